Context: an optimization exercise on an open-source flow, tuned for a short achievable clock period and few clock cycles. The choices shown serve that exercise and are no tape-out recipe. Function was checked by simulation only, so behaviour that the tests miss may differ from the original. The runs stand in the order in which they began. Some may have run side by side, so a run need not build on the results above it, and the first need not be the original design. Some runs may be left out. An edit can pass the tests and still lose a function that they never use. Power and IR drop assume default switching activity.

<file path="flow/design.v">
  module enhanced (
	input clock,reset,Aeq0,Apos,enter,
	input [2:0] ir,
	output reg IRload,JMPmux,PCload,Meminst,MemWr,
	output reg [1:0] Asel,
	output reg Aload,Sub,Halt,
	output [3:0] showstate
  );
  reg [3:0] state, next_state;
  parameter s0=4'b0000,s1=4'b0001,s2=4'b0010,s3=4'b1000,s4=4'b1001,s5=4'b1010,s6=4'b1011,s7=4'b1100,s8=4'b1101,s9=4'b1110,s10=4'b1111;
  always @(posedge clock or negedge reset)
  begin
  if (reset == 0)
	state<=s0;
  else
	state<=next_state;
   end
   always @ (*)
   begin
   case (state)
	s0: begin
		{IRload,JMPmux,PCload,Meminst,MemWr,Asel[1:0],Aload,Sub,Halt}=10'b0000000000;
		next_state = s1;
	   end
	s1: begin
		{IRload,JMPmux,PCload,Meminst,MemWr,Asel[1:0],Aload,Sub,Halt}=10'b1010000000;
		next_state = s2;
		end
	s2: begin
		{IRload,JMPmux,PCload,Meminst,MemWr,Asel[1:0],Aload,Sub,Halt}=10'b0001000000;
		case(ir)
		3'b000 : next_state = s3;
		3'b001 : next_state = s4;
		3'b010 : next_state = s5;
		3'b011 : next_state = s6;
		3'b100 : next_state = s7;
		3'b101 : next_state = s8;
		3'b110 : next_state = s9;
		3'b111 : next_state = s10;
		endcase
		end
	s3: begin
		{IRload,JMPmux,PCload,Meminst,MemWr,Asel[1:0],Aload,Sub,Halt}=10'b0000010100;
		next_state = s0;
		end
	s4: begin
		{IRload,JMPmux,PCload,Meminst,MemWr,Asel[1:0],Aload,Sub,Halt}=10'b0001100000;
		next_state = s0;
		end
	s5: begin
		{IRload,JMPmux,PCload,Meminst,MemWr,Asel[1:0],Aload,Sub,Halt}=10'b0000000100;
		next_state = s0;
		end
	s6: begin
		{IRload,JMPmux,PCload,Meminst,MemWr,Asel[1:0],Aload,Sub,Halt}=10'b0000000110;
		next_state = s0;
		end
	s7: begin
		{IRload,JMPmux,PCload,Meminst,MemWr,Asel[1:0],Aload,Sub,Halt}=10'b0000001100;
		if(enter == 1)
		next_state = s0;
		else
		next_state = s7;
		end
	s8: begin
		if(Aeq0 == 1)
		{IRload,JMPmux,PCload,Meminst,MemWr,Asel[1:0],Aload,Sub,Halt}=10'b0110000000;
		else
		{IRload,JMPmux,PCload,Meminst,MemWr,Asel[1:0],Aload,Sub,Halt}=10'b0100000000;
		next_state = s0;
		end
	s9: begin
		if(Apos == 1)
		{IRload,JMPmux,PCload,Meminst,MemWr,Asel[1:0],Aload,Sub,Halt}=10'b0110000000;
		else
		{IRload,JMPmux,PCload,Meminst,MemWr,Asel[1:0],Aload,Sub,Halt}=10'b0100000000;
		next_state = s0;
		end
	s10: begin
		{IRload,JMPmux,PCload,Meminst,MemWr,Asel[1:0],Aload,Sub,Halt}=10'b0000000001;
		next_state = s10;
		end
	default : begin
		{IRload,JMPmux,PCload,Meminst,MemWr,Asel[1:0],Aload,Sub,Halt}=10'b0000000000;
		next_state = s0;
		end
	endcase
	end
	assign showstate = state;
	endmodule
module enhanced_dp(
	input clock,reset,
	input IRload,JMPmux,PCload,Meminst,MemWr,Aload,sub,
	input [1:0] Asel,
	input [7:0] input1,
	input prog_we,
	input [4:0] prog_addr,
	input [7:0] prog_data,
	input [4:0] dbg_addr,
	output [7:0] dbg_data,
	output Aeq0,Apos,
	output [2:0] ir,
	output [7:0] out1
);
reg [7:0] inData;
reg [7:0] ir_reg;
reg [4:0] pc;
reg [7:0] avalue;
reg [7:0] ram [31:0];
always @ (posedge clock , negedge reset) begin
if (reset == 0)
begin
	ir_reg <= 0;
end
else
	if(IRload == 0)
	begin
	ir_reg <= ir_reg;
	end
	else
	begin
	ir_reg[7:5] <= inData[7:5];
	ir_reg[4:0] <= inData[4:0];
	end
end
always @ (posedge clock , negedge reset)begin
if (reset ==0)
	pc <= 0;
else
	begin
	if (PCload == 0)
	pc <= pc;
	else
	begin
	if (JMPmux == 1)
	pc <= ir_reg[4:0];
	else
	pc <= pc +1;
	end
	end
end
always @ (posedge clock)begin
if (MemWr == 0)
	begin
	if(Meminst == 1) begin
	inData <= ram[ir_reg[4:0]];
	end
	else
	inData<=ram[pc];
	end
end
always @ (posedge clock)begin
if (prog_we == 1)
	ram[prog_addr] <= prog_data;
else if (MemWr == 1)
	begin
	if(Meminst ==1)
	ram[ir_reg[4:0]] <=  avalue;
	else
	ram[pc] <= avalue;
	end
end
always @ (posedge clock , negedge reset) begin
if (reset ==0)
	avalue <= 0;
else
	if(Aload == 0)
	avalue <= avalue;
	else
	begin
	case (Asel)
	2'b00 : begin
			if(sub == 1)
			avalue <= avalue - inData;
			else
			avalue <= avalue + inData;
			end
	2'b01 : avalue <= input1;
	2'b10 : avalue <= inData;
	default : avalue <= avalue;
	endcase
	end
end
assign Aeq0= ~(|avalue);
assign Apos= ~(avalue>>7);
assign out1= avalue;
assign ir = ir_reg[7:5];
assign dbg_data = ram[dbg_addr];
endmodule
module integrate(
input clock,reset,enter,
input [7:0] in1,
input prog_we,
input [4:0] prog_addr,
input [7:0] prog_data,
input [4:0] dbg_addr,
output [7:0] dbg_data,
output halt,
output in_req,
output [7:0] out1
);
wire IRload,JMPmux,PCload,Meminst,MemWr,Aload,Sub,Aeq0,Apos;
wire [1:0] Asel;
wire [2:0] irReg;
wire [3:0] statechg;
enhanced e1(clock,reset,Aeq0,Apos,enter,irReg[2:0],IRload,JMPmux,PCload,Meminst,MemWr,Asel[1:0],Aload,Sub,halt,statechg[3:0]);
enhanced_dp e2(clock,reset,IRload,JMPmux,PCload,Meminst,MemWr,Aload,Sub,Asel[1:0],in1[7:0],prog_we,prog_addr[4:0],prog_data[7:0],dbg_addr[4:0],dbg_data[7:0],Aeq0,Apos,irReg[2:0],out1[7:0]);
assign in_req = (statechg == 4'b1100);
endmodule
</file>
<file path="flow/run.sh">
#!/bin/bash
# synth_recipe.tcl (not shown) runs the flow's synth.tcl, then flattens the netlist and writes it again
# the make line also repeats each setting of config.mk as NAME=value (left out here)
make -C /OpenROAD-flow-scripts/flow DESIGN_CONFIG=/design/flow/config.mk WORK_HOME=/design/flow/orfs CLKGATE_MAP_FILE= SYNTH_SCRIPT=/design/flow/synth_recipe.tcl finish
</file>
<file path="flow/config.mk">
export PLATFORM = sky130hd
export DESIGN_NAME = integrate
export DESIGN_NICKNAME = integrate
export VERILOG_FILES = /design/flow/design.v
export SDC_FILE = /design/flow/constraint.sdc
export NUM_CORES = 4
export LEC_CHECK = 0
export CAP_MARGIN = 20
export CORE_MARGIN = 2
export CORE_UTILIZATION = 40
export PLACE_DENSITY = 0.6
export SLEW_MARGIN = 20
</file>
<file path="flow/constraint.sdc">
create_clock -name core_clock -period 6.5 [get_ports {clock}]
set_input_delay 1.3000 -clock core_clock [delete_from_list [all_inputs] [get_ports {clock}]]
set_output_delay 1.3000 -clock core_clock [all_outputs]
set_load 0.01 [all_outputs]
</file>
==> run notes, run 1 <==
STA:
- Based on the critical path, the design can be clocked at up to ~190 MHz.
- The final max-slew violation count is 0.
- The final setup skew is between 30 and 40 ps.
- Setup repair after global routing left no endpoint under its margin.
- In this run the tightest slew margin relative to its limit is 0.2184.
- The total of endpoints with negative setup slack in the final report is 0.
- Subtracting the final worst setup slack from the clock period gives 5368 ps.
- The least setup slack across all paths after layout is 1132 ps.
- The fraction of the cycle the final worst path needs is 0.8258.
- The number of hold-slack violations in the final timing report is 0.
- Adding up every negative setup slack in the final design gives 0 ps.
- The transition time at the pin with the least slew margin is 1168 ps.

Setup path:
- The kind of critical path is in2out.
- The critical path goes through buf_4 > buf_12 > mux4_2 > mux4_2 > mux2_2 > clkdlybuf4s50_1.
- The startpoint kind of the worst setup timing path is an input port.
- For the worst setup path, the data required time is between 5000 and 6000 ps.
- For this design, the slowest cell found on the critical path is sky130_fd_sc_hd__mux4_2.
- The cell that appears most often on the critical path is sky130_fd_sc_hd__mux4_2.
- Among cell families on the critical path, the largest total delay comes from multiplexers.
- The worst setup path is captured at an output port.
- In this run the worst path has a maximum fanout of 43.
- The largest incremental delay on the critical path is 580 ps.
- The critical path contains buffers and inverters numbering 3 combined.
- Data arrives at the worst endpoint at roughly 4100 ps.

CTS:
- The TritonCTS clock tree is built.
- The count of instances resized after the clock tree is built is 0.
- The level count of the clock H-tree is 2.
- The clock slew seen by the registers of the worst setup and hold paths is 60 ps.
- The clock tree root buffer cell is sky130_fd_sc_hd__clkbuf_16.
- The number of clock sinks is 289.
- The cts-stage hold buffer count is 0.
- Buffers added to address setup during post-CTS repair amount to 0.
- The clock insertion delay at the later pin of the skew report is approximately 570 ps.
- The maximum buffer depth of the clock tree is 3.
- The number of buffers inserted during clock tree synthesis is 34.

Pwr:
- The total power draw is ~0.0075 W.
- The analysis attributes to cell leakage a power of approximately 5.8 nW.
- The worst ir drop on vdd is 0.2042 mV.
- Power spread over the standard cell area amounts to slightly above 400 nW/um^2.

Final layout:
- e2.ram holds more flip-flops than any other register.
- The library cell used most frequently in the layout, excluding fill and tap cells, is sky130_fd_sc_hd__edfxtp_1.
- Measured on the finished design, the core utilization comes to 0.4567.
- Summing all multi-input logic gate instances after layout gives 7216 sq um.
- The number of flip-flops under the largest register name is 256.
- The total inserted antenna cells is 0.
- Of the cells placed in the final design, the portion with a size suffix greater than 1 is 0.3134.
- The growth of design area from synthesis to finish is 12.33%.
- The net total in the final layout is 1036.
- The library cells used most frequently in the layout, excluding fill and tap cells, are sky130_fd_sc_hd__edfxtp_1, sky130_fd_sc_hd__mux4_2, sky130_fd_sc_hd__nor2_1.
- After filler insertion, the fill cell instance count of the layout stands at between 3k and 4k.
- The sequential cells in the finished layout cover a total of 8569 sq um.

Yosys:
- Of the post-synthesis cell area, the dominant cell type holds 0.4896.
- The mean post-synth cell area is 16.64 sq um.
- By area the synthesized netlist is led by sky130_fd_sc_hd__edfxtp_1, sky130_fd_sc_hd__mux4_2, sky130_fd_sc_hd__dfrtp_1, sky130_fd_sc_hd__mux2_2, sky130_fd_sc_hd__mux2i_1.
- Counting flops with a built-in enable in the synthesized netlist gives 264.
- Counting every instance in the synthesized netlist gives 973.
- The compound-cell area share of the yosys netlist came to 0.06321.
- The number of warnings printed during yosys synthesis is 2.
- After synthesis the cells add up to around 16000 sq um.
- Summed over all instances, the cell type with the most area after synthesis is sky130_fd_sc_hd__edfxtp_1.
- The total nets after synthesis is 1016.
- Among all flip-flop cells after synthesis, the most frequent one is sky130_fd_sc_hd__edfxtp_1.
- The number of distinct standard cells referenced by the synthesized netlist is 58.
- The register bit count reported by yosys is between 200 and 300.
- The sequential cell area fraction in the yosys report is 0.5283.
- In the synthesized netlist the async set-or-reset flop fraction comes to 0.08651.
- The post-synthesis share of cell area spent on xor and xnor gates is 0.007032.
- Of the total synthesized cell area, the portion taken by full adders, half adders and majority gates is 0.01051.
- The portion of synthesized area spent on multiplexers is 0.3154.
- Of the total synthesized cell area, the portion taken by AND, OR, NAND and NOR gates is 0.04807.
- The main combinational cell family by area after synthesis is multiplexers.

Die:
- The initial standard-cell utilization of the core is 0.4066.
- In this run the standard cell core region covers 39820 sq um.
- The count of boundary I/O pins is 48.
- The horizontal extent of the die is approximately 200 um.
- After floorplanning, the core was divided into 73 placement rows.
- The die is 205.2 um tall.
- The floorplan step defined a die boundary enclosing 42100 sq um.

GRT:
- The total routing resource utilization after global routing is 0.2337.
- Entering global routing, the biggest net connects 55 pins.
- The number of antenna violations at the first check in global routing is 2.
- The via count of the first global-routing pass is 9838.
- The remaining global-route overflow is 0.
- The first-pass GRT wire length is about 70 mm.

Placement:
- Input and output buffers added on the ports amount to 47.
- The routability congestion estimate is 0.9380.
- The HPWL after detailed placement is 32.02 mm.
- The worst slack at placement is 1106 ps.

Detailed routing:
- Once detail routing completed, the nets flagged for antenna violations numbered 0.
- The first-iteration detailed-routing DRC count is 1463.
- The count of unresolved DRC violations after routing is 0.
- The final routed wirelength across all metal layers is 48.14 mm.
- The final route contains 10.29k vias.
- The via-per-instance ratio is 6.671.
- The number of iterations in the first detailed-routing pass is 5.
- Dividing the detail-routed wire length by the instance count gives 31.20 um.

Worst hold path:
- The tightest min-delay check is of the reg2reg type.

Status:
- The run finished with no timing, DRC or antenna violations.

Flow run:
- The max-capacitance violation count is 0.
[per-stage QoR]
stage	hold slack [ps]	cell area (sq um)	std cells
3_5_place_dp	487.6	17120	1482
6_report	500.3	18190	1543
5_1_grt	519.2	18190	1543
4_1_cts	500.2	18170	1543
2_1_floorplan	471.6	16190	973
3_3_place_gp	488.3	17110	1482
[layer usage]
| metal | GRT usage | vias up | wire length, um |
|---|---|---|---|
| li1 | - | 4157 | - |
| met1 | 0.3447 | 5285 | 19760 |
| met2 | 0.3261 | 753 | 20320 |
| met3 | 0.08188 | 94 | 6544 |
| met4 | 0.06835 | 4 | 1492 |
| met5 | 0 | - | 27 |
[area by class of cell]
type / count / share of cell area
Multi-Input combinational cell: 586 / 0.3967
Tap cell: 525 / 0.03612
Timing Repair Buffer: 66 / 0.03467
Sequential cell: 289 / 0.4712
Clock inverter: 15 / 0.008187
Inverter: 16 / 0.003302
Clock buffer: 46 / 0.04981
[path summary, 6_finish.rpt]
| path | from | to | slack [ps] | cells after the start |
|---|---|---|---|---|
| worst max-delay path | dbg_addr[0] | dbg_data[0] | 1130 | 6 |
| worst min-delay path | e2.ir_reg[5] | e2.ir_reg[5] | 500 | 1 |
| worst max register to register | e1.state[3] | e2.ram[5][5] | 2520 | 6 |
| worst min register to register | e2.ir_reg[5] | e2.ir_reg[5] | 500 | 1 |
| max in group asynchronous | reset | e2.ir_reg[0] | 5070 | 2 |
| min in group asynchronous | reset | e1.state[0] | 1130 | 2 |
[Yosys cell counts, types with 6 or more instances]
cell type / n
sky130_fd_sc_hd__buf_2: 20
sky130_fd_sc_hd__a21o_1: 7
sky130_fd_sc_hd__o211ai_1: 8
sky130_fd_sc_hd__edfxtp_1: 264
sky130_fd_sc_hd__o221ai_1: 6
sky130_fd_sc_hd__buf_1: 7
sky130_fd_sc_hd__nor2b_1: 12
sky130_fd_sc_hd__a22oi_1: 15
sky130_fd_sc_hd__a221oi_1: 19
sky130_fd_sc_hd__o22ai_1: 9
sky130_fd_sc_hd__buf_4: 12
sky130_fd_sc_hd__mux4_2: 197
sky130_fd_sc_hd__nor2_1: 57
sky130_fd_sc_hd__a21oi_1: 17
sky130_fd_sc_hd__dfrtp_1: 25
sky130_fd_sc_hd__o21ai_0: 12
sky130_fd_sc_hd__nand2b_1: 10
sky130_fd_sc_hd__mux2_2: 31
sky130_fd_sc_hd__mux2i_1: 32
sky130_fd_sc_hd__a22o_1: 14
sky130_fd_sc_hd__clkbuf_1: 42
sky130_fd_sc_hd__nand2_1: 35
sky130_fd_sc_hd__xnor2_1: 12
sky130_fd_sc_hd__nor3_1: 14
sky130_fd_sc_hd__ha_1: 12
sky130_fd_sc_hd__a31oi_1: 6
sky130_fd_sc_hd__inv_1: 16
[report_power, final]
part / switching [W] / total [W] / leakage (nW) / internal, W
logic: 0.00164 / 0.00309 / 2.63 / 0.00145
registers: 0.000375 / 0.00260 / 2.69 / 0.00223
clock network: 0.000797 / 0.00183 / 0.506 / 0.00104
total: 0.00281 / 0.00752 / 5.83 / 0.00472
[logic make-up after synthesis]
logic type / count (synthesis)
buffers and inverters: 98
AOI/OAI and AO/OA: 139
adders and majority gates: 13
muxes: 260
and+or+nand+nor: 161
DFF: 289
xor gates and xnor gates: 13
Testbench counts, summed over its fixed seeds: cycles 68,356.
==> inputs of run 2 (changes only) <==
==> flow/design.v (replaced) <==
module integrate(
input clock,reset,enter,
input [7:0] in1,
input prog_we,
input [4:0] prog_addr,
input [7:0] prog_data,
input [4:0] dbg_addr,
output [7:0] dbg_data,
output halt,
output in_req,
output [7:0] out1
);
reg [7:0] ram [31:0];
reg [4:0] pc;
reg [7:0] avalue;
reg halted;
wire [7:0] ins = ram[pc];
wire [2:0] op = ins[7:5];
wire [4:0] addr = ins[4:0];
wire [7:0] opd = ram[addr];
wire run = reset & ~halted;
wire [4:0] pc1 = pc + 5'd1;
always @(posedge clock or negedge reset) begin
  if (reset == 0) begin
    pc <= 0;
    avalue <= 0;
    halted <= 0;
  end else if (!halted) begin
    case (op)
      3'b000: begin avalue <= opd; pc <= pc1; end
      3'b001: pc <= pc1;
      3'b010: begin avalue <= avalue + opd; pc <= pc1; end
      3'b011: begin avalue <= avalue - opd; pc <= pc1; end
      3'b100: if (enter) begin avalue <= in1; pc <= pc1; end
      3'b101: pc <= (avalue == 8'd0) ? addr : pc1;
      3'b110: pc <= (avalue[7] == 1'b0) ? addr : pc1;
      3'b111: halted <= 1'b1;
    endcase
  end
end
always @(posedge clock) begin
  if (prog_we)
    ram[prog_addr] <= prog_data;
  else if (run && op == 3'b001)
    ram[addr] <= avalue;
end
assign halt = reset & (halted | op == 3'b111);
assign in_req = run & (op == 3'b100);
assign out1 = avalue;
assign dbg_data = ram[dbg_addr];
endmodule
==> run notes, run 2 <==
Status:
- The run finished with no timing, DRC or antenna violations.

Setup path:
- The slowest stage of the critical path belongs to the cell sky130_fd_sc_hd__or4_4.
- The number of buffers and inverters on the critical path is 3.
- The number of cells on the worst reg-to-reg path is 26.
- The largest incremental delay on the critical path is 620 ps.
- Counting buffers and inverters, the worst setup path is 26 cells deep.
- The worst path arrival time is 6660 ps.
- The most numerous cell type found on the critical path is sky130_fd_sc_hd__buf_4.
- STA classifies the critical path endpoint as a flop.
- The worst setup path is launched from a flop.
- At the worst endpoint, the required time is 6960 ps.
- In this run the worst path has a maximum fanout of 7.
- The kind of cell adding the most delay to the critical path is compound AO/OA/AOI/OAI gates.
- The kind of critical path is reg2reg.

GRT:
- The number of antenna violations at the first check in global routing came to 0.
- The global routing stage identified its most utilized layer as met2.
- For met2 alone, demand over resource in global routing was 0.4128.
- The first global-routing pass estimated 83.90 mm of wire.
- The pin count of the biggest net entering global routing is 65.
- In the global route stage, met1 resource usage came out at 0.3865.
- For met3 alone, demand over resource in global routing was 0.06531.
- Global routing finished with a remaining overflow of 0.
- For this run, the total global-route usage over all layers was measured as 0.2752.
- The via count of the first global-routing pass is 12.27k.

STA:
- The number of hold-slack violations in the final timing report was 0.
- Static timing analysis puts the maximum clock frequency at roughly 160 MHz.
- Setup violations remaining at the end of the flow were counted as 0.
- Across the routed clock network, the largest skew measured is roughly 21 ps.
- Summed over all failing endpoints, the final setup total negative slack is 0 ps.
- Headroom to the max-slew limit came out at 0.3365.
- At the pin with the least slew margin, the transition time is 982.8 ps.
- The fraction of the cycle the final worst path needs is 0.9536.
- Setup repair after global routing left no endpoint under its margin.
- The final max-slew violation count is 0.
- The time the final worst path needs with I/O delays and setup is 6199 ps.

Final layout:
- Relative to the synthesized area, the layout overhead comes to 16.77%.
- Leaving out fill and tap cells, the most frequent cells in the layout are sky130_fd_sc_hd__edfxtp_1, sky130_fd_sc_hd__nand2_1, sky130_fd_sc_hd__mux4_2.
- Leaving out fill and tap cells, the most frequent cell in the layout is sky130_fd_sc_hd__edfxtp_1.
- After the last flow step, the layout net total stands at approximately 1.4k.
- After filler insertion, the fill cell instance count of the layout stands at 3582.
- In the final layout, the registers with the most flip-flops are ram x256, avalue x8, pc x5.
- The layout cell share with drive strength beyond 1 is 0.2719.
- The register with the most flip-flops in the final layout is ram.
- The number of flip-flops under the largest register name is 256.

Die:
- The die is slightly above 200 um wide.
- The total area inside the core boundary comes to 40650 sq um.
- The die is 206.6 um tall.
- 48 I/O pins were placed.
- The cell row count is 74.
- The floorplan step defined a die boundary enclosing 42670 sq um.
- The initial standard-cell utilization of the core is 0.4038.

Detailed routing:
- The number of nets with antenna violations after detailed routing is 0.
- For this run, design rule violations remaining after detail routing come to 0.
- The number of vias in the routed layout is 12.70k.
- After detailed routing, the number of vias per cell comes to 6.589.
- The first routing iteration left approximately 1.8k violations.
- For this block, the routed nets add up to 58.66 mm of wire.
- The number of iterations in the first detailed-routing pass is 8.
- After detailed routing, the average wire length per cell comes to just over 30 um.

Yosys:
- The fraction of registers with async set/reset is 0.05185.
- Sorting the synthesized cells by area gives the leading types as sky130_fd_sc_hd__edfxtp_1, sky130_fd_sc_hd__mux4_2, sky130_fd_sc_hd__mux2i_1, sky130_fd_sc_hd__nand2_1, sky130_fd_sc_hd__mux2_2.
- The register bit count reported by yosys is between 200 and 300.
- The top cell type by total area after synthesis is sky130_fd_sc_hd__edfxtp_1.
- The cell area after technology mapping is 16410 sq um.
- By count the netlist is led by sky130_fd_sc_hd__edfxtp_1, sky130_fd_sc_hd__nand2_1, sky130_fd_sc_hd__mux4_2.
- Each instance of the synthesized netlist takes up on average between 10 and 15 sq um.
- For this run, the register share of the synthesized area comes to 0.4897.
- Counting flops with a built-in enable in the synthesized netlist gives between 200 and 300.
- The cell count after synthesis came out at roughly 1.3k.
- The number of warnings printed during yosys synthesis is 1.
- Of the post-synthesis cell area, the dominant cell type holds 0.4684.
- The number of distinct standard cells referenced by the synthesized netlist is 84.
- Yosys instantiated no cell more often than sky130_fd_sc_hd__edfxtp_1.
- When the netlist entered floorplanning its net count stood at 1296.
- The main flop type after synthesis is sky130_fd_sc_hd__edfxtp_1.

Worst hold path:
- The worst min-delay path class is reg2reg.
- The cell depth of the worst hold path is 2.

CTS:
- In this run, CTS created clock tree buffers numbering 30.
- The clock insertion delay at the later pin of the skew report is 590 ps.
- The number of clock sinks is 270.
- The root buffer cell chosen for the clock tree is sky130_fd_sc_hd__clkbuf_16.
- In this run the number of H-tree levels came out at 1.
- The cts-stage hold buffer count is 0.
- The longest clock path from root to sink contains 3 buffers.
- The clock slew seen by the registers of the worst setup and hold paths is around 60 ps.
- TritonCTS built the clock tree.

Flow run:
- The max-capacitance violation count is 0.

Placement:
- The routability congestion estimate is 0.9667.
- Buffers placed on the I/O ports in this run total 47.
- The HPWL after detailed placement is 40.52 mm.
run 2: changes by cell type in the layout (fill, tap and decap cells not counted), sizes merged, moves of 16 or more:
| cell | previous run | this run |
|---|---|---|
| nor2 | 58 | 77 |
| mux2i | 32 | 110 |
| o21ai | 13 | 40 |
| mux4 | 197 | 122 |
| buf | 21 | 130 |
| a21oi | 17 | 38 |
| nand2 | 35 | 124 |
| and3 | 3 | 19 |
| nand3 | 5 | 70 |
run 2: worst paths after layout:
kind                         from         to  slack (ps)
max                         pc[0]  avalue[7]         300
min                        halted     halted         530
max reg2reg                 pc[0]  avalue[7]         300
min reg2reg                halted     halted         530
max in group asynchronous   reset      pc[0]        5190
min in group asynchronous   reset  avalue[3]        1070
run 2: layout make-up:
cell class	count	area (sq um)	share of cell area
Sequential cell	270	8044	0.4197
Multi-Input combinational cell	879	7921	0.4133
Clock inverter	17	121.4	0.006333
Clock buffer	35	769.5	0.04015
Inverter	16	60.06	0.003134
Timing Repair Buffer	177	1578	0.08233
Antenna cell	2	5.005	0.0002611
Tap cell	532	665.6	0.03473
run 2: cells by family (layout without fill, tap and decap cells):
| kind of cell | Yosys count | in the layout | share of synthesized area |
|---|---|---|---|
| flip-flops | 270 | 270 | 0.4897 |
| buffers and inverters | 107 | 245 | 0.03164 |
| XOR/XNOR | 9 | 9 | 0.004803 |
| other | 0 | 2 | 0 |
| AND/OR/NAND/NOR | 363 | 363 | 0.1056 |
| AO/OA/AOI/OAI | 231 | 231 | 0.1023 |
| multiplexers | 266 | 266 | 0.2578 |
| adder cells (fa/ha/maj) | 10 | 10 | 0.008081 |
run 2: repair_timing:
item,4_1_cts,5_1_grt
setup buffers,0,10
gates resized for setup,0,12
setup endpoints to repair,0,1
run 2: metrics by stage:
| step | util | hold WS (ps) | cells | area [sq um] | setup slack [ps] |
|---|---|---|---|---|---|
| 3_5_place_dp | 0.4453 | 519.9 | 1863 | 18100 | 302.9 |
| 3_3_place_gp | 0.4452 | 499.8 | 1863 | 18090 | 376.8 |
| 4_1_cts | 0.4672 | 534.1 | 1915 | 18990 | 273.5 |
| 5_1_grt | 0.4714 | 560.7 | 1926 | 19160 | 0.2256 |
| 2_1_floorplan | - | 468.4 | 1256 | 16410 | 936.0 |
| 6_report | 0.4715 | 525.3 | 1928 | 19160 | 301.4 |
run 2: metal layers:
metal	vias up	wire length, um
met3	154	6118
met1	6397	24050
met4	0	2712
met5	-	0
met2	831	25780
li1	5322	-
run 2: worst register-to-register path: cells and delay by family (launching register included):
family | cells | cell delay [ps]
adders and majority gates | 1 | 300
muxes | 3 | 650
DFF | 1 | 550
and+or+nand+nor | 8 | 1760
xor gates and xnor gates | 2 | 340
AOI/OAI and AO/OA | 9 | 1890
buffers and inverters | 3 | 580
Testbench counts for the RTL of run 2, summed over its fixed seeds: cycles 16,705.
Power of run 2 is not shown: the default activity estimate is doubtful for this run.
==> inputs of run 3 (changes only) <==
==> flow/design.v (replaced) <==
module integrate(
input clock,reset,enter,
input [7:0] in1,
input prog_we,
input [4:0] prog_addr,
input [7:0] prog_data,
input [4:0] dbg_addr,
output [7:0] dbg_data,
output halt,
output in_req,
output [7:0] out1
);
localparam W = 3;
localparam NS = 2 * W - 1;    
reg [255:0] ram;
reg [5*(NS+1)-1:0] pcs;       
reg [8*W-1:0] ir;
reg [7:0] avalue;
function [7:0] rd;
  input [255:0] m;
  input [4:0] a;
  rd = m[a*8 +: 8];
endfunction
function [7:0] padd;
  input [7:0] x, y;
  input cin;
  reg [7:0] g, p, g1, p1, g2, p2, g3;
  begin
    g = x & y;
    p = x ^ y;
    g[0] = g[0] | (p[0] & cin);
    g1 = g | ({p[7:1], 1'b0} & {g[6:0], 1'b0});
    p1 = p & {p[6:0], 1'b1};
    g2 = g1 | ({p1[7:2], 2'b0} & {g1[5:0], 2'b0});
    p2 = p1 & {p1[5:0], 2'b11};
    g3 = g2 | ({p2[7:4], 4'b0} & {g2[3:0], 4'b0});
    padd = p ^ {g3[6:0], cin};
  end
endfunction
function [7:0] add3;
  input [7:0] x, y, z;
  input c0, c1;
  reg [7:0] s, c;
  begin
    s = x ^ y ^ z;
    c = {(x[6:0] & y[6:0]) | (x[6:0] & z[6:0]) | (y[6:0] & z[6:0]), c0};
    add3 = padd(s, c, c1);
  end
endfunction
wire [2:0] op [0:W-1];
wire [4:0] ad [0:W-1];
wire [7:0] val [0:W-1];
genvar gj;
generate for (gj = 0; gj < W; gj = gj + 1) begin : slot
  assign op[gj] = ir[8*gj+5 +: 3];
  assign ad[gj] = ir[8*gj +: 5];
  assign val[gj] = (op[gj] == 3'b100) ? in1 : rd(ram, ad[gj]);
end endgenerate
wire az = (avalue == 8'd0);
wire ap = ~avalue[7];
reg [W-1:0] reach, exec, tk, isalu, isldin, isaddsub, isst, isj;
reg [W:0] len;                
reg ireq, alu_seen, in_seen, hit, tgt_found, tgt_hit;
reg [4:0] tgt;
reg [7:0] anew, base, tx, ty;
reg [7:0] rl [1:W];
reg [8*NS-1:0] sq;            
reg [8*W-1:0] tw;             
reg [8*W-1:0] irn;
reg [4:0] q, xa;
reg [7:0] w8;
reg ldin_seen;
integer j, k, i;
always @(*) begin
  for (j = 0; j < W; j = j + 1) begin
    isalu[j] = op[j] == 3'b000 || op[j] == 3'b010 || op[j] == 3'b011 || op[j] == 3'b100;
    isldin[j] = op[j] == 3'b000 || op[j] == 3'b100;
    isaddsub[j] = op[j] == 3'b010 || op[j] == 3'b011;
    isst[j] = op[j] == 3'b001;
    isj[j] = op[j] == 3'b101 || op[j] == 3'b110;
    tk[j] = (op[j] == 3'b101 && az) || (op[j] == 3'b110 && ap);
  end
  alu_seen = 1'b0;
  in_seen = 1'b0;
  ireq = 1'b0;
  for (j = 0; j < W; j = j + 1) begin
    hit = 1'b0;
    for (k = 0; k < j; k = k + 1)
      if (isst[k] && (ad[k] == pcs[5*j +: 5] ||
          ((op[j] == 3'b000 || isaddsub[j]) && ad[k] == ad[j])))
        hit = 1'b1;
    if (j == 0)
      reach[j] = op[j] != 3'b111;
    else
      reach[j] = exec[j-1] && !tk[j-1] && op[j] != 3'b111 && !hit &&
                 !(alu_seen && (isst[j] || isj[j])) &&
                 !(in_seen && op[j] == 3'b100) &&
                 !(j >= 2 && isaddsub[j] && isalu[j-1] && isalu[j-2] && !isldin[j-1]);
    exec[j] = reach[j] && (op[j] != 3'b100 || enter);
    if (reach[j] && op[j] == 3'b100) ireq = 1'b1;
    if (isalu[j]) alu_seen = 1'b1;
    if (op[j] == 3'b100) in_seen = 1'b1;
  end
  len = 0;
  len[0] = !exec[0];
  for (j = 1; j < W; j = j + 1)
    len[j] = exec[j-1] && !exec[j];
  len[W] = exec[W-1];
  ldin_seen = 1'b0;
  for (j = 1; j <= W; j = j + 1) begin
    if (isldin[j-1]) ldin_seen = 1'b1;
    base = ldin_seen ? 8'd0 : avalue;
    ty = isalu[j-1] ? (val[j-1] ^ {8{op[j-1] == 3'b011}}) : 8'd0;
    if (j >= 2) begin
      tx = (isalu[j-2] && !isldin[j-1]) ? (val[j-2] ^ {8{op[j-2] == 3'b011}}) : 8'd0;
      rl[j] = add3(base, tx, ty, isalu[j-2] && !isldin[j-1] && op[j-2] == 3'b011,
                   isalu[j-1] && op[j-1] == 3'b011);
    end else
      rl[j] = padd(base, ty, isalu[j-1] && op[j-1] == 3'b011);
  end
  anew = avalue;
  for (j = 1; j <= W; j = j + 1)
    if (len[j]) anew = rl[j];
  tgt_found = 1'b0;
  tgt = 5'd0;
  tgt_hit = 1'b0;
  for (j = W - 1; j >= 0; j = j - 1)
    if (tk[j]) begin
      tgt = ad[j];
    end
  for (j = 0; j < W; j = j + 1)
    if (exec[j] && tk[j]) tgt_hit = 1'b1;
  for (i = 0; i < NS; i = i + 1) begin
    xa = pcs[5*(i+1) +: 5];
    w8 = rd(ram, xa);
    for (k = 0; k < W; k = k + 1)
      if (exec[k] && isst[k] && ad[k] == xa) w8 = avalue;
    sq[8*i +: 8] = w8;
  end
  for (i = 0; i < W; i = i + 1) begin
    xa = tgt + i[4:0];
    w8 = rd(ram, xa);
    for (k = 0; k < W; k = k + 1)
      if (exec[k] && isst[k] && ad[k] == xa) w8 = avalue;
    tw[8*i +: 8] = w8;
  end
  irn = ir;
  q = pcs[4:0];
  for (j = 1; j <= W; j = j + 1)
    if (len[j]) begin
      irn = sq[8*(j-1) +: 8*W];
      q = pcs[5*j +: 5];
    end
  if (tgt_hit) begin
    irn = tw;
    q = tgt;
  end
end
always @(posedge clock) begin
  for (i = 0; i < 32; i = i + 1) begin
    if (prog_we && prog_addr == i)
      ram[8*i +: 8] <= prog_data;
    else if (reset)
      for (k = 0; k < W; k = k + 1)
        if (exec[k] && isst[k] && ad[k] == i) ram[8*i +: 8] <= avalue;
  end
end
always @(posedge clock) begin
  for (i = 0; i < W; i = i + 1) begin
    if (!reset)
      ir[8*i +: 8] <= (prog_we && prog_addr == i) ? prog_data : ram[8*i +: 8];
    else
      ir[8*i +: 8] <= irn[8*i +: 8];
  end
end
always @(posedge clock or negedge reset) begin
  if (reset == 0) begin
    for (k = 0; k <= NS; k = k + 1) pcs[5*k +: 5] <= k;
    avalue <= 0;
  end else begin
    for (k = 0; k <= NS; k = k + 1) pcs[5*k +: 5] <= q + k;
    avalue <= anew;
  end
end
assign halt = reset & (op[0] == 3'b111);
assign in_req = reset & ireq;
assign out1 = avalue;
assign dbg_data = rd(ram, dbg_addr);
endmodule
--- a/flow/config.mk
+++ b/flow/config.mk
@@ -5,8 +5,11 @@
 export SDC_FILE = /design/flow/constraint.sdc
 export NUM_CORES = 4
 export LEC_CHECK = 0
+export ABC_CLOCK_PERIOD_IN_PS = 2500
 export CAP_MARGIN = 20
 export CORE_MARGIN = 2
 export CORE_UTILIZATION = 40
 export PLACE_DENSITY = 0.6
+export SETUP_SLACK_MARGIN = 3.0
 export SLEW_MARGIN = 20
+export TNS_END_PERCENT = 100
==> run notes, run 3 <==
Status:
- The run finished with no timing, DRC or antenna violations.

STA:
- The worst path in the final design needs a cycle of 4934 ps, including I/O delays and setup.
- For the final database, setup skew stands at 60.13 ps.
- At the pin with the least slew margin, the transition time is around 1200 ps.
- Setup repair after global routing could not meet its margin everywhere.
- The number of hold-slack violations in the final timing report is 0.
- Setup total negative slack on the finished layout was measured at 0 ps.
- The maximum frequency from static timing analysis is 202.7 MHz.
- Hold is met by 510.1 ps.
- In the finished design, the share of the clock period the worst path needs comes to 0.7590.
- The final max-slew violation count is 0.
- The relative max-transition margin is 0.2174.
- The total of endpoints with negative setup slack in the final report is 0.

Final layout:
- The net total in the final layout is 3971.
- Relative to the synthesized area, the layout overhead comes to 25.62%.
- The largest registers in the layout are ram x256, ir x24, pcs x24.
- The register with the highest flop count is ram.
- Of the cells placed in the final design, the portion with a size suffix greater than 1 is 0.4975.
- The library cell used most frequently in the layout, excluding fill and tap cells, is sky130_fd_sc_hd__mux4_2.
- The finished layout holds 5329 standard cells, fillers aside.
- In the layout the commonest cells are sky130_fd_sc_hd__mux4_2, sky130_fd_sc_hd__nand2_1, sky130_fd_sc_hd__buf_4.
- The register with the most flip-flops in the layout has 256 of them.
- After filler insertion, the fill cell instance count of the layout stands at 8847.

Setup path:
- STA classifies the critical path startpoint as a flop.
- For the worst setup path, the data required time is ~7000 ps.
- The setup check on the worst reg-to-reg path leaves a slack of 1570 ps.
- The origin of the worst setup path is ram[16].
- The destination of the worst register-to-register timing path is avalue[7].
- The worst path arrival time is 5460 ps.
- The nature of the critical path endpoint is a flop.
- The startpoint identified for the worst register-to-register timing path is ram[16].
- The number of cells on the worst reg-to-reg path is 22.
- The kind of critical path is reg2reg.
- The biggest fanout along the worst timing path is 10.

Detailed routing:
- The first detailed-routing pass ran for 12 iterations.
- Summing over every cut layer, the via total after detailed routing is 41.58k.
- The first-iteration detailed-routing DRC count is 7811.
- The final routed wirelength across all metal layers is ~220 mm.
- After detailed routing, the number of vias per cell comes to just under 8.
- After detailed routing, the number of remaining DRC violations is 0.
- The number of nets with antenna violations after detailed routing is 0.
- The average wire per standard cell is 41.25 um.

Yosys:
- The number of warnings printed during yosys synthesis is 3.
- The top cell type by total area after synthesis is sky130_fd_sc_hd__mux4_2.
- The number of nets handed over by synthesis was between 3k and 4k.
- The register bit count reported by yosys is ~310.
- After technology mapping, the gate count stands at between 3k and 4k.
- By count the netlist is led by sky130_fd_sc_hd__mux4_2, sky130_fd_sc_hd__nand2_1, sky130_fd_sc_hd__clkbuf_1.
- The mean post-synth cell area is 11.44 sq um.
- Of the post-synthesis cell area, the dominant cell type holds 0.3625.
- The cell with the most instances after synthesis is sky130_fd_sc_hd__mux4_2.
- The number of flops mapped to enable cells by yosys is 280.
- Yosys attributes the largest share of cell area to sky130_fd_sc_hd__mux4_2, sky130_fd_sc_hd__edfxtp_1, sky130_fd_sc_hd__mux2_2, sky130_fd_sc_hd__mux2i_1, sky130_fd_sc_hd__nand2_1.
- The fraction of registers with async set/reset is 0.1026.
- The number of distinct standard cells referenced by the synthesized netlist is 100.
- The sequential cell area fraction in the yosys report is 0.2172.
- The main flop type after synthesis is sky130_fd_sc_hd__edfxtp_1.
- After synthesis the cells add up to 42430 sq um.

GRT:
- The first-pass GRT wire length is roughly 300 mm.
- The number of antenna violations at the first check in global routing was 6.
- The via count of the first global-routing pass is 39.58k.
- After global routing the overflow that remains totals 0.
- The total routing resource utilization after global routing is 0.3949.
- The pin count of the biggest net entering global routing is 74.

CTS:
- The clock tree root buffer cell is sky130_fd_sc_hd__clkbuf_16.
- TritonCTS built the clock tree.
- TritonCTS created 41 clock buffers.
- The number of clock sinks is 312.
- The clock insertion delay at the later pin of the skew report is 620 ps.
- The clock passes through at most 3 buffers.
- The level count of the clock H-tree is 2.
- The clock slew seen by the registers of the worst setup and hold paths is approximately 70 ps.

Die:
- The cell row count is around 120.
- The overall die area is 108700 sq um.
- The horizontal extent of the die is 329.7 um.
- In this run the vertical extent of the chip is between 300 and 400 um.
- The core footprint is 105300 sq um.
- The initial standard-cell utilization of the core is 0.4031.
- The count of boundary I/O pins is 48.

Placement:
- The routability congestion estimate is 1.074.
- The number of port buffers is 47.
- The placed cell count is 4879.
- Detailed placement ended at an HPWL of 143.3 mm.

Worst hold path:
- The worst min-delay path class is in2async.

Flow run:
- The max-capacitance violation count is 0.
-- run 3: cell type report --
| type | count | area [sq um] | area share |
|---|---|---|---|
| Clock inverter | 17 | 200.2 | 0.003756 |
| Timing Repair Buffer | 597 | 7144 | 0.1340 |
| Multi-Input combinational cell | 2902 | 33580 | 0.6299 |
| Clock buffer | 56 | 1155 | 0.02167 |
| Antenna cell | 10 | 25.02 | 0.0004695 |
| Inverter | 41 | 188.9 | 0.003545 |
| Timing Repair inverter | 3 | 26.28 | 0.0004929 |
| Tap cell | 1391 | 1740 | 0.03265 |
| Sequential cell | 312 | 9245 | 0.1734 |
-- run 3: critical path, cell delays in order, from the launching register on --
cell and delay (ps):
sky130_fd_sc_hd__edfxtp_1 700, sky130_fd_sc_hd__mux4_2 580, sky130_fd_sc_hd__mux4_2 500, sky130_fd_sc_hd__mux2i_4 180, sky130_fd_sc_hd__buf_12 140, sky130_fd_sc_hd__nand3_1 60
sky130_fd_sc_hd__o21ai_1 80, sky130_fd_sc_hd__inv_1 60, sky130_fd_sc_hd__o21ai_2 170, sky130_fd_sc_hd__nor2b_4 170, sky130_fd_sc_hd__fa_1 400, sky130_fd_sc_hd__inv_2 80
sky130_fd_sc_hd__fa_2 190, sky130_fd_sc_hd__inv_2 50, sky130_fd_sc_hd__a21o_1 170, sky130_fd_sc_hd__a21o_1 170, sky130_fd_sc_hd__a21o_1 180, sky130_fd_sc_hd__a21oi_2 200
sky130_fd_sc_hd__o21ai_1 100, sky130_fd_sc_hd__xor2_1 180, sky130_fd_sc_hd__xnor2_1 160, sky130_fd_sc_hd__o221ai_1 140, sky130_fd_sc_hd__o21ai_1 160
-- run 3: metrics by stage --
stage | worst slack (ps) | utilization | instance area [sq um]
final | 1566 | 0.5064 | 53300
after global placement | 730.9 | 0.4247 | 44710
after CTS | 1652 | 0.4926 | 51860
after global routing | 1389 | 0.5061 | 53280
after detailed placement | 986.5 | 0.4250 | 44740
after floorplan | 1738 | - | 43330
-- run 3: cell families after synthesis --
kind of cell,share of synthesized area
simple gates,0.08979
fa+ha+maj,0.01622
flops,0.2172
xor+xnor,0.02722
buf+inv,0.04892
mux,0.4977
compound gates,0.1029
-- run 3: how the worst max path moves through the flow --
stage,to,slack [ps],cells after the start
finish,avalue[7],1570,22
global route,avalue[6],1390,22
CTS,avalue[7],1650,22
detailed placement,avalue[7],990,18
global placement,avalue[7],730,20
floorplan,avalue[6],1740,24
-- run 3: metal layers --
layer  up-vias  GRT usage  routed length [um]
met1     20338     0.4684               69120
met3      1245     0.1904               38740
met5         -   0.005217                 287
li1      15408          -                   -
met2      4582     0.5558               89480
met4        10     0.2870               22190
-- run 3: repair_timing --
item	4_1_cts	5_1_grt
hold endpoints to repair	0	0
setup endpoints to repair	371	386
pin swaps	129	100
gates resized for setup	564	162
hold buffers	0	0
gates cloned	37	5
setup buffers	272	53
Testbench counts for the RTL of run 3, summed over its fixed seeds: cycles 8,680.
Power of run 3 is not shown: the default activity estimate is doubtful for this run.
==> inputs of run 4 (changes only) <==
==> flow/design.v (replaced) <==
module integrate(
input clock,reset,enter,
input [7:0] in1,
input prog_we,
input [4:0] prog_addr,
input [7:0] prog_data,
input [4:0] dbg_addr,
output [7:0] dbg_data,
output halt,
output in_req,
output [7:0] out1
);
localparam W = 4;
localparam JAL = 1;           
localparam NS = 2 * W - 1;    
reg [255:0] ram;
reg [5*(NS+1)-1:0] pcs;       
reg [31:0] poh;               
reg [8*W-1:0] ir;
reg [32*W-1:0] oh;            
reg [7:0] avalue;
function [31:0] dec;
  input [4:0] a;
  begin
    dec = 32'd0;
    dec[a] = 1'b1;
  end
endfunction
function [31:0] rot;
  input [31:0] x;
  input integer n;
  rot = (x << n) | (x >> (32 - n));
endfunction
function [7:0] rdoh;
  input [255:0] m;
  input [31:0] s;
  integer b;
  begin
    rdoh = 8'd0;
    for (b = 0; b < 32; b = b + 1)
      rdoh = rdoh | (m[8*b +: 8] & {8{s[b]}});
  end
endfunction
function [7:0] padd;
  input [7:0] x, y;
  input cin;
  reg [7:0] g, p, g1, p1, g2, p2, g3;
  begin
    g = x & y;
    p = x ^ y;
    g[0] = g[0] | (p[0] & cin);
    g1 = g | ({p[7:1], 1'b0} & {g[6:0], 1'b0});
    p1 = p & {p[6:0], 1'b1};
    g2 = g1 | ({p1[7:2], 2'b0} & {g1[5:0], 2'b0});
    p2 = p1 & {p1[5:0], 2'b11};
    g3 = g2 | ({p2[7:4], 4'b0} & {g2[3:0], 4'b0});
    padd = p ^ {g3[6:0], cin};
  end
endfunction
function [7:0] add3;
  input [7:0] x, y, z;
  input c0, c1;
  reg [7:0] s, c;
  begin
    s = x ^ y ^ z;
    c = {(x[6:0] & y[6:0]) | (x[6:0] & z[6:0]) | (y[6:0] & z[6:0]), c0};
    add3 = padd(s, c, c1);
  end
endfunction
wire [2:0] op [0:W-1];
wire [4:0] ad [0:W-1];
wire [7:0] mv [0:W-1];
wire [7:0] val [0:W-1];
genvar gj;
generate for (gj = 0; gj < W; gj = gj + 1) begin : slot
  assign op[gj] = ir[8*gj+5 +: 3];
  assign ad[gj] = ir[8*gj +: 5];
  assign mv[gj] = rdoh(ram, oh[32*gj +: 32]);
  assign val[gj] = (op[gj] == 3'b100) ? in1 : mv[gj];
end endgenerate
wire az = (avalue == 8'd0);
wire ap = ~avalue[7];
wire [31:0] aoh = dec(avalue[4:0]);
reg [W-1:0] reach, exec, tk, isalu, isldin, isaddsub, isst, isj, jal, aluseen, tsel, tsel2;
reg [W:0] len, rsel;
reg ireq, alu_seen, in_seen, hit, fw, tbase;
reg [7:0] anew, base, tx, ty, w8;
reg [7:0] rl [1:W];
reg [8*NS-1:0] sq;            
reg [32*NS-1:0] sqoh;
reg [8*W*W-1:0] tw;           
reg [32*W*W-1:0] twoh;
reg [8*W-1:0] irb, irn;
reg [32*W-1:0] ohb, ohn;
reg [4:0] qb, q;
reg [31:0] pohb, pohn, s32;
reg [4:0] xa;
reg ldin_seen;
integer j, k, i;
integer ii, kk, i2, k3;
always @(*) begin
  for (j = 0; j < W; j = j + 1) begin
    isalu[j] = op[j] == 3'b000 || op[j] == 3'b010 || op[j] == 3'b011 || op[j] == 3'b100;
    isldin[j] = op[j] == 3'b000 || op[j] == 3'b100;
    isaddsub[j] = op[j] == 3'b010 || op[j] == 3'b011;
    isst[j] = op[j] == 3'b001;
    isj[j] = op[j] == 3'b101 || op[j] == 3'b110;
    tk[j] = (op[j] == 3'b101 && az) || (op[j] == 3'b110 && ap);
  end
  alu_seen = 1'b0;
  in_seen = 1'b0;
  ireq = 1'b0;
  for (j = 0; j < W; j = j + 1) begin
    aluseen[j] = alu_seen;
    jal[j] = alu_seen && isj[j];
    hit = 1'b0;
    for (k = 0; k < j; k = k + 1)
      if (isst[k] && (ad[k] == pcs[5*j +: 5] ||
          ((op[j] == 3'b000 || isaddsub[j]) && ad[k] == ad[j])))
        hit = 1'b1;
    if (j == 0)
      reach[j] = op[j] != 3'b111;
    else
      reach[j] = exec[j-1] && !(tk[j-1] && !aluseen[j-1]) && !jal[j-1] &&
                 op[j] != 3'b111 && !hit &&
                 !(alu_seen && isst[j]) &&
                 !(JAL == 0 && alu_seen && isj[j]) &&
                 !(in_seen && op[j] == 3'b100) &&
                 !(j >= 2 && isaddsub[j] && isalu[j-1] && isalu[j-2] && !isldin[j-1]);
    exec[j] = reach[j] && (op[j] != 3'b100 || enter);
    if (reach[j] && op[j] == 3'b100) ireq = 1'b1;
    if (isalu[j]) alu_seen = 1'b1;
    if (op[j] == 3'b100) in_seen = 1'b1;
  end
  len = 0;
  len[0] = !exec[0];
  for (j = 1; j < W; j = j + 1)
    len[j] = exec[j-1] && !exec[j];
  len[W] = exec[W-1];
  rsel = 0;
  for (j = 1; j <= W; j = j + 1)
    if (len[j]) begin
      if (jal[j-1]) rsel[j-1] = 1'b1;
      else rsel[j] = 1'b1;
    end
  ldin_seen = 1'b0;
  for (j = 1; j <= W; j = j + 1) begin
    if (isldin[j-1]) ldin_seen = 1'b1;
    base = ldin_seen ? 8'd0 : avalue;
    ty = isalu[j-1] ? (val[j-1] ^ {8{op[j-1] == 3'b011}}) : 8'd0;
    if (j >= 2) begin
      tx = (isalu[j-2] && !isldin[j-1]) ? (val[j-2] ^ {8{op[j-2] == 3'b011}}) : 8'd0;
      rl[j] = add3(base, tx, ty, isalu[j-2] && !isldin[j-1] && op[j-2] == 3'b011,
                   isalu[j-1] && op[j-1] == 3'b011);
    end else
      rl[j] = padd(base, ty, isalu[j-1] && op[j-1] == 3'b011);
  end
  anew = avalue;
  for (j = 1; j <= W; j = j + 1)
    if (rsel[j]) anew = rl[j];
  for (j = 0; j < W; j = j + 1) begin
    tsel[j] = exec[j] && tk[j] && !aluseen[j];
    tsel2[j] = 1'b0;
    if (j >= 1 && exec[j] && jal[j])
      tsel2[j] = (op[j] == 3'b101) ? (rl[j] == 8'd0) : !rl[j][7];
  end
  for (i = 0; i < NS; i = i + 1) begin
    xa = pcs[5*(i+1) +: 5];
    w8 = rdoh(ram, rot(poh, i + 1));
    fw = 1'b0;
    for (k = 0; k < W; k = k + 1)
      if (exec[k] && isst[k] && ad[k] == xa) fw = 1'b1;
    sq[8*i +: 8] = fw ? avalue : w8;
    sqoh[32*i +: 32] = fw ? aoh : dec(w8[4:0]);
  end
  for (j = 0; j < W; j = j + 1)
    for (i = 0; i < W; i = i + 1) begin
      xa = ad[j] + i;
      w8 = (i == 0) ? mv[j] : rdoh(ram, rot(oh[32*j +: 32], i));
      fw = 1'b0;
      for (k = 0; k < W; k = k + 1)
        if (exec[k] && isst[k] && ad[k] == xa) fw = 1'b1;
      tw[8*(W*j+i) +: 8] = fw ? avalue : w8;
      twoh[32*(W*j+i) +: 32] = fw ? aoh : dec(w8[4:0]);
    end
  irb = ir;
  ohb = oh;
  qb = pcs[4:0];
  pohb = poh;
  for (j = 1; j <= W; j = j + 1)
    if (len[j]) begin
      irb = sq[8*(j-1) +: 8*W];
      ohb = sqoh[32*(j-1) +: 32*W];
      qb = pcs[5*j +: 5];
      pohb = rot(poh, j);
    end
  for (j = 0; j < W; j = j + 1)
    if (tsel[j]) begin
      irb = tw[8*W*j +: 8*W];
      ohb = twoh[32*W*j +: 32*W];
      qb = ad[j];
      pohb = oh[32*j +: 32];
    end
  irn = irb;
  ohn = ohb;
  q = qb;
  pohn = pohb;
  for (j = 1; j < W; j = j + 1)
    if (tsel2[j]) begin
      irn = tw[8*W*j +: 8*W];
      ohn = twoh[32*W*j +: 32*W];
      q = ad[j];
      pohn = oh[32*j +: 32];
    end
end
always @(posedge clock) begin
  for (ii = 0; ii < 32; ii = ii + 1) begin
    if (prog_we && prog_addr == ii)
      ram[8*ii +: 8] <= prog_data;
    else if (reset)
      for (kk = 0; kk < W; kk = kk + 1)
        if (exec[kk] && isst[kk] && oh[32*kk + ii]) ram[8*ii +: 8] <= avalue;
  end
end
always @(posedge clock) begin
  for (i2 = 0; i2 < W; i2 = i2 + 1) begin
    if (!reset) begin
      ir[8*i2 +: 8] <= (prog_we && prog_addr == i2) ? prog_data : ram[8*i2 +: 8];
      oh[32*i2 +: 32] <= dec((prog_we && prog_addr == i2) ? prog_data[4:0] : ram[8*i2 +: 5]);
    end else begin
      ir[8*i2 +: 8] <= irn[8*i2 +: 8];
      oh[32*i2 +: 32] <= ohn[32*i2 +: 32];
    end
  end
end
always @(posedge clock or negedge reset) begin
  if (reset == 0) begin
    for (k3 = 0; k3 <= NS; k3 = k3 + 1) pcs[5*k3 +: 5] <= k3;
    poh <= 32'd1;
    avalue <= 0;
  end else begin
    for (k3 = 0; k3 <= NS; k3 = k3 + 1) pcs[5*k3 +: 5] <= q + k3;
    poh <= pohn;
    avalue <= anew;
  end
end
assign halt = reset & (op[0] == 3'b111);
assign in_req = reset & ireq;
assign out1 = avalue;
assign dbg_data = rdoh(ram, dec(dbg_addr));
endmodule
==> run notes, run 4 <==
Status:
- The flow did not finish.
- The flow halted during 5_1_grt.
- The first error in the log reads "[ERROR GRT-0116] Global routing finished with congestion. Check the congestion regions in the DRC Viewer".

Yosys:
- Counting flops with a built-in enable in the synthesized netlist gives 416.
- The top cell type by total area after synthesis is sky130_fd_sc_hd__a22oi_1.
- Counting flops with an async set or reset pin after synthesis yields a share of 0.1440.
- The gate count after technology mapping is 13.67k.
- The number of distinct standard cells referenced by the synthesized netlist is 141.
- The register bit count reported by yosys is 486.
- The total nets after synthesis is 13.86k.
- The sequential cell area fraction in the yosys report is 0.1487.
- During synthesis, Yosys emitted a total of 3 warnings.
- The share of synthesized area in the top cell type comes to 0.2061.
- In the synthesized netlist the dominant register cell turns out to be sky130_fd_sc_hd__edfxtp_1.
- By area the synthesized netlist is led by sky130_fd_sc_hd__a22oi_1, sky130_fd_sc_hd__edfxtp_1, sky130_fd_sc_hd__clkbuf_1, sky130_fd_sc_hd__nand4_1, sky130_fd_sc_hd__a221oi_1.
- The cell area that synthesis handed to floorplanning was approximately 96000 sq um.
- In this run the mean area of a mapped cell was 7.013 sq um.
- The cell with the most instances after synthesis is sky130_fd_sc_hd__a22oi_1.
- Ranked by instance count, the synthesized netlist is headed by sky130_fd_sc_hd__a22oi_1, sky130_fd_sc_hd__clkbuf_1, sky130_fd_sc_hd__nand2_1.

GRT:
- Entering global routing, the biggest net connects around 130 pins.
- The via count of the first global-routing pass is ~170k.
- In the global route stage, overall resource usage came out at 0.8910.
- The remaining global-route overflow is 1657.
- The first-pass GRT wire length is approximately 1600 mm.

CTS:
- The clock tree root buffer cell is sky130_fd_sc_hd__clkbuf_16.
- The number of clock sinks is just under 500.
- After clock tree synthesis, the flow added hold-fix buffers numbering 0.
- The clock tree synthesis step divided the H-tree into 3 levels.
- The number of buffers inserted during clock tree synthesis is 69.
- In this run the deepest clock path goes through 3 buffers.

Die:
- From left edge to right edge, the die measures 493.5 um.
- The count of boundary I/O pins is 48.
- The floorplan has 179 rows.
- The initial standard-cell utilization of the core is 0.4025.
- The die is between 400 and 500 um tall.

Placement:
- At the end of routability-driven placement, the weighted congestion stood at 1.303.
- Port buffering added 47 buffers.
- The worst slack at placement is -821.7 ps.
- After detailed placement, the design holds a cell count of between 15k and 20k.
- Once detailed placement completed, the half-perimeter wirelength came to around 750 mm.
[run 4: changes by cell type after synthesis, sizes merged, moves of 194 or more]
cell    change
a22o      +331
nand3     +294
a31oi     +194
a21oi     +550
a221oi    +399
nand4     +698
o21ai     +558
mux4      -684
a22oi    +2605
clkbuf   +1181
nor3      +194
nor2      +733
nand2     +546
buf       +471
[run 4: kinds of logic after synthesis]
| group | count (synthesis) | share of synthesized area |
|---|---|---|
| flip-flops | 486 | 0.1487 |
| AND/OR/NAND/NOR | 3865 | 0.2032 |
| adder cells (fa/ha/maj) | 162 | 0.02342 |
| AO/OA/AOI/OAI | 6239 | 0.4652 |
| multiplexers | 272 | 0.03080 |
| buffers and inverters | 2281 | 0.09527 |
| XOR/XNOR | 360 | 0.03335 |
[run 4: timing repair]
| item | CTS |
|---|---|
| gates cloned | 4 |
| pin swaps | 70 |
| buffers inserted | 81 |
| gates resized for setup | 188 |
| endpoints found under the setup margin | 597 |
[run 4: per-stage QoR]
step,cell area [sq um],hold slack [ps]
3_5_place_dp,113700,635.3
4_1_cts,117600,653.3
3_3_place_gp,113600,623.2
2_1_floorplan,96840,964.4
[run 4: worst max-delay path by stage]
stage                      start  endpoint  slack [ps]  cells past startpoint
after detailed placement  in1[0]     ir[4]        -820                     21
after CTS                 oh[82]    oh[72]         310                     26
after global placement    in1[0]     ir[4]        -700                     21
after floorplan           ram[0]   pcs[34]         730                     28
[run 4: metal layers]
metal	global-route usage	GRT overflow
met2	0.9682	754
met3	0.8272	153
met1	0.8994	113
met4	0.8665	612
met5	0.6166	25
Testbench counts for the RTL of run 4, summed over its fixed seeds: cycles 6,803.
==> inputs of run 5 (changes only) <==
==> flow/design.v (replaced) <==
module integrate(
input clock,reset,enter,
input [7:0] in1,
input prog_we,
input [4:0] prog_addr,
input [7:0] prog_data,
input [4:0] dbg_addr,
output [7:0] dbg_data,
output halt,
output in_req,
output [7:0] out1
);
localparam W = 4;
localparam NS = 2 * W - 1;    
reg [255:0] ram;
reg [5*(NS+1)-1:0] pcs;       
reg [8*W-1:0] ir;
reg [7:0] avalue;
function [7:0] rd;
  input [255:0] m;
  input [4:0] a;
  rd = m[a*8 +: 8];
endfunction
function [7:0] padd;
  input [7:0] x, y;
  input cin;
  reg [7:0] g, p, g1, p1, g2, p2, g3;
  begin
    g = x & y;
    p = x ^ y;
    g[0] = g[0] | (p[0] & cin);
    g1 = g | ({p[7:1], 1'b0} & {g[6:0], 1'b0});
    p1 = p & {p[6:0], 1'b1};
    g2 = g1 | ({p1[7:2], 2'b0} & {g1[5:0], 2'b0});
    p2 = p1 & {p1[5:0], 2'b11};
    g3 = g2 | ({p2[7:4], 4'b0} & {g2[3:0], 4'b0});
    padd = p ^ {g3[6:0], cin};
  end
endfunction
function [7:0] add3;
  input [7:0] x, y, z;
  input c0, c1;
  reg [7:0] s, c;
  begin
    s = x ^ y ^ z;
    c = {(x[6:0] & y[6:0]) | (x[6:0] & z[6:0]) | (y[6:0] & z[6:0]), c0};
    add3 = padd(s, c, c1);
  end
endfunction
wire [2:0] op [0:W-1];
wire [4:0] ad [0:W-1];
wire [7:0] mv [0:W-1];
genvar gj;
generate for (gj = 0; gj < W; gj = gj + 1) begin : slot
  assign op[gj] = ir[8*gj+5 +: 3];
  assign ad[gj] = ir[8*gj +: 5];
  assign mv[gj] = rd(ram, ad[gj]);
end endgenerate
wire az = (avalue == 8'd0);
wire ap = ~avalue[7];
reg [W-1:0] reach, exec, tk, isalu, isldin, isaddsub, isst, isj;
reg [W:0] len;                
reg ireq, alu_seen, in_seen, hit, tgt_found, tgt_hit;
reg [4:0] tgt;
reg [7:0] anew, base, tx, ty;
reg [7:0] bsel, tsx, tsy;
reg cx, cy;
reg [8*NS-1:0] sq;            
reg [8*W-1:0] tw;             
reg [8*W-1:0] irn;
reg [4:0] q, xa;
reg [7:0] w8;
reg ldin_seen, in_last;
integer j, k, i;
always @(*) begin
  for (j = 0; j < W; j = j + 1) begin
    isalu[j] = op[j] == 3'b000 || op[j] == 3'b010 || op[j] == 3'b011 || op[j] == 3'b100;
    isldin[j] = op[j] == 3'b000 || op[j] == 3'b100;
    isaddsub[j] = op[j] == 3'b010 || op[j] == 3'b011;
    isst[j] = op[j] == 3'b001;
    isj[j] = op[j] == 3'b101 || op[j] == 3'b110;
    tk[j] = (op[j] == 3'b101 && az) || (op[j] == 3'b110 && ap);
  end
  alu_seen = 1'b0;
  in_seen = 1'b0;
  ireq = 1'b0;
  for (j = 0; j < W; j = j + 1) begin
    hit = 1'b0;
    for (k = 0; k < j; k = k + 1)
      if (isst[k] && (ad[k] == pcs[5*j +: 5] ||
          ((op[j] == 3'b000 || isaddsub[j]) && ad[k] == ad[j])))
        hit = 1'b1;
    if (j == 0)
      reach[j] = op[j] != 3'b111;
    else
      reach[j] = exec[j-1] && !tk[j-1] && op[j] != 3'b111 && !hit &&
                 !(alu_seen && (isst[j] || isj[j])) &&
                 !(in_seen && op[j] == 3'b100) &&
                 !(j >= 2 && isaddsub[j] && isalu[j-1] && isalu[j-2] && !isldin[j-1]);
    exec[j] = reach[j] && (op[j] != 3'b100 || enter);
    if (reach[j] && op[j] == 3'b100) ireq = 1'b1;
    if (isalu[j]) alu_seen = 1'b1;
    if (op[j] == 3'b100) in_seen = 1'b1;
  end
  len = 0;
  len[0] = !exec[0];
  for (j = 1; j < W; j = j + 1)
    len[j] = exec[j-1] && !exec[j];
  len[W] = exec[W-1];
  bsel = len[0] ? avalue : 8'd0;
  tsx = 8'd0;
  tsy = 8'd0;
  cx = 1'b0;
  cy = 1'b0;
  ldin_seen = 1'b0;
  in_last = 1'b0;
  for (j = 1; j <= W; j = j + 1) begin
    if (isldin[j-1]) begin
      ldin_seen = 1'b1;
      in_last = op[j-1] == 3'b100;
    end
    base = !ldin_seen ? avalue : in_last ? in1 : 8'd0;
    ty = (isalu[j-1] && op[j-1] != 3'b100) ? (mv[j-1] ^ {8{op[j-1] == 3'b011}}) : 8'd0;
    if (j >= 2)
      tx = (isalu[j-2] && !isldin[j-1] && op[j-2] != 3'b100) ? (mv[j-2] ^ {8{op[j-2] == 3'b011}}) : 8'd0;
    else
      tx = 8'd0;
    if (len[j]) begin
      bsel = bsel | base;
      tsx = tsx | tx;
      tsy = tsy | ty;
      cx = cx | (j >= 2 && isalu[j-2] && !isldin[j-1] && op[j-2] == 3'b011);
      cy = cy | (isalu[j-1] && op[j-1] == 3'b011);
    end
  end
  anew = add3(bsel, tsx, tsy, cx, cy);
  tgt_found = 1'b0;
  tgt = 5'd0;
  tgt_hit = 1'b0;
  for (j = W - 1; j >= 0; j = j - 1)
    if (tk[j]) begin
      tgt = ad[j];
    end
  for (j = 0; j < W; j = j + 1)
    if (exec[j] && tk[j]) tgt_hit = 1'b1;
  for (i = 0; i < NS; i = i + 1) begin
    xa = pcs[5*(i+1) +: 5];
    w8 = rd(ram, xa);
    for (k = 0; k < W; k = k + 1)
      if (exec[k] && isst[k] && ad[k] == xa) w8 = avalue;
    sq[8*i +: 8] = w8;
  end
  for (i = 0; i < W; i = i + 1) begin
    xa = 5'd0;
    for (j = W - 1; j >= 0; j = j - 1)
      if (tk[j]) xa = ad[j] + i[4:0];
    w8 = rd(ram, xa);
    for (k = 0; k < W; k = k + 1)
      if (exec[k] && isst[k] && ad[k] == xa) w8 = avalue;
    tw[8*i +: 8] = w8;
  end
  irn = ir;
  q = pcs[4:0];
  for (j = 1; j <= W; j = j + 1)
    if (len[j]) begin
      irn = sq[8*(j-1) +: 8*W];
      q = pcs[5*j +: 5];
    end
  if (tgt_hit) begin
    irn = tw;
    q = tgt;
  end
end
always @(posedge clock) begin
  for (i = 0; i < 32; i = i + 1) begin
    if (prog_we && prog_addr == i)
      ram[8*i +: 8] <= prog_data;
    else if (reset)
      for (k = 0; k < W; k = k + 1)
        if (exec[k] && isst[k] && ad[k] == i) ram[8*i +: 8] <= avalue;
  end
end
always @(posedge clock) begin
  for (i = 0; i < W; i = i + 1) begin
    if (!reset)
      ir[8*i +: 8] <= (prog_we && prog_addr == i) ? prog_data : ram[8*i +: 8];
    else
      ir[8*i +: 8] <= irn[8*i +: 8];
  end
end
always @(posedge clock or negedge reset) begin
  if (reset == 0) begin
    for (k = 0; k <= NS; k = k + 1) pcs[5*k +: 5] <= k;
    avalue <= 0;
  end else begin
    for (k = 0; k <= NS; k = k + 1) pcs[5*k +: 5] <= q + k;
    avalue <= anew;
  end
end
assign halt = reset & (op[0] == 3'b111);
assign in_req = reset & ireq;
assign out1 = avalue;
assign dbg_data = rd(ram, dbg_addr);
endmodule
--- a/flow/config.mk
+++ b/flow/config.mk
@@ -8,8 +8,8 @@
 export ABC_CLOCK_PERIOD_IN_PS = 2500
 export CAP_MARGIN = 20
 export CORE_MARGIN = 2
-export CORE_UTILIZATION = 40
-export PLACE_DENSITY = 0.6
+export CORE_UTILIZATION = 30
+export PLACE_DENSITY = 0.5
 export SETUP_SLACK_MARGIN = 3.0
 export SLEW_MARGIN = 20
 export TNS_END_PERCENT = 100
==> run notes, run 5 <==
Status:
- The run finished with no timing, DRC or antenna violations.

STA:
- At the pin with the least slew margin, the transition time is around 1200 ps.
- The final max-slew violation count is 0.
- The worst path needs 5092 ps of the cycle, external delays included.
- The number of hold-slack violations in the final timing report was 0.
- Setup violations remaining at the end of the flow were counted as 0.
- The final-layout setup total negative slack is 0 ps.
- Derived from the worst setup path, the maximum achievable clock frequency is 196.4 MHz.
- In the finished design, the share of the clock period the worst path needs comes to 0.7834.
- The final setup skew is 46.22 ps.
- Setup repair after global routing could not meet its margin everywhere.
- In this run the tightest slew margin relative to its limit is 0.2181.

Detailed routing:
- The detailed router finished its first iteration with 12.39k violations.
- For this block, the via count after detailed routing is ~60k.
- In the routed design, unresolved DRC markers number 0.
- After detailed routing, the average wire length per cell comes to 48.14 um.
- For this block, the routed nets add up to around 380 mm of wire.
- The detail route stage leaves a number of antenna-violating nets equal to 0.
- Using the TritonRoute via totals, the vias-per-cell ratio works out to 7.561.
- The number of iterations in the first detailed-routing pass is 15.

Yosys:
- The area share of the leading cell type in the synthesized netlist is 0.3496.
- In the synthesized netlist, the cells that appear most often are sky130_fd_sc_hd__mux4_2, sky130_fd_sc_hd__nand2_1, sky130_fd_sc_hd__clkbuf_1.
- After synthesis, the netlist uses 118 different library cells.
- The mean post-synth cell area is 9.948 sq um.
- The number of warnings printed during yosys synthesis is 3.
- Counting flops with an async set or reset pin after synthesis yields a share of 0.1166.
- Synthesis produced 5408 cells.
- The total nets after synthesis is 5498.
- The sequential cell area fraction in the yosys report is 0.1786.
- Ranked by total cell area, the synthesized netlist is headed by sky130_fd_sc_hd__mux4_2, sky130_fd_sc_hd__edfxtp_1, sky130_fd_sc_hd__nand2_1, sky130_fd_sc_hd__mux2i_1, sky130_fd_sc_hd__clkbuf_1.
- The cell with the most instances after synthesis is sky130_fd_sc_hd__mux4_2.
- The number of flops mapped to enable cells by yosys is 288.
- For this run, the leading register cell type out of synthesis is sky130_fd_sc_hd__edfxtp_1.
- The largest total area in the synthesized netlist belongs to sky130_fd_sc_hd__mux4_2.
- The register bit count reported by yosys is 326.
- The cell area after technology mapping is 53800 sq um.

Final layout:
- The layout cell share with drive strength beyond 1 is 0.4532.
- The library cell used most frequently in the layout, excluding fill and tap cells, is sky130_fd_sc_hd__mux4_2.
- The growth of design area from synthesis to finish is 28.10%.
- ram holds more flip-flops than any other register.
- Leaving out fill and tap cells, the most frequent cells in the layout are sky130_fd_sc_hd__mux4_2, sky130_fd_sc_hd__nand2_1, sky130_fd_sc_hd__buf_4.
- The register with the most flip-flops in the layout has 256 of them.
- After filler insertion, the fill cell instance count of the layout stands at ~17k.
- The largest registers in the layout are ram x256, ir x32, pcs x30.
- Leaving out filler cells and counting taps, the final layout contains 7936.
- At the end of the flow, the number of nets in the layout was between 5k and 6k.

Placement:
- The routability congestion estimate is about 1.1.
- After detailed placement, the design holds a cell count of about 7.4k.
- The number of port buffers is 47.
- The wire-length estimate of the detail-placed layout is 250.6 mm.

Die:
- In this run the horizontal extent of the chip is 427.5 um.
- The floorplan has 155 rows.
- The die span in y is ~430 um.
- For this configuration, the core starts out at a cell density of 0.3018.
- The core footprint is 178200 sq um.
- The count of boundary I/O pins is 48.
- The die covers 182700 sq um.

Worst hold path:
- The min-delay analysis places its worst path in the category in2async.

Setup path:
- By startpoint and endpoint, the worst setup path is classified as reg2reg.
- The worst setup path is launched from a flop.
- The nature of the critical path endpoint is a flop.
- The worst path arrival time is 5690 ps.
- The biggest fanout along the worst timing path is 10.
- The required arrival time at the worst endpoint is just over 7000 ps.

Flow run:
- Across the run, the number of max-cap violations was 0.

GRT:
- In the global route stage, overall resource usage came out at 0.4063.
- The number of antenna violations at the first check in global routing was 44.
- The pin count of the biggest net entering global routing is 53.
- After global routing the overflow that remains totals 0.
- The first-pass GRT wire length is roughly 500 mm.
- The via count of the first global-routing pass is ~55k.

CTS:
- The number of buffers inserted during clock tree synthesis is 45.
- The level count of the clock H-tree is 2.
- The number of clock sinks is roughly 330.
- In this run the deepest clock path goes through 3 buffers.
- Clock-pin slew was measured on the worst setup and hold paths at 60 ps.
- The TritonCTS clock tree is built.
- The clock insertion delay at the later pin of the skew report is 700 ps.
- The cell sitting at the root of the clock tree is a sky130_fd_sc_hd__clkbuf_16.
- The cts-stage hold buffer count is 0.
==> run 5: changes by cell type after synthesis, moves of 407 or more <==
cell	delta
sky130_fd_sc_hd__clkbuf_1	-910
sky130_fd_sc_hd__a22oi_1	-2576
sky130_fd_sc_hd__nand4_1	-672
sky130_fd_sc_hd__o21ai_0	-407
sky130_fd_sc_hd__nor2_1	-747
sky130_fd_sc_hd__mux4_2	+835
sky130_fd_sc_hd__a21oi_1	-532
==> run 5: per-stage QoR <==
step                  util  worst slack [ps]  cell area (sq um)  hold slack (ps)
global route        0.3864              1280              68870            589.7
floorplan                -              1393              54870            787.8
detailed placement  0.3255             310.3              58020            840.5
global placement    0.3253             133.3              57990            838.4
CTS                 0.3751              1540              66850            609.2
finish              0.3867              1408              68910            591.4
==> run 5: worst max-delay path: stages, from the launching register on <==
cell	delay [ps]
sky130_fd_sc_hd__edfxtp_1	510
sky130_fd_sc_hd__buf_12	200
sky130_fd_sc_hd__buf_4	170
sky130_fd_sc_hd__buf_12	160
sky130_fd_sc_hd__mux4_2	510
sky130_fd_sc_hd__mux4_2	480
sky130_fd_sc_hd__mux2i_1	250
sky130_fd_sc_hd__buf_4	270
sky130_fd_sc_hd__xor2_1	250
sky130_fd_sc_hd__nand2_1	80
sky130_fd_sc_hd__nand2_1	60
sky130_fd_sc_hd__a21oi_1	60
sky130_fd_sc_hd__fa_1	540
sky130_fd_sc_hd__inv_1	40
sky130_fd_sc_hd__ha_1	330
sky130_fd_sc_hd__nor2b_1	170
sky130_fd_sc_hd__buf_4	130
sky130_fd_sc_hd__buf_4	120
sky130_fd_sc_hd__buf_4	130
sky130_fd_sc_hd__buf_4	120
sky130_fd_sc_hd__buf_4	130
sky130_fd_sc_hd__nor2_4	120
sky130_fd_sc_hd__xnor2_2	120
==> run 5: worst paths after layout <==
path | startpoint | to | slack (ps) | cells after the start
min | reset | avalue[5] | 590 | 1
max in group asynchronous | reset | pcs[30] | 5010 | 2
min reg2reg | pcs[4] | pcs[4] | 910 | 5
min in group core_clock | pcs[4] | pcs[4] | 910 | 5
max reg2reg | ir[0] | avalue[5] | 1410 | 22
max | ir[0] | avalue[5] | 1410 | 22
==> run 5: layer usage <==
layer,vias up,global-route usage,wire length [um]
li1,21521,-,-
met1,29888,0.4686,123800
met2,6572,0.5534,149700
met3,1980,0.2130,65590
met4,40,0.3325,42340
met5,-,0.004762,534
==> run 5: kinds of logic after synthesis <==
kind of cell | Yosys count | synth area share
AND/OR/NAND/NOR | 1582 | 0.1374
multiplexers | 1206 | 0.4223
AO/OA/AOI/OAI | 1082 | 0.1360
buffers and inverters | 889 | 0.06770
flip-flops | 326 | 0.1786
XOR/XNOR | 263 | 0.04282
adder cells (fa/ha/maj) | 60 | 0.01521
==> run 5: layout make-up <==
cell class	instances	area [sq um]	area share
well taps	2355	2947	0.04276
clock buffers	56	1209	0.01754
multi-input cells	4200	44400	0.6443
inverters	52	230.2	0.003341
repair buffers	901	10010	0.1453
clock inverters	28	430.4	0.006246
flip-flops and latches	326	9641	0.1399
diodes	18	45.04	0.0006536
==> run 5: repair_timing <==
item                       CTS  global route
cloned                      39             9
hold endpoints to repair     0             0
setup endpoints to repair  346           353
pin swaps                  137           119
buffers inserted           312            76
resized for setup          699           257
Testbench counts for the RTL of run 5, summed over its fixed seeds: cycles 7,906.
Power of run 5 is not shown: the default activity estimate is doubtful for this run.
==> inputs of run 6 (changes only) <==
--- a/flow/design.v
+++ b/flow/design.v
@@ -63,7 +63,7 @@
 reg ireq, alu_seen, in_seen, hit, tgt_found, tgt_hit;
 reg [4:0] tgt;
 reg [7:0] anew, base, tx, ty;
-reg [7:0] bsel, tsx, tsy;
+reg [7:0] ssel, csel;
 reg cx, cy;
 reg [8*NS-1:0] sq;            
 reg [8*W-1:0] tw;             
@@ -107,10 +107,8 @@
   for (j = 1; j < W; j = j + 1)
     len[j] = exec[j-1] && !exec[j];
   len[W] = exec[W-1];
-  bsel = len[0] ? avalue : 8'd0;
-  tsx = 8'd0;
-  tsy = 8'd0;
-  cx = 1'b0;
+  ssel = len[0] ? avalue : 8'd0;
+  csel = 8'd0;
   cy = 1'b0;
   ldin_seen = 1'b0;
   in_last = 1'b0;
@@ -125,15 +123,14 @@
       tx = (isalu[j-2] && !isldin[j-1] && op[j-2] != 3'b100) ? (mv[j-2] ^ {8{op[j-2] == 3'b011}}) : 8'd0;
     else
       tx = 8'd0;
+    cx = j >= 2 && isalu[j-2] && !isldin[j-1] && op[j-2] == 3'b011;
     if (len[j]) begin
-      bsel = bsel | base;
-      tsx = tsx | tx;
-      tsy = tsy | ty;
-      cx = cx | (j >= 2 && isalu[j-2] && !isldin[j-1] && op[j-2] == 3'b011);
+      ssel = ssel | (base ^ tx ^ ty);
+      csel = csel | {(base[6:0] & tx[6:0]) | (base[6:0] & ty[6:0]) | (tx[6:0] & ty[6:0]), cx};
       cy = cy | (isalu[j-1] && op[j-1] == 3'b011);
     end
   end
-  anew = add3(bsel, tsx, tsy, cx, cy);
+  anew = padd(ssel, csel, cy);
   tgt_found = 1'b0;
   tgt = 5'd0;
   tgt_hit = 1'b0;
--- a/flow/config.mk
+++ b/flow/config.mk
@@ -10,6 +10,6 @@
 export CORE_MARGIN = 2
 export CORE_UTILIZATION = 30
 export PLACE_DENSITY = 0.5
-export SETUP_SLACK_MARGIN = 3.0
+export SETUP_SLACK_MARGIN = 2.0
 export SLEW_MARGIN = 20
-export TNS_END_PERCENT = 100
+export TNS_END_PERCENT = 20
==> run notes, run 6 <==
Setup path:
- The launch point of the worst reg-to-reg path is ir[24].
- The nature of the critical path endpoint is a flop.
- On the worst path, the slowest cell contributes a delay of 680 ps.
- The critical path's slowest cell is sky130_fd_sc_hd__mux2i_1.
- The kind of critical path is reg2reg.
- The critical path contains buffers and inverters numbering 4 combined.
- The biggest fanout along the worst timing path is 10.
- The origin of the worst setup path is ir[24].
- Among cell families on the critical path, the largest total delay comes from multiplexers.
- Data on the critical path is required at its endpoint by 7060 ps.
- For flop-to-flop paths, the worst setup slack is around 1300 ps.
- The worst path arrival time is between 5000 and 6000 ps.
- In this run the critical register-to-register path is captured at avalue[7].
- Traced cell by cell, the critical path runs through buf_4 > buf_12 > buf_12 > buf_4 > mux4_2 > mux4_2 > mux2i_1 > mux2_2 > nor2_1 > fa_1 > mux2i_1 > o21ai_0 > ha_1 > a21oi_2 > xnor2_1 > xnor2_1.
- STA classifies the critical path startpoint as a flop.
- The number of cells on the worst reg-to-reg path is 16.

Final layout:
- The net total in the final layout is 5509.
- The register with the highest flop count is ram.
- Of the cells placed in the final design, the portion with a size suffix greater than 1 is 0.4383.
- The number of flip-flops under the largest register name is about 260.
- The fill cell total of the finished layout is about 18k.
- Registers take 9661 sq um.
- Relative to the synthesized area, the layout overhead comes to 20.14%.
- The largest registers in the layout are ram x256, ir x32, pcs x30.
- The combined area of the multi-input logic cells is ~44000 sq um.
- The most common cell after layout, fill and taps aside is sky130_fd_sc_hd__mux4_2.
- The top cell types in the final layout, fill and taps aside, are sky130_fd_sc_hd__mux4_2, sky130_fd_sc_hd__buf_4, sky130_fd_sc_hd__nand2_1.

STA:
- The final setup skew is 80.46 ps.
- In the finished design, the share of the clock period the worst path needs comes to 0.7974.
- The final max-slew violation count is 0.
- Setup repair after global routing could not meet its margin everywhere.
- The relative max-transition margin is 0.1332.
- The number of hold-slack violations in the final timing report is 0.
- The total of endpoints with negative setup slack in the final report is 0.
- For the finished layout, the period the worst path requires is 5183 ps.
- Static timing analysis puts the maximum clock frequency at around 190 MHz.
- The transition time at the pin with the least slew margin is between 1000 and 1500 ps.
- Setup total negative slack on the finished layout was measured at 0 ps.

CTS:
- CTS built an H-tree with a depth of 2.
- The number of buffers inserted during clock tree synthesis is 47.
- The maximum buffer depth of the clock tree is 3.
- The root buffer cell chosen for the clock tree is sky130_fd_sc_hd__clkbuf_16.
- The clock insertion delay at the later pin of the skew report is 710 ps.
- After clock tree synthesis, the clock-pin slew on the worst setup and hold paths is 60 ps.
- TritonCTS built the clock tree.
- The number of clock sinks is 326.

Detailed routing:
- The number of iterations in the first detailed-routing pass is 8.
- Dividing the detail-routed wire length by the instance count gives about 49 um.
- The number of nets with antenna violations after detailed routing is 0.
- The via-per-instance ratio is between 7 and 8.
- The final routed wirelength across all metal layers is between 300 and 400 mm.
- The count of unresolved DRC violations after routing is 0.
- The first-iteration detailed-routing DRC count is 12.23k.
- Detailed routing inserted a total of 60.71k vias.

Yosys:
- The cell with the most instances after synthesis is sky130_fd_sc_hd__mux4_2.
- The number of warnings printed during yosys synthesis is 3.
- Synthesis produced 5357 cells.
- The number of nets in the synthesized netlist is ~5.5k.
- Counting distinct cell types in the post-synthesis netlist gives 102.
- After synthesis, the cell types taking the most area are sky130_fd_sc_hd__mux4_2, sky130_fd_sc_hd__edfxtp_1, sky130_fd_sc_hd__mux2_2, sky130_fd_sc_hd__nand2_1, sky130_fd_sc_hd__mux2i_1.
- The sequential cell area fraction in the yosys report is 0.1717.
- Dividing the synthesized area by the synthesized cell count gives about 10 sq um.
- In the synthesized netlist the dominant register cell turns out to be sky130_fd_sc_hd__edfxtp_1.
- By count the netlist is led by sky130_fd_sc_hd__mux4_2, sky130_fd_sc_hd__nand2_1, sky130_fd_sc_hd__clkbuf_1.
- The register bit count reported by yosys is 326.
- Summed over all instances, the cell type with the most area after synthesis is sky130_fd_sc_hd__mux4_2.
- Yosys mapped a number of flops with a built-in enable equal to 288.
- In this run the cell area of the synthesized design comes to 55940 sq um.
- The area share of the leading cell type in the synthesized netlist is 0.3724.
- The fraction of registers with async set/reset is 0.1166.

GRT:
- The remaining global-route overflow is 0.
- The first-pass GRT wire length is 511.6 mm.
- The number of antenna violations at the first check in global routing is 35.
- Entering global routing, the biggest net connects 90 pins.
- The via count of the first global-routing pass is 54.65k.
- The total routing resource utilization after global routing is 0.3937.

Die:
- In this run the core area contains 158 standard-cell rows.
- 48 I/O pins were placed.
- The horizontal extent of the die is 435.8 um.
- The overall die area is 189900 sq um.
- The core footprint is 185400 sq um.
- The initial utilization of the core area, before any placement, comes to 0.3017.
- The die is 435.8 um tall.

Placement:
- The HPWL after detailed placement is 253.3 mm.
- At the end of routability-driven placement, the weighted congestion stood at 1.053.
- Input and output buffers added on the ports amount to 47.

Flow run:
- The max-capacitance violation count is 0.

Status:
- The flow ran to the end and the layout has no timing, DRC or antenna violations.

Worst hold path:
- The worst min-delay path class is in2async.
-- run 6: stage by stage --
stage	worst slack, ps	cells	hold slack, ps	utilization	instance area (sq um)
2_1_floorplan	1764	5357	853.4	-	56410
5_1_grt	1366	7921	734.9	0.3619	67110
6_report	1317	7961	693.8	0.3624	67210
3_3_place_gp	395.3	7527	918.7	0.3260	60450
3_5_place_dp	510.1	7528	907.8	0.3261	60460
4_1_cts	1540	7813	704.2	0.3526	65380
-- run 6: logic make-up (layout without fill, tap and decap cells) --
logic type | count (synthesis) | count (layout) | synth area share
and+or+nand+nor | 1477 | 1477 | 0.1250
xor gates and xnor gates | 237 | 237 | 0.03710
muxes | 1416 | 1416 | 0.4661
other | 0 | 44 | 0
adders and majority gates | 80 | 80 | 0.02098
AOI/OAI and AO/OA | 924 | 925 | 0.1152
buffers and inverters | 897 | 976 | 0.06390
DFF | 326 | 326 | 0.1717
-- run 6: final cells by class --
type                    instances  area share
diodes                         44    0.001638
flip-flops and latches        326      0.1437
clock inverters                29    0.004021
inverters                      51    0.003351
repair buffers                838      0.1239
well taps                    2480     0.04617
multi-input cells            4135      0.6586
clock buffers                  58     0.01858
-- run 6: worst max path at each step --
stage	endpoint	depth (start not counted)
finish	avalue[7]	16
global route	avalue[7]	21
CTS	in_req	14
detailed placement	ir[21]	16
global placement	ir[21]	16
floorplan	avalue[7]	24
-- run 6: worst reg2reg max path, cell delays in order (launching register included) --
cell	delay, ps
sky130_fd_sc_hd__edfxtp_1	400
sky130_fd_sc_hd__buf_4	150
sky130_fd_sc_hd__buf_12	130
sky130_fd_sc_hd__buf_12	190
sky130_fd_sc_hd__buf_4	340
sky130_fd_sc_hd__mux4_2	550
sky130_fd_sc_hd__mux4_2	470
sky130_fd_sc_hd__mux2i_1	680
sky130_fd_sc_hd__mux2_2	420
sky130_fd_sc_hd__nor2_1	160
sky130_fd_sc_hd__fa_1	420
sky130_fd_sc_hd__mux2i_1	140
sky130_fd_sc_hd__o21ai_0	160
sky130_fd_sc_hd__ha_1	370
sky130_fd_sc_hd__a21oi_2	170
sky130_fd_sc_hd__xnor2_1	140
sky130_fd_sc_hd__xnor2_1	140
-- run 6: metal layers --
metal	vias to the layer above	wire (um)	track usage
met1	30492	128700	0.4579
li1	21513	-	-
met4	34	43400	0.3234
met2	6788	149700	0.5199
met3	1886	69640	0.2196
met5	-	856	0.02218
-- run 6: repair_timing --
action / in CTS / in global routing
resized for setup: 298 / 184
gates cloned: 22 / 7
buffers inserted: 176 / 97
pin swaps: 28 / 49
endpoints found under the hold margin: 0 / 0
endpoints found under the setup margin: 331 / 256
hold buffers: 0 / 0
Testbench counts for the RTL of run 6, summed over its fixed seeds: cycles 7,906.
Power of run 6 is not shown: the default activity estimate is doubtful for this run.

==> static timing again, ports no longer ideal <==
No port has a modelled driver above. Below, the same layouts with a new extraction and two added sets of constraints. Step 1, drivers: a clkbuf_16 drives clock and a buf_2 each remaining input, both assumed. Step 2 moves the port delays by t, midway between the first and last clock arrival at a register: inputs arrive t later, outputs are due t later. That takes back most of the time a late clock gives input paths. a / b / c = ideal / step 1 / step 2; a / b = the first two.
run	t, ns	setup WS [ns]	latest minus earliest clock arrival (ns)	worst data-port slew with drivers (ns)	cell pins on the clock port's net
run 1	0.601	1.132 / 1.110 / 1.110	0.034 / 0.034	0.07	1
run 2	0.637	0.301 / 0.301 / 0.301	0.021 / 0.022	0.05	1
run 3	0.660	1.566 / 1.566 / 1.566	0.061 / 0.061	0.21	1
run 5	0.756	1.408 / 1.408 / 0.994	0.048 / 0.048	0.42	1
run 6	0.748	1.317 / 1.317 / 1.291	0.081 / 0.080	0.24	1
After both steps setup and hold are still met in every run listed. For run 5, which loses most, drivers alone change the setup slack by 0.000 ns; drivers and shift together by -0.414 ns.
